Context: an optimization exercise on an open-source flow, tuned for small area, a short achievable clock period and few clock cycles. The choices shown serve that exercise and are no tape-out recipe. Where RTL was checked, it was by simulation tests only, not by an equivalence proof against the original. Runs are listed by start time; runs that overlapped did not see each other's results, and the first one shown may already differ from the original design. Some runs may be left out. An edit can pass the tests and still lose a function that they never use. Only the layout flow was run in runs 1 to 5, 9, 11 and 12; the RTL was not checked for function there.

**design/flow/run.sh**
```bash
#!/bin/bash
# synth_recipe.tcl (not shown) runs the flow's synth.tcl, then flattens the netlist and writes it again
# the make line also repeats each setting of config.mk as NAME=value (left out here)
make -C /OpenROAD-flow-scripts/flow DESIGN_CONFIG=/design/flow/config.mk WORK_HOME=/design/flow/orfs CLKGATE_MAP_FILE= SYNTH_SCRIPT=/design/flow/synth_recipe.tcl finish
```
**design/flow/config.mk**
```make
export PLATFORM = sky130hd
export DESIGN_NAME = seq_gcd
export DESIGN_NICKNAME = seq_gcd
export VERILOG_FILES = /design/flow/design.v
export SDC_FILE = /design/flow/constraint.sdc
export NUM_CORES = 4
export LEC_CHECK = 0
export CAP_MARGIN = 20
export CORE_MARGIN = 2
export CORE_UTILIZATION = 40
export SLEW_MARGIN = 20
```
**design/flow/constraint.sdc**
```tcl
create_clock -name core_clock -period 80.0 [get_ports {clk}]
set_input_delay 16.0000 -clock core_clock [delete_from_list [all_inputs] [get_ports {clk}]]
set_output_delay 16.0000 -clock core_clock [all_outputs]
set_load 0.01 [all_outputs]
```
**design/flow/design.v**
```verilog
module seq_gcd (
        clk,
        rst_n,
        load_i,
        a_i,
        b_i,
        gcd_o,
        done_o
);
        input wire clk;
        input wire rst_n;
        input wire load_i;
        input wire [31:0] a_i;
        input wire [31:0] b_i;
        output wire [31:0] gcd_o;
        output reg done_o;
        reg [31:0] a_q;
        reg [31:0] b_q;
        wire [31:0] a_muxed;
        wire [31:0] b_muxed;
        reg CS;
        reg NS;
        reg load_int;
        always @(posedge clk or negedge rst_n) begin : proc_seq
                if (~rst_n) begin
                        a_q <= 0;
                        b_q <= 0;
                end
                else begin
                        a_q <= a_muxed;
                        b_q <= b_muxed;
                end
        end
        assign gcd_o = a_q;
        assign a_muxed = (load_int ? a_i : b_q);
        assign b_muxed = (load_int ? b_i : a_q % b_q);
        always @(posedge clk or negedge rst_n) begin : proc_update_state
                if (~rst_n)
                        CS <= 1'd0;
                else
                        CS <= NS;
        end
        always @(*) begin : proc_compute_NS
                load_int = 1'b0;
                done_o = 1'b0;
                case (CS)
                        1'd0: begin
                                done_o = 1'b0;
                                load_int = load_i;
                                if (load_i)
                                        NS = 1'd1;
                                else
                                        NS = 1'd0;
                        end
                        1'd1: begin
                                load_int = 1'b0;
                                done_o = b_q == 0;
                                if (b_q == 0)
                                        NS = 1'd0;
                                else
                                        NS = 1'd1;
                        end
                endcase
        end
endmodule
```
==> results of run 1 <==
## logic make-up (layout without fill, tap and decap cells)
family	after synthesis	after routing	share of synthesized area (%)
buffers and inverters	354	454	4.09
xor gates and xnor gates	369	369	9.88
other	0	1	0
and+or+nand+nor	1666	1666	23.9
adders and majority gates	530	530	20.3
muxes	97	97	3.18
DFF	65	65	4.97
AOI/OAI and AO/OA	1643	1644	33.7
## state kept, by name, summed over array words and instances (netlist names)
| register | flops |
|---|---|
| a_q | 32 |
| b_q | 32 |
| CS | 1 |
## what timing repair did
action                                  4_1_cts  5_1_grt
buffers inserted                              0       10
endpoints found under the setup margin       32       32
cloned                                        0        1
resized for setup                             6       87
pin swaps                                     0        7
## layout by cell type (no fill, tap or decap), types with 18 or more instances in the layout
cell             count
a211o_1             24
a211oi_1            49
a21boi_0            24
a21o_1             208
a21oi_1            394
a31o_2              20
a31oi_1             66
and2_1              38
and3_1              39
buf_4              138
clkdlybuf4s50_1     98
dfrtp_1             65
ha_1               529
inv_1              191
mux2_2              55
mux2i_1             42
nand2_1            480
nand2b_1            43
nand3_1            116
nand4_1             66
nor2_1             490
nor2b_1             29
nor3_1             145
nor4_1              38
o211ai_1            62
o21a_1             120
o21ai_0            283
o21ai_1             18
o21bai_1            54
o31ai_1             39
or2_2               46
or3_1               49
xnor2_1            227
xor2_1             142
## worst register-to-register path, delay by kind of cell (launching register included)
kind | cells | cell delay [ns]
compound gates | 159 | 43.29
xor+xnor | 1 | 0.15
fa+ha+maj | 31 | 10.80
buf+inv | 14 | 3.11
flops | 1 | 0.55
mux | 7 | 2.32
simple gates | 67 | 15.91
## metal layers
metal,up-vias,wire (µm),global-route usage [%]
li1,17897,-,-
met1,17993,64900,46.4
met2,1980,62300,51.6
met3,375,14400,5.45
met4,0,6760,13.8
met5,-,0,0
## through the flow
| step | utilization [%] | cell area, µm² | setup slack (ns) | TNS (ns) | hold slack, ns |
|---|---|---|---|---|---|
| floorplan | - | 32700 | 9.07 | 0 | 0.485 |
| finish | 45.0 | 36300 | 3.85 | 0 | 0.593 |
| global route | 45.0 | 36300 | -0.195 | -2.17 | 0.642 |
| global placement | 44.0 | 35500 | -0.528 | -7.02 | 0.568 |
| detailed placement | 44.0 | 35600 | -0.998 | -22.40 | 0.574 |
| CTS | 44.4 | 35900 | 0.140 | 0 | 0.591 |
## final timing paths
path / to / slack, ns
max in group asynchronous: b_q[23] / 63.36
worst max register to register: b_q[31] / 3.85
min in group asynchronous: a_q[24] / 15.51
worst min-delay path: CS / 0.59
worst max-delay path: b_q[31] / 3.85
worst min register to register: CS / 0.59
## area by class of cell
cell class / count / area share, %
inverter: 198 / 2.05
clock buffer: 9 / 0.620
multi-input combinational: 4306 / 83.2
antenna: 1 / 0.00689
sequential: 65 / 4.48
timing repair buffer: 240 / 5.73
clock inverter: 7 / 0.234
tap: 1060 / 3.65
==> impl_metrics.yaml, run 1 <==
logic_synthesis:
  synthFlopType: "dfrtp_1"
  synthArstFlopShare_pct: 100
  synth.most_common_cell: "ha_1"
  synth_area_mm2: 0.0327
  yosys.area.top_type_share_pct: 20.2
  synth_top_area_cell: "ha_1"
  yosys-top-cells-count: "529 x ha_1, 499 x nor2_1, 480 x nand2_1"
  ys_ff_latch: 65
  ys_warn_count: 1
  synth_area_leaders: "ha_1 20%, a21oi_1 6.2%, xnor2_1 6.1%"
  seq_area_frac_synth_pct: 4.97
  synth_area_per_cell_um2: 6.93
  synthCells: 4724
  synth_enable_flop_cells: 0
  ys_types: 92
cells_and_area:
  multiInputGateArea_mm2: 0.0302
  fin_nets: 5417
  final_layout_size_suffix_gt1_share_pct: 8.56
  fin_cells: 5886
  nFillCells: 8390
  regArea_mm2: 0.00163
  area_growth_pct: 11.0
worst_setup_path:
  cpPeakStageDelay_ns: 0.71
  crit_path_top_delay_cell: "or4_1"
  r2r_start: "b_q[18]"
  crit_top_cell: "ha_1"
  endpoint_kind: "flop"
  critPathLaunch: "b_q[18]"
  reg2reg_depth: 279
  path_depth: 279
  critPathMaxFanout: 30
  worstSetupPathType: "reg -> reg"
  cp.arrival_ns: 76.49
  worst_setup_path_start_kind: "flop"
  path_delay_family: "compound AO/OA/AOI/OAI gates"
  cp.required_ns: 80.35
  path_buf_inv: 14
global_routing:
  grt_pass1_wl_um: 219000
  overflow: 0
  antenna_found_initial: 2
  grt_max_degree: 84
  grt_pass1_vias: 34788
  grt_usage_pct: 33.6
cts:
  cts_tree: "yes"
  clkTransAtPathRegs_ns: 0.08
  root_buffer: "clkbuf_16"
  cts.sinks: 65
  clk_latency_ns: 0.41
  cts_hold_buf: 0
  clockBufferDepth: 2
  htree_levels: 3
  cts_buffers: 9
place:
  place.detailed.hpwl_um: 117000
  place_congestion: 1.08
  io_buffers: 99
  dp.cells: 5858
sta:
  fmax_mhz: 13.1
  maxSlewViolCount: 0
  hold_viol: 0
  tightest_slew_ns: 1.12
  finClkSkew_ns: 0.0255
  fin_crit_ns: 76.15
  relSlewSlack_pct: 25.3
  finalSetupViolations: 0
  min_period_over_period_pct: 95.2
run:
  max_cap_viol_count: 0
drt:
  route.detailed.drc: 0
  avgViaCountPerCell: 6.50
  vias: 38245
  wl_per_cell_um: 25.2
  dr.pass1.iters: 7
  routed_wl_um: 148000
  drt-initial-drc-count: 4166
  final_antenna_net_count: 0
die:
  pin_count: 100
  start_util_pct: 40.5
  fp-row-count: 104
  die_w_um: 290
  dieArea_mm2: 0.0841
  core_mm2: 0.0808
  die_h_um: 290
worst_hold_path:
  whs_path_depth: 2
  hold_path_class: "reg -> reg"
  hp-start: "CS"
status:
  status: "complete, no violations"
Power of run 1 is left out: the tool's default activity adds up to more than one toggle a clock period on the data nets, which glitch-free logic cannot reach.
==> run 2: changes to the inputs <==
==> design/flow/design.v (replaced) <==
module seq_gcd (
        clk,
        rst_n,
        load_i,
        a_i,
        b_i,
        gcd_o,
        done_o
);
        input wire clk;
        input wire rst_n;
        input wire load_i;
        input wire [31:0] a_i;
        input wire [31:0] b_i;
        output wire [31:0] gcd_o;
        output reg done_o;
        reg [31:0] x, y;
        reg [4:0] k;
        reg busy, rs;
        wire xnz = |x;
        wire ynz = |y;
        wire strip = ~x[0] & ~y[0] & xnz & ynz;
        wire caseA = ~x[0] & ynz;
        wire caseC = x[0] & y[0];
        wire add = caseC & (x[1] ^ y[1]);
        wire sub = ~add;
        wire [31:0] P;
        wire [31:0] Q;
        wire [32:0] cp, cq;
        assign cp[0] = sub;
        assign cq[0] = 1'b1;
        genvar g;
        generate
                for (g = 0; g < 32; g = g + 1) begin : rip
                        wire yb = (y[g] & caseC) ^ sub;
                        wire xb = ~(x[g] & caseC);
                        assign P[g] = x[g] ^ yb ^ cp[g];
                        assign cp[g+1] = (x[g] & yb) | (x[g] & cp[g]) | (yb & cp[g]);
                        assign Q[g] = y[g] ^ xb ^ cq[g];
                        assign cq[g+1] = (y[g] & xb) | (y[g] & cq[g]) | (xb & cq[g]);
                end
        endgenerate
        wire xgty = ~cq[32];
        wire keepy = caseA | (caseC & xgty);
        wire usep = caseA | (caseC & (add | xgty));
        wire [32:0] sel = usep ? {add & cp[32], P} : {1'b0, Q};
        wire [31:0] v1 = sel[32:1];
        wire tA = ~strip & ~sel[1] & ~sel[2];
        wire [31:0] v2 = tA ? {2'b0, v1[31:2]} : v1;
        wire tB = ~strip & (tA ? ~sel[3] : ~sel[1]);
        wire [31:0] xn = tB ? {1'b0, v2[31:1]} : v2;
        wire [31:0] yr = keepy ? y : x;
        wire fin = ~strip & ((xn == yr) | (xn == 32'd0));
        wire kz = (k == 5'd0);
        always @(posedge clk) begin
                if (~busy) begin
                        x <= a_i;
                        y <= b_i;
                        k <= 5'd0;
                        rs <= 1'b0;
                end else if (rs) begin
                        y <= {y[30:0], 1'b0};
                        k <= k - 5'd1;
                end else begin
                        x <= xn;
                        y <= strip ? {1'b0, y[31:1]} : yr;
                        if (strip)
                                k <= k + 5'd1;
                        if (fin & ~kz)
                                rs <= 1'b1;
                end
        end
        always @(posedge clk or negedge rst_n) begin
                if (~rst_n) begin
                        busy <= 1'b0;
                        done_o <= 1'b0;
                end else begin
                        busy <= load_i | (busy & ~done_o);
                        done_o <= busy & ~done_o & (rs ? (k == 5'd1) : (fin & kz));
                end
        end
        assign gcd_o = y;
endmodule
==> impl_metrics.yaml, run 2 <==
global_routing:
  overflow: 0
  grt_pass1_wl_um: 60200
  grt_pass1_vias: 9063
  antenna_found_initial: 0
  grt_max_degree: 72
  grt_usage_pct: 34.5
cells_and_area:
  top_regs: "x x32, y x32, k x5"
  nFillCells: 2207
  final_layout_size_suffix_gt1_share_pct: 9.36
  antenna_cells: 0
  multiInputGateArea_mm2: 0.00665
  design_area_mm2: 0.0103
  fin_nets: 1282
  layout_common_cells: "149 x nor2_1, 132 x a21oi_1, 117 x nand2_1"
  final_common_cell: "nor2_1"
  regArea_mm2: 0.00178
  area_growth_pct: 17.9
drt:
  drt-initial-drc-count: 1314
  dr.pass1.iters: 6
  final_antenna_net_count: 0
  route.detailed.drc: 0
  routed_wl_um: 40300
  vias: 9384
  avgViaCountPerCell: 6.54
  wl_per_cell_um: 28.1
worst_setup_path:
  r2r_slack_ns: 61.43
  cp.arrival_ns: 18.84
  worst_setup_path_start_kind: "flop"
  r2r_start: "x[0]"
  crit_top_cell: "fa_1"
  endpoint_kind: "flop"
  worstSetupPathType: "reg -> reg"
  crit_path_top_delay_cell: "edfxtp_1"
  reg2reg_depth: 44
  r2r_end: "done_o"
  critPathMaxFanout: 63
  cpPeakStageDelay_ns: 0.94
  cp.required_ns: 80.27
die:
  die_w_um: 152
  start_util_pct: 40.4
  fp-row-count: 54
  pin_count: 100
  dieArea_mm2: 0.0231
  core_mm2: 0.0217
  die_h_um: 152
logic_synthesis:
  synthCells: 1097
  synth_area_mm2: 0.00876
  synth_area_per_cell_um2: 7.98
  synthFlopType: "dfxtp_1"
  seq_area_frac_synth_pct: 20.2
  yosys.area.top_type_share_pct: 14.2
  synth_top_area_cell: "fa_1"
  synth_area_leaders: "fa_1 14%, edfxtp_1 11%, dfxtp_1 8.7%"
  yosys-top-cells-count: "149 x nor2_1, 133 x a21oi_1, 117 x nand2_1"
  ys_ff_latch: 72
  synth.most_common_cell: "nor2_1"
  synthArstFlopShare_pct: 2.78
  ys_warn_count: 1
  synth_enable_flop_cells: 32
  ys_types: 79
place:
  io_buffers: 99
  place.detailed.hpwl_um: 30700
  place_congestion: 1.03
  placed_cell_area_mm2: 0.0100
sta:
  relSlewSlack_pct: 11.6
  maxSlewViolCount: 0
  min_period_over_period_pct: 23.2
  rsz0062_at_grt: "no"
  hold_viol: 0
  tightest_slew_ns: 1.32
  finalSetupViolations: 0
  finClkSkew_ns: 0.00671
  fin_crit_ns: 18.57
  fin_setup_tns_ns: 0
  fmax_mhz: 53.9
cts:
  htree_levels: 3
  cts_tree: "yes"
  postCtsSetupRepairBufs: 0
  cts.sinks: 72
  clk_latency_ns: 0.35
  cts_hold_buf: 0
  ctsResizeCount: 0
  clkTransAtPathRegs_ns: 0.07
  root_buffer: "clkbuf_16"
  clockBufferDepth: 2
  cts_buffers: 9
worst_hold_path:
  hold-path-endpoint: "k[4]"
  whs_path_depth: 2
  hp-start: "k[4]"
  hold_path_class: "reg -> reg"
run:
  max_cap_viol_count: 0
status:
  status: "complete, no violations"
-- run 2: changes by cell type in the layout (fill, tap and decap cells not counted), sizes merged, moves of 117 or more --
cell	change
a21o	-207
a21oi	-269
buf	-117
ha	-525
inv	-185
nand2	-360
nor2	-349
nor3	-125
o21a	-120
o21ai	-283
xnor2	-186
xor2	-134
-- run 2: cell families (layout without fill, tap and decap cells) --
| family | count (synthesis) | in the layout | share of synthesized area [%] |
|---|---|---|---|
| simple gates | 411 | 411 | 22.9 |
| compound gates | 358 | 358 | 27.4 |
| buf+inv | 97 | 153 | 4.54 |
| flops | 72 | 72 | 20.2 |
| fa+ha+maj | 66 | 66 | 14.7 |
| xor+xnor | 49 | 49 | 4.90 |
| mux | 43 | 43 | 5.19 |
| other cells | 1 | 2 | 0.0428 |
-- run 2: layer usage --
layer	up-vias	track usage, %	routed length, µm
li1	4168	-	-
met1	4555	46.6	16400
met2	547	53.1	17800
met3	114	7.07	3940
met4	0	16.4	2160
met5	-	0	0
-- run 2: per-stage QoR --
stage,hold WS (ns),util [%],cells,setup slack [ns]
after floorplan,0.481,-,1098,63.21
after global routing,0.569,47.6,1434,60.58
after CTS,0.530,47.6,1434,61.58
after global placement,0.497,46.0,1417,61.81
after detailed placement,0.515,46.1,1418,61.64
final,0.526,47.6,1434,61.43
-- run 2: worst max-delay path, delay by kind of cell, from the launching register on --
kind	cells	cell delay (ns)
fa+ha+maj	29	12.43
compound gates	8	2.89
simple gates	4	1.16
flops	1	0.94
buf+inv	2	0.66
mux	1	0.33
-- run 2: worst max-delay path by stage --
stage	start	end	slack [ns]	cells after the start
floorplan	x[0]	done_o	63.21	49
CTS	x[0]	done_o	61.58	44
global placement	x[0]	done_o	61.81	45
detailed placement	x[0]	done_o	61.64	44
global route	x[0]	done_o	60.58	44
finish	x[0]	done_o	61.43	44
-- run 2: cell type report --
type,count,area share [%]
flip-flops and latches,72,17.2
repair buffers,124,11.4
clock inverters,5,0.654
multi-input cells,929,64.3
inverters,13,0.472
well taps,280,3.39
clock buffers,11,2.56
Power of run 2 is left out for the same reason.
==> run 3: changes to the inputs <==
--- a/design/flow/design.v
+++ b/design/flow/design.v
@@ -16,7 +16,7 @@
         output reg done_o;
         reg [31:0] x, y;
         reg [4:0] k;
-        reg busy, rs;
+        reg busy, rs, h;
         wire xnz = |x;
         wire ynz = |y;
         wire strip = ~x[0] & ~y[0] & xnz & ynz;
@@ -41,8 +41,8 @@
                 end
         endgenerate
         wire xgty = ~cq[32];
-        wire keepy = caseA | (caseC & xgty);
-        wire usep = caseA | (caseC & (add | xgty));
+        wire keepy = (caseA & ~strip) | (caseC & xgty);
+        wire usep = (caseA & ~strip) | (caseC & (add | xgty));
         wire [32:0] sel = usep ? {add & cp[32], P} : {1'b0, Q};
         wire [31:0] v1 = sel[32:1];
         wire tA = ~strip & ~sel[1] & ~sel[2];
@@ -50,7 +50,7 @@
         wire tB = ~strip & (tA ? ~sel[3] : ~sel[1]);
         wire [31:0] xn = tB ? {1'b0, v2[31:1]} : v2;
         wire [31:0] yr = keepy ? y : x;
-        wire fin = ~strip & ((xn == yr) | (xn == 32'd0));
+        wire fin = ~strip & ((x == y) | ~xnz);
         wire kz = (k == 5'd0);
         always @(posedge clk) begin
                 if (~busy) begin
@@ -58,13 +58,16 @@
                         y <= b_i;
                         k <= 5'd0;
                         rs <= 1'b0;
+                        h <= 1'b0;
                 end else if (rs) begin
+                        x <= xn;
                         y <= {y[30:0], 1'b0};
                         k <= k - 5'd1;
                 end else begin
                         x <= xn;
-                        y <= strip ? {1'b0, y[31:1]} : yr;
-                        if (strip)
+                        y <= yr;
+                        h <= strip & ~h;
+                        if (strip & ~h)
                                 k <= k + 5'd1;
                         if (fin & ~kz)
                                 rs <= 1'b1;
==> impl_metrics.yaml, run 3 <==
cts:
  htree_levels: 3
  cts_tree: "yes"
  cts_buffers: 9
  root_buffer: "clkbuf_16"
  clockBufferDepth: 2
  clkTransAtPathRegs_ns: 0.06
  ctsResizeCount: 0
  cts_hold_buf: 0
  cts.sinks: 73
  clk_latency_ns: 0.36
  postCtsSetupRepairBufs: 0
logic_synthesis:
  ys_ff_latch: 73
  synthCells: 881
  ys_types: 60
  synthArstFlopShare_pct: 2.74
  synthFlopType: "dfxtp_1"
  synth.most_common_cell: "nand2_1"
  ys_warn_count: 1
  synth_area_per_cell_um2: 8.53
  synth_area_leaders: "fa_1 17%, edfxtp_1 13%, dfxtp_1 10%"
  synth_top_area_cell: "fa_1"
  synth_enable_flop_cells: 32
  yosys.area.top_type_share_pct: 16.5
  seq_area_frac_synth_pct: 23.9
  synth_area_mm2: 0.00751
  yosys-top-cells-count: "94 x nand2_1, 76 x nor3_1, 72 x inv_1"
die:
  core_mm2: 0.0186
  dieArea_mm2: 0.0199
  fp-row-count: 50
  die_w_um: 141
  start_util_pct: 40.4
  die_h_um: 141
  pin_count: 100
worst_setup_path:
  cp.required_ns: 64.00
  r2r_start: "y[0]"
  cpPeakStageDelay_ns: 0.61
  cp_cell_sequence: "clkdlybuf4s50_1"
  r2r_slack_ns: 63.24
  cp.arrival_ns: 1.53
  r2r_end: "x[23]"
  worst_setup_path_start_kind: "flop"
  path_depth: 1
  critPathLaunch: "y[7]"
  critPathMaxFanout: 6
  endpoint_kind: "primary output"
  path_delay_family: "buffers and inverters"
  endpoint: "gcd_o[7]"
  worstSetupPathType: "reg -> out"
  path_buf_inv: 1
  crit_path_top_delay_cell: "clkdlybuf4s50_1"
  reg2reg_depth: 43
global_routing:
  grt_max_degree: 80
  grt_pass1_wl_um: 39000
  overflow: 0
  antenna_found_initial: 0
  grt_usage_pct: 24.9
  grt_pass1_vias: 6970
sta:
  fmax_mhz: 57.1
  finClkSkew_ns: 0.0109
  maxSlewViolCount: 0
  fin_crit_ns: 17.53
  fin_setup_tns_ns: 0
  holdWs_ns: 0.465
  rsz0062_at_grt: "no"
  hold_viol: 0
  tightest_slew_ns: 1.09
  relSlewSlack_pct: 27.0
  min_period_over_period_pct: 21.9
  finalWorstSetupSlack_ns: 62.47
  finalSetupViolations: 0
cells_and_area:
  final_layout_size_suffix_gt1_share_pct: 7.52
  layout_common_cells: "99 x clkdlybuf4s50_1, 94 x nand2_1, 76 x nor3_1"
  area_growth_pct: 19.6
  antenna_cells: 0
  nFillCells: 1818
  design_area_mm2: 0.00899
  top_regs: "x x32, y x32, k x5"
  fin_nets: 1075
  final_common_cell: "clkdlybuf4s50_1"
place:
  place_congestion: 0.906
  place.detailed.hpwl_um: 17100
  placed_cell_area_mm2: 0.00862
  io_buffers: 99
  dpl_worst_slack_ns: 62.86
drt:
  final_antenna_net_count: 0
  drt-initial-drc-count: 594
  wl_per_cell_um: 20.5
  routed_wl_um: 24100
  avgViaCountPerCell: 5.92
  dr.pass1.iters: 5
  route.detailed.drc: 0
  vias: 6979
run:
  max_cap_viol_count: 0
status:
  status: "complete, no violations"
worst_hold_path:
  hold_path_class: "reg -> reg"
run 3: layout make-up:
type / instances / area (µm²) / area share (%)
multi-input cells: 669 / 5160 / 57.5
flip-flops and latches: 73 / 1790 / 20.0
repair buffers: 113 / 1100 / 12.2
well taps: 234 / 293 / 3.26
inverters: 73 / 274 / 3.05
clock buffers: 12 / 267 / 2.97
clock inverters: 4 / 97.6 / 1.09
run 3: logic make-up (layout without fill, tap and decap cells):
kind of cell / Yosys count / in the layout / share of synthesized area [%]
compound gates: 180 / 180 / 19.1
xor+xnor: 37 / 37 / 4.41
fa+ha+maj: 69 / 69 / 17.7
buf+inv: 139 / 202 / 7.56
flops: 73 / 73 / 23.9
mux: 36 / 36 / 5.13
simple gates: 347 / 347 / 22.3
run 3: worst min path at each step:
stage / cells past startpoint / endpoint / start
6_report: 1 / done_o / done_o
5_1_grt: 1 / busy / done_o
4_1_cts: 1 / busy / done_o
3_5_place_dp: 1 / busy / done_o
3_3_place_gp: 1 / done_o / done_o
2_1_floorplan: 2 / k[4] / k[4]
run 3: per-layer routing:
layer  vias up  track usage, %  wire length (µm)
met3        44            4.59              1290
met5         -               0                 0
met4         0            7.89               566
met1      3453            34.9             11100
met2       226            39.2             11100
li1       3256               -                 -
run 3: through the flow:
step           std cells  util [%]
6_report            1178      48.4
5_1_grt             1178      48.4
4_1_cts             1178      48.3
3_5_place_dp        1162      46.4
3_3_place_gp        1162      46.4
2_1_floorplan        881         -
Power of run 3 is left out for the same reason.
==> run 4: changes to the inputs <==
--- a/design/flow/design.v
+++ b/design/flow/design.v
@@ -24,22 +24,41 @@
         wire caseC = x[0] & y[0];
         wire add = caseC & (x[1] ^ y[1]);
         wire sub = ~add;
-        wire [31:0] P;
-        wire [31:0] Q;
+        localparam L = 24;
+        wire [31:0] yb = {32{sub}} ^ (y & {32{caseC}});
+        wire [31:0] xb = ~(x & {32{caseC}});
         wire [32:0] cp, cq;
+        wire [32:L] cp0, cp1, cq0, cq1;
+        wire [31:0] P, Q, P0, P1, Q0, Q1;
         assign cp[0] = sub;
         assign cq[0] = 1'b1;
+        assign cp0[L] = 1'b0;
+        assign cp1[L] = 1'b1;
+        assign cq0[L] = 1'b0;
+        assign cq1[L] = 1'b1;
         genvar g;
         generate
-                for (g = 0; g < 32; g = g + 1) begin : rip
-                        wire yb = (y[g] & caseC) ^ sub;
-                        wire xb = ~(x[g] & caseC);
-                        assign P[g] = x[g] ^ yb ^ cp[g];
-                        assign cp[g+1] = (x[g] & yb) | (x[g] & cp[g]) | (yb & cp[g]);
-                        assign Q[g] = y[g] ^ xb ^ cq[g];
-                        assign cq[g+1] = (y[g] & xb) | (y[g] & cq[g]) | (xb & cq[g]);
+                for (g = 0; g < L; g = g + 1) begin : lo
+                        assign P[g] = x[g] ^ yb[g] ^ cp[g];
+                        assign cp[g+1] = (x[g] & yb[g]) | (x[g] & cp[g]) | (yb[g] & cp[g]);
+                        assign Q[g] = y[g] ^ xb[g] ^ cq[g];
+                        assign cq[g+1] = (y[g] & xb[g]) | (y[g] & cq[g]) | (xb[g] & cq[g]);
+                end
+                for (g = L; g < 32; g = g + 1) begin : hi
+                        assign P0[g] = x[g] ^ yb[g] ^ cp0[g];
+                        assign cp0[g+1] = (x[g] & yb[g]) | (x[g] & cp0[g]) | (yb[g] & cp0[g]);
+                        assign P1[g] = x[g] ^ yb[g] ^ cp1[g];
+                        assign cp1[g+1] = (x[g] & yb[g]) | (x[g] & cp1[g]) | (yb[g] & cp1[g]);
+                        assign Q0[g] = y[g] ^ xb[g] ^ cq0[g];
+                        assign cq0[g+1] = (y[g] & xb[g]) | (y[g] & cq0[g]) | (xb[g] & cq0[g]);
+                        assign Q1[g] = y[g] ^ xb[g] ^ cq1[g];
+                        assign cq1[g+1] = (y[g] & xb[g]) | (y[g] & cq1[g]) | (xb[g] & cq1[g]);
                 end
         endgenerate
+        assign P[31:L] = cp[L] ? P1[31:L] : P0[31:L];
+        assign cp[32] = cp[L] ? cp1[32] : cp0[32];
+        assign Q[31:L] = cq[L] ? Q1[31:L] : Q0[31:L];
+        assign cq[32] = cq[L] ? cq1[32] : cq0[32];
         wire xgty = ~cq[32];
         wire keepy = (caseA & ~strip) | (caseC & xgty);
         wire usep = (caseA & ~strip) | (caseC & (add | xgty));
==> impl_metrics.yaml, run 4 <==
status:
  status: "complete, no violations"
cts:
  clk_latency_ns: 0.34
  postCtsSetupRepairBufs: 0
  htree_levels: 3
  clkTransAtPathRegs_ns: 0.06
  clockBufferDepth: 2
  ctsResizeCount: 0
  root_buffer: "clkbuf_16"
  cts_hold_buf: 0
  cts_buffers: 9
  cts.sinks: 73
  cts_tree: "yes"
die:
  pin_count: 100
  start_util_pct: 40.5
  die_w_um: 141
  fp-row-count: 50
  dieArea_mm2: 0.0200
  die_h_um: 141
  core_mm2: 0.0186
cells_and_area:
  layout_common_cells: "139 x nor2_1, 99 x clkdlybuf4s50_1, 72 x nand2_1"
  top_regs: "x x32, y x32, k x5"
  antenna_cells: 0
  fin_nets: 1081
  final_layout_size_suffix_gt1_share_pct: 8.76
  area_growth_pct: 18.2
  final_common_cell: "nor2_1"
worst_setup_path:
  critPathMaxFanout: 8
  cp.arrival_ns: 1.64
  path_delay_family: "flip-flops"
  worstSetupPathType: "reg -> out"
  crit_path_top_delay_cell: "edfxtp_1"
  cp_cell_sequence: "clkdlybuf4s50_1"
  path_buf_inv: 1
  worst_setup_path_start_kind: "flop"
  cpPeakStageDelay_ns: 0.66
  endpoint_kind: "primary output"
  cp.required_ns: 64.00
logic_synthesis:
  yosys-top-cells-count: "139 x nor2_1, 72 x nand2_1, 69 x mux2i_1"
  synth_top_area_cell: "edfxtp_1"
  ys_warn_count: 1
  synthFlopType: "dfxtp_1"
  synthCells: 876
  synth_area_leaders: "edfxtp_1 13%, fa_1 12%, dfxtp_1 10%"
  seq_area_frac_synth_pct: 23.7
  synthArstFlopShare_pct: 2.74
  synth_area_mm2: 0.00755
  synth.most_common_cell: "nor2_1"
  synth_area_per_cell_um2: 8.62
  yosys.area.top_type_share_pct: 12.7
  ys_ff_latch: 73
  synth_enable_flop_cells: 32
  ys_types: 69
sta:
  fmax_mhz: 56.7
  finClkSkew_ns: 0.00538
  finalSetupViolations: 0
  relSlewSlack_pct: 33.2
  hold_viol: 0
  tightest_slew_ns: 1.00
  fin_setup_tns_ns: 0
  rsz0062_at_grt: "no"
  fin_crit_ns: 17.64
  maxSlewViolCount: 0
  min_period_over_period_pct: 22.1
drt:
  drt-initial-drc-count: 434
  dr.pass1.iters: 5
  vias: 6424
  route.detailed.drc: 0
  avgViaCountPerCell: 5.43
  routed_wl_um: 21600
  wl_per_cell_um: 18.2
  final_antenna_net_count: 0
global_routing:
  grt_max_degree: 66
  grt_usage_pct: 22.3
  antenna_found_initial: 0
  grt_pass1_wl_um: 34900
  grt_pass1_vias: 6493
  overflow: 0
place:
  io_buffers: 99
  place_congestion: 0.921
  place.detailed.hpwl_um: 16100
worst_hold_path:
  hold_path_class: "reg -> reg"
run:
  max_cap_viol_count: 0
-- run 4: logic make-up after synthesis --
logic type                 share of synthesized area, %
and+or+nand+nor                                    20.0
AOI/OAI and AO/OA                                  10.4
buffers and inverters                              6.56
muxes                                              16.1
DFF                                                23.7
adders and majority gates                          16.3
xor gates and xnor gates                           6.99
-- run 4: layout make-up --
type,instances,area [µm²]
Sequential cell,73,1800
Inverter,63,236
Timing Repair Buffer,108,1060
Multi-Input combinational cell,688,5270
Tap cell,234,293
Clock buffer,13,260
Fill cell,1817,9710
Clock inverter,3,15.0
-- run 4: metrics by stage --
stage	setup slack, ns	utilization [%]	std cells	hold WS (ns)	area, µm²
after floorplan	63.51	-	876	0.495	7550
after global placement	62.69	46.4	1166	0.448	8650
after detailed placement	62.71	46.4	1166	0.457	8650
after CTS	62.33	47.9	1182	0.464	8930
after global routing	62.29	47.9	1182	0.487	8930
final	62.36	47.9	1182	0.462	8930
-- run 4: path summary, 6_finish.rpt --
kind	start	to	slack, ns	cells past startpoint
worst max-delay path	y[1]	gcd_o[1]	62.36	1
worst min-delay path	done_o	done_o	0.46	1
worst min register to register	done_o	done_o	0.46	1
max in group asynchronous	rst_n	busy	64.04	1
worst max register to register	y[0]	x[19]	66.17	36
min in group asynchronous	rst_n	busy	15.82	1
-- run 4: metal layers --
| metal | vias up | track usage (%) | wire length [µm] |
|---|---|---|---|
| met3 | 21 | 3.41 | 1150 |
| met2 | 193 | 35.8 | 9970 |
| met4 | 0 | 5.63 | 283 |
| li1 | 3152 | - | - |
| met1 | 3058 | 31.5 | 10200 |
| met5 | - | 0 | 0 |
Power of run 4 is left out for the same reason.
==> run 5: changes to the inputs <==
==> design/flow/design.v: back to that of run 3 <==
==> design/flow/flow/run.sh (new file) <==
#!/bin/bash
# Standard layout, with every port buffered by a sky130_fd_sc_hd__buf_1 instead of the
# cell buffer_ports picks by default.
set -euo pipefail
export BUFFER_PORTS_ARGS="-buffer_cell sky130_fd_sc_hd__buf_1"
bash standard.sh "BUFFER_PORTS_ARGS=$BUFFER_PORTS_ARGS" finish > standard.log 2>&1
==> design/flow/standard.sh (new file) <==
#!/bin/bash
# synth_recipe.tcl (not shown) runs the flow's synth.tcl, then flattens the netlist and writes it again
# the make line also repeats each setting of config.mk as NAME=value (left out here)
make -C /OpenROAD-flow-scripts/flow DESIGN_CONFIG=/design/flow/config.mk WORK_HOME=/design/flow/orfs CLKGATE_MAP_FILE= SYNTH_SCRIPT=/design/flow/synth_recipe.tcl "${@:-finish}"
removed: design/flow/run.sh
==> impl_metrics.yaml, run 5 <==
status:
  status: "complete, no violations"
cts:
  cts_hold_buf: 0
  root_buffer: "clkbuf_16"
  clkTransAtPathRegs_ns: 0.06
  clk_latency_ns: 0.36
  ctsResizeCount: 0
  cts_tree: "yes"
  clockBufferDepth: 2
  htree_levels: 3
  cts_buffers: 9
  postCtsSetupRepairBufs: 0
  cts.sinks: 73
cells_and_area:
  fin_nets: 1076
  final_common_cell: "buf_1"
  antenna_cells: 0
  area_growth_pct: 10.5
  layout_common_cells: "99 x buf_1, 94 x nand2_1, 76 x nor3_1"
  top_regs: "x x32, y x32, k x5"
  postLayoutCoreUtil_pct: 44.7
  final_layout_size_suffix_gt1_share_pct: 7.30
place:
  dpl_worst_slack_ns: 63.13
  place_congestion: 0.844
  io_buffers: 99
  place.detailed.hpwl_um: 16500
logic_synthesis:
  synthArstFlopShare_pct: 2.74
  ys_ff_latch: 73
  ys_warn_count: 1
  yosys-top-cells-count: "94 x nand2_1, 76 x nor3_1, 72 x inv_1"
  yosys.area.top_type_share_pct: 16.5
  synth_area_per_cell_um2: 8.53
  synthCells: 881
  seq_area_frac_synth_pct: 23.9
  synthFlopType: "dfxtp_1"
  synth_area_mm2: 0.00751
  synth_area_leaders: "fa_1 17%, edfxtp_1 13%, dfxtp_1 10%"
  synth_top_area_cell: "fa_1"
  ys_types: 60
  synth_enable_flop_cells: 32
  synth.most_common_cell: "nand2_1"
worst_setup_path:
  critPathLaunch: "y[25]"
  critPathMaxFanout: 6
  cp.required_ns: 64.00
  cp.arrival_ns: 1.12
  path_delay_family: "flip-flops"
  cp_cell_sequence: "buf_1"
  path_buf_inv: 1
  cpPeakStageDelay_ns: 0.56
  crit_path_top_delay_cell: "edfxtp_1"
  worst_setup_path_start_kind: "flop"
  r2r_start: "y[0]"
  worstSetupPathType: "reg -> out"
  endpoint_kind: "primary output"
drt:
  wl_per_cell_um: 20.0
  avgViaCountPerCell: 5.93
  drt-initial-drc-count: 642
  dr.pass1.iters: 6
  vias: 6991
  route.detailed.drc: 0
  routed_wl_um: 23600
  final_antenna_net_count: 0
global_routing:
  overflow: 0
  grtUsageMet3_pct: 4.18
  grt_usage_pct: 24.6
  top_usage_layer: "met2"
  grt_pass1_wl_um: 38300
  use_met2_pct: 37.2
  antenna_found_initial: 0
  met1_usage_pct: 35.0
  grt_pass1_vias: 6832
  grt_max_degree: 80
sta:
  fmax_mhz: 58.4
  finalWorstSetupSlack_ns: 62.88
  rsz0062_at_grt: "no"
  maxSlewViolCount: 0
  finalSetupViolations: 0
  hold_viol: 0
  fin_setup_tns_ns: 0
  min_period_over_period_pct: 21.4
  fin_crit_ns: 17.12
  tightest_slew_ns: 1.12
  holdWs_ns: 0.471
  relSlewSlack_pct: 25.3
  finClkSkew_ns: 0.00780
run:
  max_cap_viol_count: 0
die:
  core_mm2: 0.0186
  fp-row-count: 50
  pin_count: 100
  start_util_pct: 40.4
  dieArea_mm2: 0.0199
  die_h_um: 141
  die_w_um: 141
worst_hold_path:
  hold_path_class: "reg -> reg"
  hp-start: "done_o"
run 5: cell count changes after synthesis, moves of 22 or more:
cell and delta:
a32oi_1 +26, and2_1 +22, and3_1 +29, mux2_2 -41, mux2i_1 -35, nand2_1 +22, nor2_1 -68, nor3_1 +47
run 5: layer usage:
| layer | vias to the layer above | wire length, µm | part of all wire, % |
|---|---|---|---|
| met3 | 57 | 1700 | 7.2 |
| met1 | 3362 | 10600 | 45 |
| met4 | 0 | 690 | 2.9 |
| li1 | 3267 | - | - |
| met2 | 305 | 10600 | 45 |
| met5 | - | 0 | 0 |
run 5: worst paths after layout:
kind	slack (ns)	cells past startpoint	endpoint
worst max-delay path	62.88	1	gcd_o[25]
worst min register to register	0.47	1	done_o
max in group asynchronous	64.43	1	busy
min in group asynchronous	15.42	1	done_o
worst max register to register	63.17	43	x[2]
worst min-delay path	0.47	1	done_o
run 5: cell families after synthesis:
| group | after synthesis | share of synthesized area, % |
|---|---|---|
| xor gates and xnor gates | 37 | 4.41 |
| muxes | 36 | 5.13 |
| DFF | 73 | 23.9 |
| AOI/OAI and AO/OA | 180 | 19.1 |
| buffers and inverters | 139 | 7.56 |
| and+or+nand+nor | 347 | 22.3 |
| adders and majority gates | 69 | 17.7 |
run 5: per-stage QoR:
stage | cells | cell area, µm²
after floorplan | 881 | 7510
after global placement | 1163 | 8000
after detailed placement | 1163 | 8000
after CTS | 1179 | 8290
after global routing | 1179 | 8300
final | 1179 | 8300
run 5: cell type report:
cell class | instances | area [µm²]
inverter | 73 | 274
multi-input combinational | 669 | 5160
timing repair buffer | 114 | 484
tap | 234 | 293
clock inverter | 6 | 58.8
fill | 1902 | 10300
sequential | 73 | 1790
clock buffer | 10 | 229
Power of run 5 is left out for the same reason.
==> run 6: changes to the inputs <==
--- a/design/flow/design.v
+++ b/design/flow/design.v
@@ -24,20 +24,17 @@
         wire caseC = x[0] & y[0];
         wire add = caseC & (x[1] ^ y[1]);
         wire sub = ~add;
-        wire [31:0] P;
-        wire [31:0] Q;
+        wire [31:0] yb = {32{sub}} ^ (y & {32{caseC}});
+        wire [31:0] xb = ~(x & {32{caseC}});
         wire [32:0] cp, cq;
+        wire [31:0] P, Q;
         assign cp[0] = sub;
         assign cq[0] = 1'b1;
         genvar g;
         generate
                 for (g = 0; g < 32; g = g + 1) begin : rip
-                        wire yb = (y[g] & caseC) ^ sub;
-                        wire xb = ~(x[g] & caseC);
-                        assign P[g] = x[g] ^ yb ^ cp[g];
-                        assign cp[g+1] = (x[g] & yb) | (x[g] & cp[g]) | (yb & cp[g]);
-                        assign Q[g] = y[g] ^ xb ^ cq[g];
-                        assign cq[g+1] = (y[g] & xb) | (y[g] & cq[g]) | (xb & cq[g]);
+                        assign {cp[g+1], P[g]} = x[g] + yb[g] + cp[g];
+                        assign {cq[g+1], Q[g]} = y[g] + xb[g] + cq[g];
                 end
         endgenerate
         wire xgty = ~cq[32];
@@ -50,7 +47,7 @@
         wire tB = ~strip & (tA ? ~sel[3] : ~sel[1]);
         wire [31:0] xn = tB ? {1'b0, v2[31:1]} : v2;
         wire [31:0] yr = keepy ? y : x;
-        wire fin = ~strip & ((x == y) | ~xnz);
+        wire fin = ~strip & ((caseC & sub & ~|P) | ~xnz);
         wire kz = (k == 5'd0);
         always @(posedge clk) begin
                 if (~busy) begin
==> impl_metrics.yaml, run 6 <==
die:
  dieArea_mm2: 0.0178
  fp-row-count: 47
  die_w_um: 133
  core_mm2: 0.0165
  start_util_pct: 40.6
  pin_count: 100
  die_h_um: 133
sta:
  maxSlewViolCount: 0
  relSlewSlack_pct: 22.9
  rsz0062_at_grt: "no"
  finalSetupViolations: 0
  finClkSkew_ns: 0.00414
  fin_setup_tns_ns: 0
  tightest_slew_ns: 1.15
  fmax_mhz: 58.0
  fin_crit_ns: 17.23
  min_period_over_period_pct: 21.5
  hold_viol: 0
logic_synthesis:
  synth_top_area_cell: "fa_1"
  ys_types: 64
  synth_compound_area_share_pct: 13.1
  synth_area_leaders: "fa_1 19%, edfxtp_1 14%, dfxtp_1 12%"
  synth_fa_ha_area_share_pct: 19.3
  seq_area_frac_synth_pct: 26.8
  synth_top_family_by_area: "simple AND/OR/NAND/NOR gates"
  synth_area_mm2: 0.00669
  yosys.area.top_type_share_pct: 18.6
  synth_area_per_cell_um2: 8.52
  yosys-top-cells-count: "109 x nand2_1, 69 x inv_1, 67 x and3_1"
  synth_enable_flop_cells: 32
  synth.most_common_cell: "nand2_1"
  ys_warn_count: 1
  synth_xor_area_share_pct: 0.767
  synthArstFlopShare_pct: 2.74
  synth.area.mux_share_pct: 7.02
  synthFlopType: "dfxtp_1"
  synthCells: 785
  ys_ff_latch: 73
  yosys.area_share.simple_pct: 25.4
cells_and_area:
  final_common_cell: "nand2_1"
  final_layout_size_suffix_gt1_share_pct: 5.01
  area_growth_pct: 11.9
  fin_nets: 987
  design_area_mm2: 0.00748
  layout_common_cells: "109 x nand2_1, 99 x buf_1, 69 x inv_1"
  top_regs: "x x32, y x32, k x5"
  antenna_cells: 0
cts:
  clockBufferDepth: 2
  ctsResizeCount: 0
  clkTransAtPathRegs_ns: 0.06
  clk_latency_ns: 0.35
  postCtsSetupRepairBufs: 0
  root_buffer: "clkbuf_16"
  cts_hold_buf: 0
  cts_buffers: 9
  htree_levels: 3
  cts_tree: "yes"
  cts.sinks: 73
status:
  status: "complete, no violations"
place:
  placed_cell_area_mm2: 0.00720
  place.detailed.hpwl_um: 16900
  place_congestion: 0.909
  io_buffers: 99
drt:
  final_antenna_net_count: 0
  vias: 6376
  wl_per_cell_um: 21.5
  drt-initial-drc-count: 811
  avgViaCountPerCell: 5.91
  route.detailed.drc: 0
  routed_wl_um: 23200
  dr.pass1.iters: 5
global_routing:
  grt_usage_pct: 26.7
  antenna_found_initial: 1
  grt_pass1_wl_um: 36100
  grt_pass1_vias: 6162
  grt_max_degree: 86
  overflow: 0
worst_hold_path:
  hold_path_class: "reg -> reg"
worst_setup_path:
  endpoint_kind: "primary output"
  cp.required_ns: 64.00
  critPathMaxFanout: 38
  cp.arrival_ns: 1.23
  worst_setup_path_start_kind: "flop"
  worstSetupPathType: "reg -> out"
run:
  max_cap_viol_count: 0
## run 6: cell count changes after synthesis, sizes merged, moves of 24 or more
cell   previous run  this run
a32oi            26         0
and2             32         3
and3             30        67
nand3             3        46
nor3             76        15
o31ai            25         1
xor2             33         4
## run 6: final timing paths
path	startpoint	to	slack (ns)	depth (start not counted)
max in group asynchronous	rst_n	busy	64.44	1
min in group asynchronous	rst_n	done_o	15.42	1
worst max register to register	x[0]	x[2]	63.15	40
worst min-delay path	done_o	busy	0.48	1
worst max-delay path	y[0]	gcd_o[0]	62.77	2
worst min register to register	done_o	busy	0.48	1
## run 6: final cells by class
class,count,area [µm²]
Fill cell,1699,8980
Timing Repair Buffer,111,462
Clock buffer,12,236
Clock inverter,4,45.0
Tap cell,220,275
Inverter,70,263
Multi-Input combinational cell,589,4410
Sequential cell,73,1790
## run 6: kinds of logic (layout without fill, tap and decap cells)
kind of cell               after synthesis  count (layout)
adders and majority gates               66              66
DFF                                     73              73
other                                    1               2
AOI/OAI and AO/OA                      127             127
xor gates and xnor gates                 5               5
buffers and inverters                  124             197
and+or+nand+nor                        345             345
muxes                                   44              44
## run 6: stage by stage
stage	setup slack [ns]	util [%]	hold WS [ns]	std cells
2_1_floorplan	63.51	-	0.457	786
3_3_place_gp	63.16	43.7	0.453	1063
3_5_place_dp	63.14	43.7	0.474	1063
4_1_cts	62.75	45.4	0.483	1079
5_1_grt	62.55	45.4	0.493	1079
6_report	62.77	45.4	0.483	1079
## run 6: critical path, cell delays in order, from the launching register on
cell and delay [ns]:
edfxtp_1 0.35, buf_4 0.34, buf_1 0.19
## run 6: layer usage
layer | up-vias | part of all wire [%] | track usage [%]
met1 | 3081 | 44 | 38.3
met3 | 50 | 9.0 | 5.18
met2 | 348 | 44 | 39.7
li1 | 2897 | - | -
met5 | - | 0 | 0
met4 | 0 | 3.2 | 10.5
Testbench counts for the RTL of run 6, summed over its fixed seeds: cycles 52,701.
Power of run 6 is left out for the same reason.
==> run 7: changes to the inputs <==
--- a/design/flow/config.mk
+++ b/design/flow/config.mk
@@ -8,4 +8,5 @@
 export CAP_MARGIN = 20
 export CORE_MARGIN = 2
 export CORE_UTILIZATION = 40
+export CTS_BUF_LIST = sky130_fd_sc_hd__clkbuf_8
 export SLEW_MARGIN = 20
==> impl_metrics.yaml, run 7 <==
cts:
  root_buffer: "clkbuf_8"
  ctsResizeCount: 0
  cts_buffers: 9
  htree_levels: 3
  cts.sinks: 73
  clkTransAtPathRegs_ns: 0.08
  clockBufferDepth: 2
  clk_latency_ns: 0.38
  cts_tree: "yes"
  cts_hold_buf: 0
  postCtsSetupRepairBufs: 0
cells_and_area:
  layout_common_cells: "109 x nand2_1, 99 x buf_1, 72 x inv_1"
  final_common_cell: "nand2_1"
  nFillCells: 1713
  final_layout_size_suffix_gt1_share_pct: 5.01
  antenna_cells: 0
  area_growth_pct: 10.4
  top_regs: "x x32, y x32, k x5"
  fin_nets: 987
sta:
  relSlewSlack_pct: 21.3
  fin_crit_ns: 17.27
  hold_viol: 0
  min_period_over_period_pct: 21.6
  finClkSkew_ns: 0.00837
  tightest_slew_ns: 1.18
  rsz0062_at_grt: "no"
  maxSlewViolCount: 0
  finalSetupViolations: 0
  fmax_mhz: 57.9
  fin_setup_tns_ns: 0
worst_setup_path:
  endpoint_kind: "primary output"
  cpPeakStageDelay_ns: 0.35
  worst_setup_path_start_kind: "flop"
  path_buf_inv: 2
  worstSetupPathType: "reg -> out"
  cp.arrival_ns: 1.27
  cp_cell_sequence: "buf_4 -> buf_1"
  path_delay_family: "buffers and inverters"
  crit_path_top_delay_cell: "edfxtp_1"
  cp.required_ns: 64.00
  critPathMaxFanout: 38
die:
  die_h_um: 133
  die_w_um: 133
  core_mm2: 0.0165
  dieArea_mm2: 0.0178
  start_util_pct: 40.6
  pin_count: 100
  fp-row-count: 47
drt:
  final_antenna_net_count: 0
  drt-initial-drc-count: 745
  avgViaCountPerCell: 5.92
  wl_per_cell_um: 21.5
  vias: 6385
  dr.pass1.iters: 7
  route.detailed.drc: 0
  routed_wl_um: 23200
place:
  io_buffers: 99
  place.detailed.hpwl_um: 16900
  place_congestion: 0.909
logic_synthesis:
  yosys.area.top_type_share_pct: 18.6
  synth_area_mm2: 0.00669
  yosys-top-cells-count: "109 x nand2_1, 69 x inv_1, 67 x and3_1"
  ys_ff_latch: 73
  synthArstFlopShare_pct: 2.74
  synth_area_per_cell_um2: 8.52
  synth_area_leaders: "fa_1 19%, edfxtp_1 14%, dfxtp_1 12%"
  seq_area_frac_synth_pct: 26.8
  synthCells: 785
  ys_types: 64
  synthFlopType: "dfxtp_1"
  synth_top_area_cell: "fa_1"
  synth.most_common_cell: "nand2_1"
  ys_warn_count: 1
  synth_enable_flop_cells: 32
run:
  max_cap_viol_count: 0
status:
  status: "complete, no violations"
global_routing:
  grt_usage_pct: 26.6
  antenna_found_initial: 1
  grt_pass1_wl_um: 36200
  overflow: 0
  grt_max_degree: 86
  grt_pass1_vias: 6207
worst_hold_path:
  hold_path_class: "reg -> reg"
## run 7: worst paths after layout
path / to / cells after the start / slack [ns] / start
worst min register to register: busy / 1 / 0.49 / done_o
worst max-delay path: gcd_o[0] / 2 / 62.73 / y[0]
worst max register to register: x[2] / 40 / 63.17 / x[0]
max in group asynchronous: busy / 1 / 64.47 / rst_n
worst min-delay path: busy / 1 / 0.49 / done_o
min in group asynchronous: done_o / 1 / 15.39 / rst_n
## run 7: area by class of cell
class / instances / area, µm² / share of cell area, %
clock buffer: 9 / 124 / 1.68
tap: 220 / 275 / 3.73
sequential: 73 / 1790 / 24.3
clock inverter: 7 / 56.3 / 0.763
timing repair buffer: 111 / 462 / 6.25
multi-input combinational: 589 / 4410 / 59.7
inverter: 70 / 263 / 3.56
## run 7: stage by stage
step | std cells | hold WS, ns | utilization, % | worst slack (ns) | instance area [µm²]
after floorplan | 786 | 0.457 | - | 63.51 | 6690
after global placement | 1063 | 0.453 | 43.7 | 63.16 | 7200
after detailed placement | 1063 | 0.474 | 43.7 | 63.14 | 7200
after CTS | 1079 | 0.486 | 44.8 | 62.72 | 7380
after global routing | 1079 | 0.498 | 44.8 | 62.51 | 7380
final | 1079 | 0.486 | 44.8 | 62.73 | 7380
## run 7: kinds of logic after synthesis
group / share of synthesized area (%)
adder cells (fa/ha/maj): 19.3
AO/OA/AOI/OAI: 13.1
XOR/XNOR: 0.767
other: 0.0561
AND/OR/NAND/NOR: 25.4
flip-flops: 26.8
buffers and inverters: 7.58
multiplexers: 7.02
## run 7: routing by layer
layer | vias to the layer above | track usage [%] | wire (µm)
met1 | 3093 | 38.1 | 10100
met2 | 334 | 39.5 | 10200
met3 | 55 | 5.44 | 2080
met5 | - | 0 | 0
met4 | 0 | 10.5 | 831
li1 | 2903 | - | -
Power of run 7 is left out for the same reason.
==> run 8: changes to the inputs <==
==> design/flow/design.v (replaced) <==
module seq_gcd (
        clk,
        rst_n,
        load_i,
        a_i,
        b_i,
        gcd_o,
        done_o
);
        input wire clk;
        input wire rst_n;
        input wire load_i;
        input wire [31:0] a_i;
        input wire [31:0] b_i;
        output wire [31:0] gcd_o;
        output reg done_o;
        reg [32:0] x;
        reg [31:0] y;
        reg [4:0] k;
        reg busy, rs, h;
        wire xs = x[32];
        wire xnz = |x;
        wire ynz = |y;
        wire strip = ~x[0] & ~y[0] & xnz & ynz;
        wire caseA = ~x[0] & ynz;
        wire caseC = x[0] & y[0];
        wire xoff = strip | ~(caseA | caseC);
        wire yoff = caseA & ~strip;
        wire inv = caseC & ~xs;
        wire [32:0] xg = x & {33{~xoff}};
        wire [32:0] yg = {1'b0, y & {32{~yoff}}} ^ {33{inv}};
        wire [17:0] c;
        wire [32:0] s;
        assign c[0] = inv;
        assign {c[1], s[1:0]} = xg[1:0] + yg[1:0] + c[0];
        assign {c[2], s[3:2]} = xg[3:2] + yg[3:2] + c[1];
        assign {c[3], s[5:4]} = xg[5:4] + yg[5:4] + c[2];
        assign {c[4], s[7:6]} = xg[7:6] + yg[7:6] + c[3];
        assign {c[5], s[9:8]} = xg[9:8] + yg[9:8] + c[4];
        assign {c[6], s[11:10]} = xg[11:10] + yg[11:10] + c[5];
        assign {c[7], s[13:12]} = xg[13:12] + yg[13:12] + c[6];
        assign {c[8], s[15:14]} = xg[15:14] + yg[15:14] + c[7];
        assign {c[9], s[17:16]} = xg[17:16] + yg[17:16] + c[8];
        assign {c[10], s[19:18]} = xg[19:18] + yg[19:18] + c[9];
        assign {c[11], s[21:20]} = xg[21:20] + yg[21:20] + c[10];
        assign {c[12], s[23:22]} = xg[23:22] + yg[23:22] + c[11];
        assign {c[13], s[25:24]} = xg[25:24] + yg[25:24] + c[12];
        assign {c[14], s[27:26]} = xg[27:26] + yg[27:26] + c[13];
        assign {c[15], s[29:28]} = xg[29:28] + yg[29:28] + c[14];
        assign {c[16], s[31:30]} = xg[31:30] + yg[31:30] + c[15];
        assign {c[17], s[32:32]} = xg[32:32] + yg[32:32] + c[16];
        wire [32:0] v1 = {s[32], s[32:1]};
        wire tA = ~strip & ~s[1] & ~s[2];
        wire [32:0] v2 = tA ? {{2{s[32]}}, v1[32:2]} : v1;
        wire tB = ~strip & (tA ? ~s[3] : ~s[1]);
        wire [32:0] xn = tB ? {v2[32], v2[32:1]} : v2;
        wire [31:0] xa = {x[31:1] ^ {31{xs}}, x[0]};
        wire keepy = yoff | (caseC & (s[32] == xs));
        wire [31:0] yr = keepy ? y : xa;
        wire fin = ~strip & ((caseC & ~|s) | ~xnz);
        wire kz = (k == 5'd0);
        always @(posedge clk) begin
                if (~busy) begin
                        x <= {1'b0, a_i};
                        y <= b_i;
                        k <= 5'd0;
                        rs <= 1'b0;
                        h <= 1'b0;
                end else if (rs) begin
                        x <= xn;
                        y <= {y[30:0], 1'b0};
                        k <= k - 5'd1;
                end else begin
                        x <= xn;
                        y <= yr;
                        h <= strip & ~h;
                        if (strip & ~h)
                                k <= k + 5'd1;
                        if (fin & ~kz)
                                rs <= 1'b1;
                end
        end
        always @(posedge clk or negedge rst_n) begin
                if (~rst_n) begin
                        busy <= 1'b0;
                        done_o <= 1'b0;
                end else begin
                        busy <= load_i | (busy & ~done_o);
                        done_o <= busy & ~done_o & (rs ? (k == 5'd1) : (fin & kz));
                end
        end
        assign gcd_o = y;
endmodule
--- a/design/flow/config.mk
+++ b/design/flow/config.mk
@@ -8,5 +8,4 @@
 export CAP_MARGIN = 20
 export CORE_MARGIN = 2
 export CORE_UTILIZATION = 40
-export CTS_BUF_LIST = sky130_fd_sc_hd__clkbuf_8
 export SLEW_MARGIN = 20
==> impl_metrics.yaml, run 8 <==
worst_setup_path:
  cp_cell_sequence: "buf_1"
  path_delay_family: "flip-flops"
  cp.required_ns: 64.00
  path_buf_inv: 1
  cp.arrival_ns: 1.10
  worstSetupPathType: "reg -> out"
  endpoint_kind: "primary output"
  cpPeakStageDelay_ns: 0.57
  crit_path_top_delay_cell: "edfxtp_1"
  critPathMaxFanout: 9
  worst_setup_path_start_kind: "flop"
global_routing:
  grt_max_degree: 78
  grt_pass1_vias: 4831
  overflow: 0
  antenna_found_initial: 0
  grt_pass1_wl_um: 26500
  grt_usage_pct: 21.1
worst_hold_path:
  hold_path_class: "reg -> reg"
die:
  die_h_um: 126
  core_mm2: 0.0145
  dieArea_mm2: 0.0158
  pin_count: 100
  fp-row-count: 44
  start_util_pct: 40.8
  die_w_um: 126
cts:
  ctsResizeCount: 0
  postCtsSetupRepairBufs: 0
  cts_buffers: 9
  clockBufferDepth: 2
  cts_tree: "yes"
  clkTransAtPathRegs_ns: 0.06
  root_buffer: "clkbuf_16"
  htree_levels: 3
  cts_hold_buf: 0
  clk_latency_ns: 0.34
  cts.sinks: 74
sta:
  fin_setup_tns_ns: 0
  finClkSkew_ns: 0.00964
  min_period_over_period_pct: 21.4
  maxSlewViolCount: 0
  fin_crit_ns: 17.10
  fmax_mhz: 58.5
  relSlewSlack_pct: 32.9
  tightest_slew_ns: 1.01
  hold_viol: 0
  finalSetupViolations: 0
  rsz0062_at_grt: "no"
cells_and_area:
  postLayoutCoreUtil_pct: 46.1
  area_growth_pct: 12.9
  final_common_cell: "buf_1"
  largest_reg_flops: 33
  antenna_cells: 0
  top_regs: "x x33, y x32, k x5"
  layout_common_cells: "99 x buf_1, 93 x nor2_1, 81 x a21oi_1"
  nFillCells: 1460
  top_register: "x"
  fin_nets: 855
  design_area_mm2: 0.00670
  final_layout_size_suffix_gt1_share_pct: 9.10
logic_synthesis:
  synth_area_per_cell_um2: 8.64
  synth_area_mm2: 0.00593
  yosys.area.top_type_share_pct: 16.2
  synthCells: 687
  synth_area_leaders: "edfxtp_1 16%, dfxtp_1 13%, fa_1 10%"
  synth_fa_ha_area_share_pct: 11.3
  synth_top_family_by_area: "simple AND/OR/NAND/NOR gates"
  yosys.area_share.simple_pct: 19.9
  ys_warn_count: 1
  seq_area_frac_synth_pct: 30.5
  synth_xor_area_share_pct: 9.74
  synth.most_common_cell: "nor2_1"
  synthFlopType: "dfxtp_1"
  ys_types: 54
  synth.area.mux_share_pct: 10.9
  ys_ff_latch: 74
  synthArstFlopShare_pct: 2.70
  yosys-top-cells-count: "93 x nor2_1, 81 x a21oi_1, 72 x nand2_1"
  synth_compound_area_share_pct: 13.2
  synth_enable_flop_cells: 32
  synth_top_area_cell: "edfxtp_1"
drt:
  final_antenna_net_count: 0
  routed_wl_um: 16300
  vias: 5057
  drt-initial-drc-count: 452
  dr.pass1.iters: 5
  avgViaCountPerCell: 5.37
  wl_per_cell_um: 17.3
  route.detailed.drc: 0
place:
  place_congestion: 0.887
  placed_cell_area_mm2: 0.00640
  io_buffers: 99
  place.detailed.hpwl_um: 12200
run:
  max_cap_viol_count: 0
status:
  status: "complete, no violations"
==> run 8: cell types whose count changed in the layout (fill, tap and decap cells not counted), moves of 32 or more <==
cell / before / now
fa_1: 62 / 30
nor2_1: 54 / 93
and3_1: 67 / 1
inv_1: 72 / 11
nand3_1: 46 / 1
and2_1: 2 / 36
xnor2_1: 0 / 33
nand2_1: 109 / 72
==> run 8: cells by family (layout without fill, tap and decap cells) <==
logic type / count (synthesis) / in the layout
compound gates: 140 / 140
xor+xnor: 66 / 66
fa+ha+maj: 35 / 35
buf+inv: 63 / 134
flops: 74 / 74
mux: 60 / 60
simple gates: 249 / 249
==> run 8: per-stage QoR <==
step | setup slack, ns | hold slack, ns | cells
after CTS | 62.87 | 0.537 | 942
after global placement | 63.25 | 0.489 | 926
final | 62.90 | 0.533 | 942
after floorplan | 63.50 | 0.465 | 687
after global routing | 62.81 | 0.596 | 942
after detailed placement | 63.24 | 0.530 | 926
==> run 8: layout make-up <==
| type | instances | area (µm²) | share of cell area (%) |
|---|---|---|---|
| tap | 184 | 230 | 3.44 |
| clock buffer | 13 | 282 | 4.20 |
| clock inverter | 3 | 17.5 | 0.261 |
| inverter | 11 | 41.3 | 0.616 |
| timing repair buffer | 107 | 432 | 6.44 |
| sequential | 74 | 1820 | 27.1 |
| multi-input combinational | 550 | 3880 | 57.9 |
==> run 8: path summary, 6_finish.rpt <==
path	slack, ns	to	cells after the start	from
min	0.53	h	2	h
min in group asynchronous	15.43	busy	1	rst_n
max	62.90	gcd_o[0]	1	y[0]
max reg2reg	63.32	done_o	45	y[4]
max in group asynchronous	64.43	busy	1	rst_n
min reg2reg	0.53	h	2	h
==> run 8: routing by layer <==
| layer | vias to the layer above | share of wire [%] | global-route usage, % |
|---|---|---|---|
| met3 | 26 | 5.6 | 2.85 |
| met4 | 0 | 2.6 | 8.73 |
| met5 | - | 0 | 0 |
| li1 | 2485 | - | - |
| met1 | 2376 | 50 | 32.5 |
| met2 | 170 | 42 | 29.7 |
==> run 8: worst reg2reg max path: cells and delay by family (launching register included) <==
kind	cells	cell delay (ns)
adders and majority gates	31	12.58
and+or+nand+nor	9	2.68
AOI/OAI and AO/OA	3	0.43
DFF	1	0.43
buffers and inverters	1	0.32
xor gates and xnor gates	1	0.16
Testbench counts for the RTL of run 8, summed over its fixed seeds: cycles 55,907.
Power of run 8 is left out for the same reason.
==> run 9: changes to the inputs <==
--- a/design/flow/design.v
+++ b/design/flow/design.v
@@ -29,26 +29,20 @@
         wire inv = caseC & ~xs;
         wire [32:0] xg = x & {33{~xoff}};
         wire [32:0] yg = {1'b0, y & {32{~yoff}}} ^ {33{inv}};
-        wire [17:0] c;
+        wire [11:0] c;
         wire [32:0] s;
         assign c[0] = inv;
-        assign {c[1], s[1:0]} = xg[1:0] + yg[1:0] + c[0];
-        assign {c[2], s[3:2]} = xg[3:2] + yg[3:2] + c[1];
-        assign {c[3], s[5:4]} = xg[5:4] + yg[5:4] + c[2];
-        assign {c[4], s[7:6]} = xg[7:6] + yg[7:6] + c[3];
-        assign {c[5], s[9:8]} = xg[9:8] + yg[9:8] + c[4];
-        assign {c[6], s[11:10]} = xg[11:10] + yg[11:10] + c[5];
-        assign {c[7], s[13:12]} = xg[13:12] + yg[13:12] + c[6];
-        assign {c[8], s[15:14]} = xg[15:14] + yg[15:14] + c[7];
-        assign {c[9], s[17:16]} = xg[17:16] + yg[17:16] + c[8];
-        assign {c[10], s[19:18]} = xg[19:18] + yg[19:18] + c[9];
-        assign {c[11], s[21:20]} = xg[21:20] + yg[21:20] + c[10];
-        assign {c[12], s[23:22]} = xg[23:22] + yg[23:22] + c[11];
-        assign {c[13], s[25:24]} = xg[25:24] + yg[25:24] + c[12];
-        assign {c[14], s[27:26]} = xg[27:26] + yg[27:26] + c[13];
-        assign {c[15], s[29:28]} = xg[29:28] + yg[29:28] + c[14];
-        assign {c[16], s[31:30]} = xg[31:30] + yg[31:30] + c[15];
-        assign {c[17], s[32:32]} = xg[32:32] + yg[32:32] + c[16];
+        assign {c[1], s[2:0]} = xg[2:0] + yg[2:0] + c[0];
+        assign {c[2], s[5:3]} = xg[5:3] + yg[5:3] + c[1];
+        assign {c[3], s[8:6]} = xg[8:6] + yg[8:6] + c[2];
+        assign {c[4], s[11:9]} = xg[11:9] + yg[11:9] + c[3];
+        assign {c[5], s[14:12]} = xg[14:12] + yg[14:12] + c[4];
+        assign {c[6], s[17:15]} = xg[17:15] + yg[17:15] + c[5];
+        assign {c[7], s[20:18]} = xg[20:18] + yg[20:18] + c[6];
+        assign {c[8], s[23:21]} = xg[23:21] + yg[23:21] + c[7];
+        assign {c[9], s[26:24]} = xg[26:24] + yg[26:24] + c[8];
+        assign {c[10], s[29:27]} = xg[29:27] + yg[29:27] + c[9];
+        assign {c[11], s[32:30]} = xg[32:30] + yg[32:30] + c[10];
         wire [32:0] v1 = {s[32], s[32:1]};
         wire tA = ~strip & ~s[1] & ~s[2];
         wire [32:0] v2 = tA ? {{2{s[32]}}, v1[32:2]} : v1;
==> impl_metrics.yaml, run 9 <==
sta:
  min_period_over_period_pct: 21.3
  fin_crit_ns: 17.05
  rsz0062_at_grt: "no"
  fin_setup_tns_ns: 0
  fmax_mhz: 58.6
  finalSetupViolations: 0
  finClkSkew_ns: 0.00785
  tightest_slew_ns: 1.08
  maxSlewViolCount: 0
  relSlewSlack_pct: 28.1
  hold_viol: 0
logic_synthesis:
  synth_area_per_cell_um2: 9.23
  synthArstFlopShare_pct: 2.70
  synthFlopType: "dfxtp_1"
  synth_top_area_cell: "edfxtp_1"
  synth_enable_flop_cells: 32
  synth_area_mm2: 0.00620
  ys_warn_count: 1
  seq_area_frac_synth_pct: 29.2
  synth_compound_area_share_pct: 15.2
  synth_fa_ha_area_share_pct: 11.6
  synth_area_leaders: "edfxtp_1 15%, dfxtp_1 13%, fa_1 6.8%"
  ys_types: 62
  synth_xor_area_share_pct: 10.7
  yosys.area.top_type_share_pct: 15.5
  synthCells: 672
  yosys.area_share.simple_pct: 17.8
  ys_ff_latch: 74
  synth.most_common_cell: "nand2_1"
  yosys-top-cells-count: "96 x nand2_1, 40 x dfxtp_1, 40 x xor2_1"
  synth.area.mux_share_pct: 11.6
  synth_top_family_by_area: "simple AND/OR/NAND/NOR gates"
worst_setup_path:
  worstSetupPathType: "reg -> out"
  reg2reg_depth: 43
  r2r_slack_ns: 67.26
  cp.arrival_ns: 1.05
  cpPeakStageDelay_ns: 0.51
  crit_path_top_delay_cell: "edfxtp_1"
  path_delay_family: "flip-flops"
  path_buf_inv: 1
  critPathMaxFanout: 7
  endpoint_kind: "primary output"
  cp.required_ns: 64.00
  r2r_end: "done_o"
  worst_setup_path_start_kind: "flop"
  cp_cell_sequence: "buf_1"
  r2r_start: "x[32]"
worst_hold_path:
  hold_path_class: "reg -> reg"
  whs_path_depth: 2
  hp-start: "h"
  hold-path-endpoint: "h"
cts:
  root_buffer: "clkbuf_16"
  clkTransAtPathRegs_ns: 0.06
  cts_tree: "yes"
  clk_latency_ns: 0.35
  cts_buffers: 9
  clockBufferDepth: 2
  ctsResizeCount: 0
  postCtsSetupRepairBufs: 0
  cts.sinks: 74
  htree_levels: 3
  cts_hold_buf: 0
die:
  start_util_pct: 40.8
  fp-row-count: 45
  dieArea_mm2: 0.0165
  die_h_um: 129
  die_w_um: 129
  core_mm2: 0.0152
  pin_count: 100
cells_and_area:
  fin_nets: 858
  largest_reg_flops: 33
  antenna_cells: 0
  final_layout_size_suffix_gt1_share_pct: 9.32
  top_register: "x"
  area_growth_pct: 13.2
  top_regs: "x x33, y x32, k x5"
  layout_common_cells: "99 x buf_1, 96 x nand2_1, 39 x xor2_1"
  design_area_mm2: 0.00702
  final_common_cell: "buf_1"
drt:
  route.detailed.drc: 0
  avgViaCountPerCell: 5.78
  final_antenna_net_count: 0
  drt-initial-drc-count: 395
  dr.pass1.iters: 5
  vias: 5432
  wl_per_cell_um: 19.6
  routed_wl_um: 18400
global_routing:
  grt_pass1_wl_um: 29200
  grt_usage_pct: 22.8
  grt_pass1_vias: 5383
  overflow: 0
  grt_max_degree: 63
  antenna_found_initial: 0
place:
  io_buffers: 99
  placed_cell_area_mm2: 0.00669
  place_congestion: 0.891
  place.detailed.hpwl_um: 13700
run:
  max_cap_viol_count: 0
status:
  status: "complete, no violations"
-- run 9: changes by cell type after synthesis, moves of 20 or more --
cell | previous run | this run
o221ai_1 | 1 | 23
a21o_1 | 1 | 22
nand2_1 | 72 | 96
ha_1 | 4 | 24
nor2_1 | 93 | 18
a21oi_1 | 81 | 19
-- run 9: final cells by class --
cell class / instances / area, µm²
clock buffer: 10 / 239
clock inverter: 6 / 88.8
fill: 1525 / 8180
inverter: 11 / 41.3
multi-input combinational: 543 / 4170
sequential: 74 / 1820
tap: 188 / 235
timing repair buffer: 107 / 432
-- run 9: per-stage QoR --
step                hold WS (ns)  utilization, %  worst slack, ns  instances
global route               0.531            46.2            62.91        939
floorplan                  0.466               -            63.51        672
finish                     0.508            46.2            62.95        939
CTS                        0.504            46.2            62.95        939
global placement           0.489            44.0            63.33        923
detailed placement         0.491            44.0            63.33        923
-- run 9: kinds of logic after synthesis --
group,after synthesis
simple gates,219
compound gates,135
xor+xnor,76
flops,74
mux,68
buf+inv,55
fa+ha+maj,45
-- run 9: routing by layer --
layer / share of wire, % / routed length [µm] / track usage, %
met3: 4.8 / 881 / 3.53
met4: 3.3 / 600 / 9.78
met2: 48 / 8750 / 37.9
met5: 0 / 0 / 0
met1: 44 / 8130 / 29.6
-- run 9: how the worst max path moves through the flow --
stage                 start        end  slack [ns]  depth (start not counted)
floorplan           b_i[10]      y[10]       63.51                          1
global placement      y[15]  gcd_o[15]       63.33                          1
detailed placement    y[15]  gcd_o[15]       63.33                          1
CTS                   y[15]  gcd_o[15]       62.95                          1
global route           y[0]   gcd_o[0]       62.91                          1
finish                 y[0]   gcd_o[0]       62.95                          1
Power of run 9 is left out for the same reason.
==> run 10: changes to the inputs <==
--- a/design/flow/design.v
+++ b/design/flow/design.v
@@ -29,20 +29,26 @@
         wire inv = caseC & ~xs;
         wire [32:0] xg = x & {33{~xoff}};
         wire [32:0] yg = {1'b0, y & {32{~yoff}}} ^ {33{inv}};
-        wire [11:0] c;
+        wire [17:0] c;
         wire [32:0] s;
         assign c[0] = inv;
-        assign {c[1], s[2:0]} = xg[2:0] + yg[2:0] + c[0];
-        assign {c[2], s[5:3]} = xg[5:3] + yg[5:3] + c[1];
-        assign {c[3], s[8:6]} = xg[8:6] + yg[8:6] + c[2];
-        assign {c[4], s[11:9]} = xg[11:9] + yg[11:9] + c[3];
-        assign {c[5], s[14:12]} = xg[14:12] + yg[14:12] + c[4];
-        assign {c[6], s[17:15]} = xg[17:15] + yg[17:15] + c[5];
-        assign {c[7], s[20:18]} = xg[20:18] + yg[20:18] + c[6];
-        assign {c[8], s[23:21]} = xg[23:21] + yg[23:21] + c[7];
-        assign {c[9], s[26:24]} = xg[26:24] + yg[26:24] + c[8];
-        assign {c[10], s[29:27]} = xg[29:27] + yg[29:27] + c[9];
-        assign {c[11], s[32:30]} = xg[32:30] + yg[32:30] + c[10];
+        assign {c[1], s[1:0]} = xg[1:0] + yg[1:0] + c[0];
+        assign {c[2], s[3:2]} = xg[3:2] + yg[3:2] + c[1];
+        assign {c[3], s[5:4]} = xg[5:4] + yg[5:4] + c[2];
+        assign {c[4], s[7:6]} = xg[7:6] + yg[7:6] + c[3];
+        assign {c[5], s[9:8]} = xg[9:8] + yg[9:8] + c[4];
+        assign {c[6], s[11:10]} = xg[11:10] + yg[11:10] + c[5];
+        assign {c[7], s[13:12]} = xg[13:12] + yg[13:12] + c[6];
+        assign {c[8], s[15:14]} = xg[15:14] + yg[15:14] + c[7];
+        assign {c[9], s[17:16]} = xg[17:16] + yg[17:16] + c[8];
+        assign {c[10], s[19:18]} = xg[19:18] + yg[19:18] + c[9];
+        assign {c[11], s[21:20]} = xg[21:20] + yg[21:20] + c[10];
+        assign {c[12], s[23:22]} = xg[23:22] + yg[23:22] + c[11];
+        assign {c[13], s[25:24]} = xg[25:24] + yg[25:24] + c[12];
+        assign {c[14], s[27:26]} = xg[27:26] + yg[27:26] + c[13];
+        assign {c[15], s[29:28]} = xg[29:28] + yg[29:28] + c[14];
+        assign {c[16], s[31:30]} = xg[31:30] + yg[31:30] + c[15];
+        assign {c[17], s[32:32]} = xg[32:32] + yg[32:32] + c[16];
         wire [32:0] v1 = {s[32], s[32:1]};
         wire tA = ~strip & ~s[1] & ~s[2];
         wire [32:0] v2 = tA ? {{2{s[32]}}, v1[32:2]} : v1;
--- a/design/flow/config.mk
+++ b/design/flow/config.mk
@@ -8,4 +8,5 @@
 export CAP_MARGIN = 20
 export CORE_MARGIN = 2
 export CORE_UTILIZATION = 40
+export CTS_BUF_LIST = sky130_fd_sc_hd__clkbuf_8
 export SLEW_MARGIN = 20
==> impl_metrics.yaml, run 10 <==
logic_synthesis:
  synth_area_leaders: "edfxtp_1 16%, dfxtp_1 13%, fa_1 10%"
  synth_area_mm2: 0.00593
  synth_area_per_cell_um2: 8.64
  synth.area.mux_share_pct: 10.9
  synth_xor_area_share_pct: 9.74
  synth_fa_ha_area_share_pct: 11.3
  synth_top_family_by_area: "simple AND/OR/NAND/NOR gates"
  ys_warn_count: 1
  ys_ff_latch: 74
  synthArstFlopShare_pct: 2.70
  ys_types: 54
  yosys-top-cells-count: "93 x nor2_1, 81 x a21oi_1, 72 x nand2_1"
  synth_top_area_cell: "edfxtp_1"
  yosys.area_share.simple_pct: 19.9
  synth.most_common_cell: "nor2_1"
  seq_area_frac_synth_pct: 30.5
  synth_enable_flop_cells: 32
  synthCells: 687
  synth_compound_area_share_pct: 13.2
  synthFlopType: "dfxtp_1"
  yosys.area.top_type_share_pct: 16.2
drt:
  avgViaCountPerCell: 5.37
  routed_wl_um: 16300
  route.detailed.drc: 0
  drt-initial-drc-count: 445
  wl_per_cell_um: 17.3
  dr.pass1.iters: 5
  vias: 5063
  final_antenna_net_count: 0
worst_setup_path:
  r2r_start: "y[4]"
  critPathLaunch: "y[0]"
  endpoint: "gcd_o[0]"
  worstSetupPathType: "reg -> out"
  r2r_slack_ns: 63.31
  cpPeakStageDelay_ns: 0.59
  cp.required_ns: 64.00
  crit_path_top_delay_cell: "edfxtp_1"
  endpoint_kind: "primary output"
  path_delay_family: "flip-flops"
  path_depth: 1
  r2r_end: "done_o"
  worst_setup_path_start_kind: "flop"
  reg2reg_depth: 45
  cp.arrival_ns: 1.15
  path_buf_inv: 1
  critPathMaxFanout: 9
  cp_cell_sequence: "buf_1"
cts:
  cts_hold_buf: 0
  clkTransAtPathRegs_ns: 0.09
  clk_latency_ns: 0.37
  cts_tree: "yes"
  root_buffer: "clkbuf_8"
  clockBufferDepth: 2
  cts_buffers: 9
  ctsResizeCount: 0
  cts.sinks: 74
  htree_levels: 3
  postCtsSetupRepairBufs: 0
cells_and_area:
  fin_nets: 855
  final_common_cell: "buf_1"
  antenna_cells: 0
  area_growth_pct: 11.3
  top_regs: "x x33, y x32, k x5"
  layout_common_cells: "99 x buf_1, 93 x nor2_1, 81 x a21oi_1"
  final_layout_size_suffix_gt1_share_pct: 9.10
  largest_reg_flops: 33
  top_register: "x"
sta:
  relSlewSlack_pct: 33.7
  hold_viol: 0
  finClkSkew_ns: 0.0144
  tightest_slew_ns: 0.994
  rsz0062_at_grt: "no"
  fin_crit_ns: 17.15
  min_period_over_period_pct: 21.4
  finalWorstSetupSlack_ns: 62.85
  fmax_mhz: 58.3
  maxSlewViolCount: 0
  fin_setup_tns_ns: 0
  finalSetupViolations: 0
global_routing:
  grt_usage_pct: 21.1
  antenna_found_initial: 0
  grt_pass1_wl_um: 26600
  grt_pass1_vias: 4827
  overflow: 0
  grt_max_degree: 78
die:
  fp-row-count: 44
  start_util_pct: 40.8
  die_w_um: 126
  dieArea_mm2: 0.0158
  pin_count: 100
  die_h_um: 126
  core_mm2: 0.0145
place:
  place.detailed.hpwl_um: 12200
  io_buffers: 99
  dpl_worst_slack_ns: 63.24
  place_congestion: 0.887
run:
  max_cap_viol_count: 0
worst_hold_path:
  hold_path_class: "reg -> reg"
status:
  status: "complete, no violations"
==> run 10: cell count changes in the layout (fill, tap and decap cells not counted), moves of 9 or more <==
cell / previous run / this run
a21o_1: 22 / 1
a21oi_1: 19 / 81
clkbuf_16: 9 / 0
clkbuf_8: 1 / 11
fa_1: 21 / 30
ha_1: 24 / 4
mux2i_1: 36 / 26
nand2_1: 96 / 72
nor2_1: 18 / 93
nor3b_1: 9 / 0
o221ai_1: 23 / 1
==> run 10: kinds of logic (layout without fill, tap and decap cells) <==
kind of cell | Yosys count | count (layout)
AND/OR/NAND/NOR | 249 | 249
AO/OA/AOI/OAI | 140 | 140
flip-flops | 74 | 74
XOR/XNOR | 66 | 66
buffers and inverters | 63 | 134
multiplexers | 60 | 60
adder cells (fa/ha/maj) | 35 | 35
==> run 10: routing by layer <==
metal	GRT usage [%]	wire length, µm	vias up
li1	-	-	2481
met1	32.6	8180	2397
met2	29.4	6720	158
met3	2.97	928	27
met4	8.73	440	0
met5	0	0	-
==> run 10: worst min path at each step <==
stage	from	endpoint	slack, ns	depth (start not counted)
final	h	h	0.54	2
after global routing	h	h	0.60	2
after CTS	h	h	0.54	2
after detailed placement	h	h	0.53	2
after global placement	h	h	0.49	2
after floorplan	h	h	0.47	2
==> run 10: layout make-up <==
| cell class | instances | area, µm² |
|---|---|---|
| inverter | 11 | 41.3 |
| timing repair buffer | 107 | 432 |
| clock buffer | 11 | 151 |
| sequential | 74 | 1820 |
| tap | 184 | 230 |
| fill | 1475 | 7930 |
| multi-input combinational | 550 | 3880 |
| clock inverter | 5 | 51.3 |
==> run 10: stage by stage <==
step	hold WS (ns)	util (%)	cell area, µm²	cells
after floorplan	0.465	-	5930	687
after global placement	0.489	44.0	6400	926
after detailed placement	0.530	44.0	6400	926
after CTS	0.541	45.4	6600	942
after global routing	0.600	45.4	6600	942
final	0.535	45.4	6600	942
Testbench counts for the RTL of run 10, summed over its fixed seeds: cycles 55,907.
Power of run 10 is left out for the same reason.
==> run 11: changes to the inputs <==
==> design/flow/design.v (replaced) <==
module seq_gcd_step #(parameter W = 0) (
        input  wire [32:0] x,
        input  wire [31:0] y,
        input  wire        h,
        input  wire        xnz,
        input  wire        ynz,
        output wire [32:0] xn,
        output wire [31:0] yn,
        output wire        hn,
        output wire        kinc,
        output wire        fin,
        output wire        xnz_n,
        output wire        ynz_n
);
        wire xs = x[32];
        wire strip = ~x[0] & ~y[0] & xnz & ynz;
        wire caseA = ~x[0] & ynz;
        wire caseC = x[0] & y[0];
        wire caseB = ~caseA & ~caseC;
        wire xoff = strip | caseB;
        wire yoff = caseA & ~strip;
        wire inv = caseC & ~xs;
        wire [32:0] xg = x & {33{~xoff}};
        wire [32:0] yg = {1'b0, y & {32{~yoff}}} ^ {33{inv}};
        wire [32:0] s;
        generate
                if (W == 0) begin : one
                        assign s = xg + yg + {32'd0, inv};
                end else begin : chunks
                        localparam N = (33 + W - 1) / W;
                        wire [N:0] c;
                        assign c[0] = inv;
                        genvar g;
                        for (g = 0; g < N; g = g + 1) begin : ch
                                localparam LO = g * W;
                                localparam HI = (LO + W > 33) ? 32 : LO + W - 1;
                                assign {c[g+1], s[HI:LO]} = xg[HI:LO] + yg[HI:LO] + c[g];
                        end
                end
        endgenerate
        wire sz = ~|s;
        wire [32:0] v1 = {s[32], s[32:1]};
        wire tA = ~strip & ~s[1] & ~s[2];
        wire [32:0] v2 = tA ? {{2{s[32]}}, v1[32:2]} : v1;
        wire tB = ~strip & (tA ? ~s[3] : ~s[1]);
        assign xn = tB ? {v2[32], v2[32:1]} : v2;
        wire [31:0] xa = {x[31:1] ^ {31{xs}}, x[0]};
        wire keepy = yoff | (caseC & (s[32] == xs));
        assign yn = keepy ? y : xa;
        assign hn = strip & ~h;
        assign kinc = strip & ~h;
        assign fin = ~strip & ((caseC & sz) | ~xnz);
        assign xnz_n = ~((caseC & sz) | ~xnz | (caseB & ~ynz));
        assign ynz_n = xnz | ynz;
endmodule
module seq_gcd (
        clk,
        rst_n,
        load_i,
        a_i,
        b_i,
        gcd_o,
        done_o
);
        input wire clk;
        input wire rst_n;
        input wire load_i;
        input wire [31:0] a_i;
        input wire [31:0] b_i;
        output wire [31:0] gcd_o;
        output reg done_o;
        reg [32:0] x;
        reg [31:0] y;
        reg [4:0] k;
        reg busy, rs, h;
        wire [32:0] x1, x2;
        wire [31:0] y1, y2;
        wire h1, h2, ki1, ki2, fin1, fin2, xnz1, ynz1, xnz2, ynz2;
        seq_gcd_step #(.W(0)) st1 (
                .x(x), .y(y), .h(h), .xnz(|x), .ynz(|y),
                .xn(x1), .yn(y1), .hn(h1), .kinc(ki1), .fin(fin1),
                .xnz_n(xnz1), .ynz_n(ynz1));
        seq_gcd_step #(.W(0)) st2 (
                .x(x1), .y(y1), .h(h1), .xnz(xnz1), .ynz(ynz1),
                .xn(x2), .yn(y2), .hn(h2), .kinc(ki2), .fin(fin2),
                .xnz_n(xnz2), .ynz_n(ynz2));
        wire fin = fin1 | fin2;
        wire kz = (k == 5'd0);
        always @(posedge clk) begin
                if (~busy) begin
                        x <= {1'b0, a_i};
                        y <= b_i;
                        k <= 5'd0;
                        rs <= 1'b0;
                        h <= 1'b0;
                end else if (rs) begin
                        x <= x2;
                        y <= {y[30:0], 1'b0};
                        k <= k - 5'd1;
                end else begin
                        x <= x2;
                        y <= y2;
                        h <= h2;
                        k <= k + {4'd0, ki1} + {4'd0, ki2};
                        if (fin & ~kz)
                                rs <= 1'b1;
                end
        end
        always @(posedge clk or negedge rst_n) begin
                if (~rst_n) begin
                        busy <= 1'b0;
                        done_o <= 1'b0;
                end else begin
                        busy <= load_i | (busy & ~done_o);
                        done_o <= busy & ~done_o & (rs ? (k == 5'd1) : (fin & kz));
                end
        end
        assign gcd_o = y;
endmodule
--- a/design/flow/config.mk
+++ b/design/flow/config.mk
@@ -5,6 +5,7 @@
 export SDC_FILE = /design/flow/constraint.sdc
 export NUM_CORES = 4
 export LEC_CHECK = 0
+export ABC_AREA = 1
 export CAP_MARGIN = 20
 export CORE_MARGIN = 2
 export CORE_UTILIZATION = 40
==> impl_metrics.yaml, run 11 <==
status:
  status: "complete, no violations"
logic_synthesis:
  yosys.area.top_type_share_pct: 19.0
  synthFlopType: "dfxtp_1"
  synth_enable_flop_cells: 0
  synthArstFlopShare_pct: 2.70
  synth_area_per_cell_um2: 5.72
  ys_warn_count: 1
  synth.most_common_cell: "nand2_1"
  synthCells: 1892
  synth_area_leaders: "nand2_1 19%, dfxtp_1 13%, xor2_1 8.3%"
  synth_top_area_cell: "nand2_1"
  yosys-top-cells-count: "546 x nand2_1, 208 x nor2_1, 177 x inv_1"
  ys_types: 53
  seq_area_frac_synth_pct: 13.8
  ys_ff_latch: 74
  synth_area_mm2: 0.0108
die:
  core_mm2: 0.0267
  pin_count: 100
  fp-row-count: 60
  start_util_pct: 40.5
  dieArea_mm2: 0.0284
  die_h_um: 168
  die_w_um: 168
cts:
  cts_buffers: 9
  cts_tree: "yes"
  htree_levels: 3
  postCtsSetupRepairBufs: 0
  clockBufferDepth: 2
  cts_hold_buf: 0
  clkTransAtPathRegs_ns: 0.10
  clk_latency_ns: 0.40
  ctsResizeCount: 0
  root_buffer: "clkbuf_8"
  cts.sinks: 74
drt:
  final_antenna_net_count: 0
  avgViaCountPerCell: 5.47
  vias: 12462
  drt-initial-drc-count: 1238
  dr.pass1.iters: 5
  route.detailed.drc: 0
  wl_per_cell_um: 18.1
  routed_wl_um: 41300
place:
  place.detailed.hpwl_um: 33700
  dp.cells: 2264
  place_congestion: 0.955
  io_buffers: 99
cells_and_area:
  final_layout_size_suffix_gt1_share_pct: 3.09
  fin_cells: 2280
  top_register: "x"
  top_regs: "x x33, y x32, k x5"
  fin_nets: 2070
  antenna_cells: 0
  largest_reg_flops: 33
  area_growth_pct: 7.39
  final_common_cell: "nand2_1"
  layout_common_cells: "545 x nand2_1, 208 x nor2_1, 177 x inv_1"
global_routing:
  antenna_found_initial: 0
  grt_pass1_wl_um: 63800
  overflow: 0
  grt_usage_pct: 28.8
  grt_pass1_vias: 11466
  grt_max_degree: 54
worst_setup_path:
  cp_cell_sequence: "buf_1"
  endpoint_kind: "primary output"
  path_buf_inv: 1
  cpPeakStageDelay_ns: 0.44
  cp.arrival_ns: 1.01
  cp.required_ns: 64.00
  critPathMaxFanout: 5
  path_delay_family: "flip-flops"
  worst_setup_path_start_kind: "flop"
  crit_path_top_delay_cell: "dfxtp_1"
  worstSetupPathType: "reg -> out"
sta:
  fmax_mhz: 58.8
  tightest_slew_ns: 1.01
  maxSlewViolCount: 0
  finClkSkew_ns: 0.0127
  hold_viol: 0
  finalSetupViolations: 0
  min_period_over_period_pct: 21.3
  fin_setup_tns_ns: 0
  fin_crit_ns: 17.01
  relSlewSlack_pct: 32.3
  rsz0062_at_grt: "no"
run:
  max_cap_viol_count: 0
worst_hold_path:
  hold_path_class: "reg -> reg"
==> run 11: cell types whose count changed after synthesis, sizes merged, moves of 33 or more <==
cell	delta
nand2	+482
nor2	+118
nand3	+76
xor2	+71
and2	-33
o21ai	+185
a21oi	+52
inv	+170
ha	+62
mux2	-34
==> run 11: worst paths after layout <==
path                       cells past startpoint  startpoint   endpoint  slack, ns
max in group asynchronous                      1       rst_n       busy      64.50
setup reg to reg                              49       x[32]      y[22]      70.37
hold reg to reg                                2        k[3]       k[3]       0.50
hold / removal                                 2        k[3]       k[3]       0.50
setup / recovery                               1       y[28]  gcd_o[28]      62.99
min in group asynchronous                      1       rst_n     done_o      15.36
==> run 11: metal layers <==
layer	routed length [µm]	global-route usage, %	vias to the layer above	part of all wire (%)
met5	0	0	-	0
met4	994	8.02	0	2.4
met3	2320	2.66	61	5.6
met2	18000	44.9	413	43
met1	20000	42.2	5747	48
li1	-	-	6241	-
==> run 11: cells by family (layout without fill, tap and decap cells) <==
group | after synthesis | after routing | synth area share (%)
muxes | 6 | 6 | 0.555
AOI/OAI and AO/OA | 425 | 425 | 21.4
xor gates and xnor gates | 150 | 150 | 12.4
buffers and inverters | 264 | 311 | 9.60
DFF | 74 | 74 | 13.8
adders and majority gates | 69 | 69 | 8.19
and+or+nand+nor | 904 | 904 | 34.1
==> run 11: tightest hold or removal path, stage by stage, from the launching register on <==
cell and delay, ns:
dfxtp_1 0.32, inv_1 0.08, a21oi_1 0.06
==> run 11: through the flow <==
step	worst slack [ns]	hold WS (ns)	utilization (%)	instance area, µm²
after global placement	63.44	0.482	42.5	11400
after floorplan	63.61	0.460	-	10800
after CTS	62.98	0.503	43.5	11600
after detailed placement	63.42	0.488	42.5	11400
after global routing	62.93	0.532	43.5	11600
final	62.99	0.501	43.5	11600
==> run 11: area by class of cell <==
cell class | count | area [µm²]
fill | 3077 | 15100
multi-input combinational | 1554 | 8290
sequential | 74 | 1490
inverter | 183 | 687
timing repair buffer | 112 | 469
tap | 341 | 427
clock buffer | 9 | 124
clock inverter | 7 | 119
Power of run 11 is left out for the same reason.
==> run 12: changes to the inputs <==
--- a/design/flow/design.v
+++ b/design/flow/design.v
@@ -76,11 +76,11 @@
         wire [32:0] x1, x2;
         wire [31:0] y1, y2;
         wire h1, h2, ki1, ki2, fin1, fin2, xnz1, ynz1, xnz2, ynz2;
-        seq_gcd_step #(.W(0)) st1 (
+        seq_gcd_step #(.W(11)) st1 (
                 .x(x), .y(y), .h(h), .xnz(|x), .ynz(|y),
                 .xn(x1), .yn(y1), .hn(h1), .kinc(ki1), .fin(fin1),
                 .xnz_n(xnz1), .ynz_n(ynz1));
-        seq_gcd_step #(.W(0)) st2 (
+        seq_gcd_step #(.W(3)) st2 (
                 .x(x1), .y(y1), .h(h1), .xnz(xnz1), .ynz(ynz1),
                 .xn(x2), .yn(y2), .hn(h2), .kinc(ki2), .fin(fin2),
                 .xnz_n(xnz2), .ynz_n(ynz2));
==> impl_metrics.yaml, run 12 <==
sta:
  maxSlewViolCount: 0
  finClkSkew_ns: 0.0141
  fin_setup_tns_ns: 0
  holdWs_ns: 0.505
  fin_crit_ns: 17.09
  rsz0062_at_grt: "no"
  finalSetupViolations: 0
  hold_viol: 0
  min_period_over_period_pct: 21.4
  tightest_slew_ns: 1.09
  relSlewSlack_pct: 27.3
  fmax_mhz: 58.5
global_routing:
  grt_max_degree: 86
  grt_pass1_wl_um: 53500
  grt_pass1_vias: 9522
  grt_usage_pct: 26.6
  overflow: 0
  antenna_found_initial: 1
worst_setup_path:
  critPathMaxFanout: 5
  path_buf_inv: 1
  crit_path_top_delay_cell: "dfxtp_1"
  endpoint_kind: "primary output"
  cpPeakStageDelay_ns: 0.43
  reg2reg_depth: 82
  path_depth: 1
  cp.arrival_ns: 1.09
  cp.required_ns: 64.00
  r2r_slack_ns: 63.77
  r2r_end: "y[16]"
  path_delay_family: "flip-flops"
  worstSetupPathType: "reg -> out"
  critPathLaunch: "y[22]"
  worst_setup_path_start_kind: "flop"
  endpoint: "gcd_o[22]"
  cp_cell_sequence: "buf_1"
  r2r_start: "x[7]"
cts:
  cts_buffers: 9
  cts_hold_buf: 0
  clkTransAtPathRegs_ns: 0.10
  ctsResizeCount: 0
  cts_tree: "yes"
  postCtsSetupRepairBufs: 0
  clk_latency_ns: 0.39
  htree_levels: 3
  root_buffer: "clkbuf_8"
  cts.sinks: 74
  clockBufferDepth: 2
die:
  dieArea_mm2: 0.0258
  start_util_pct: 40.5
  die_h_um: 161
  pin_count: 100
  fp-row-count: 57
  die_w_um: 161
  core_mm2: 0.0242
drt:
  drt-initial-drc-count: 926
  routed_wl_um: 34500
  final_antenna_net_count: 0
  dr.pass1.iters: 5
  avgViaCountPerCell: 5.34
  route.detailed.drc: 0
  vias: 10403
  wl_per_cell_um: 17.7
cells_and_area:
  top_regs: "x x33, y x32, k x5"
  fin_nets: 1767
  antenna_cells: 0
  layout_common_cells: "486 x nand2_1, 141 x nor2_1, 126 x inv_1"
  area_growth_pct: 6.65
  final_common_cell: "nand2_1"
  largest_reg_flops: 33
  postLayoutCoreUtil_pct: 43.2
  top_register: "x"
  final_layout_size_suffix_gt1_share_pct: 4.98
status:
  status: "complete, no violations"
logic_synthesis:
  synth_area_per_cell_um2: 6.18
  synth.area.mux_share_pct: 0.306
  synth_xor_area_share_pct: 12.7
  synthArstFlopShare_pct: 2.70
  synthFlopType: "dfxtp_1"
  synth_top_area_cell: "nand2_1"
  ys_warn_count: 1
  synth_area_leaders: "nand2_1 19%, dfxtp_1 15%, ha_1 6.8%"
  synth_fa_ha_area_share_pct: 12.3
  yosys-top-cells-count: "486 x nand2_1, 141 x nor2_1, 127 x inv_1"
  seq_area_frac_synth_pct: 15.2
  synthCells: 1586
  synth_area_mm2: 0.00980
  ys_ff_latch: 74
  synth_compound_area_share_pct: 15.4
  ys_types: 55
  yosys.area_share.simple_pct: 34.4
  yosys.area.top_type_share_pct: 18.6
  synth_enable_flop_cells: 0
  synth.most_common_cell: "nand2_1"
  synth_top_family_by_area: "simple AND/OR/NAND/NOR gates"
worst_hold_path:
  whs_path_depth: 2
  hold_path_class: "reg -> reg"
place:
  io_buffers: 99
  place.detailed.hpwl_um: 26800
  place_congestion: 0.969
run:
  max_cap_viol_count: 0
## run 12: cell types whose count changed after synthesis, sizes merged, moves of 19 or more
cell / delta
fa: +24
o21ai: -100
nor2: -67
a22o: +20
inv: -39
nand3: +33
xor2: -29
nand2: -55
a21oi: -52
xnor2: +19
## run 12: metrics by stage
stage,setup WS (ns),instances,area [µm²]
2_1_floorplan,63.58,1586,9800
3_3_place_gp,63.38,1933,10200
3_5_place_dp,63.36,1933,10200
4_1_cts,62.92,1949,10500
5_1_grt,62.49,1949,10500
6_report,62.92,1949,10500
## run 12: per-layer routing
layer	GRT usage, %	vias up	part of all wire (%)
met5	0	-	0.038
met4	8.93	2	2.9
met3	4.05	54	8.1
met2	39.4	404	42
met1	39.2	4763	47
li1	-	5180	-
## run 12: cells by family (layout without fill, tap and decap cells)
logic type | after synthesis | count (layout)
AND/OR/NAND/NOR | 798 | 798
buffers and inverters | 229 | 268
AO/OA/AOI/OAI | 262 | 262
adder cells (fa/ha/maj) | 80 | 80
flip-flops | 74 | 74
XOR/XNOR | 140 | 140
multiplexers | 3 | 3
## run 12: area by class of cell
class / count / area (µm²)
Multi-Input combinational cell: 1283 / 7350
Timing Repair Buffer: 109 / 447
Inverter: 143 / 542
Clock inverter: 6 / 72.6
Tap cell: 324 / 405
Fill cell: 2665 / 13700
Sequential cell: 74 / 1490
Clock buffer: 10 / 138
## run 12: worst min path at each step
stage / startpoint / endpoint / slack (ns)
after CTS: k[4] / k[4] / 0.51
after floorplan: k[3] / k[3] / 0.46
final: k[4] / k[4] / 0.51
after detailed placement: k[4] / k[4] / 0.50
after global placement: k[3] / k[3] / 0.48
after global routing: k[3] / k[3] / 0.54
Power of run 12 is left out for the same reason.
==> run 13: changes to the inputs <==
--- a/design/flow/design.v
+++ b/design/flow/design.v
@@ -76,7 +76,7 @@
         wire [32:0] x1, x2;
         wire [31:0] y1, y2;
         wire h1, h2, ki1, ki2, fin1, fin2, xnz1, ynz1, xnz2, ynz2;
-        seq_gcd_step #(.W(11)) st1 (
+        seq_gcd_step #(.W(0)) st1 (
                 .x(x), .y(y), .h(h), .xnz(|x), .ynz(|y),
                 .xn(x1), .yn(y1), .hn(h1), .kinc(ki1), .fin(fin1),
                 .xnz_n(xnz1), .ynz_n(ynz1));
--- a/design/flow/config.mk
+++ b/design/flow/config.mk
@@ -5,7 +5,6 @@
 export SDC_FILE = /design/flow/constraint.sdc
 export NUM_CORES = 4
 export LEC_CHECK = 0
-export ABC_AREA = 1
 export CAP_MARGIN = 20
 export CORE_MARGIN = 2
 export CORE_UTILIZATION = 40
==> impl_metrics.yaml, run 13 <==
status:
  status: "complete, no violations"
worst_setup_path:
  crit_path_top_delay_cell: "dfxtp_1"
  endpoint_kind: "primary output"
  cpPeakStageDelay_ns: 0.53
  cp.arrival_ns: 1.15
  reg2reg_depth: 63
  cp_cell_sequence: "buf_1"
  path_buf_inv: 1
  path_depth: 1
  critPathMaxFanout: 5
  worstSetupPathType: "reg -> out"
  path_delay_family: "flip-flops"
  worst_setup_path_start_kind: "flop"
  cp.required_ns: 64.00
global_routing:
  antenna_found_initial: 1
  overflow: 0
  grt_pass1_wl_um: 62400
  grt_pass1_vias: 10212
  grt_max_degree: 78
  grt_usage_pct: 30.4
cts:
  cts_buffers: 9
  cts_hold_buf: 0
  cts.sinks: 74
  htree_levels: 3
  clockBufferDepth: 2
  postCtsSetupRepairBufs: 0
  root_buffer: "clkbuf_8"
  clkTransAtPathRegs_ns: 0.09
  ctsResizeCount: 0
  cts_tree: "yes"
  clk_latency_ns: 0.39
drt:
  route.detailed.drc: 0
  final_antenna_net_count: 0
  routed_wl_um: 41600
  avgViaCountPerCell: 6.12
  wl_per_cell_um: 23.0
  drt-initial-drc-count: 1186
  dr.pass1.iters: 6
  vias: 11080
sta:
  holdWs_ns: 0.468
  fin_setup_tns_ns: 0
  finalSetupViolations: 0
  finClkSkew_ns: 0.0190
  min_period_over_period_pct: 21.4
  hold_viol: 0
  fin_crit_ns: 17.15
  fmax_mhz: 58.3
  rsz0062_at_grt: "no"
  maxSlewViolCount: 0
  relSlewSlack_pct: 19.4
  tightest_slew_ns: 1.21
logic_synthesis:
  seq_area_frac_synth_pct: 14.3
  synth_area_mm2: 0.0104
  synth_area_leaders: "dfxtp_1 14%, mux2i_1 7.4%, ha_1 6.6%"
  synth_area_per_cell_um2: 7.35
  synth_top_area_cell: "dfxtp_1"
  synthFlopType: "dfxtp_1"
  synth.most_common_cell: "nand2_1"
  yosys.area.top_type_share_pct: 13.8
  synthArstFlopShare_pct: 2.70
  ys_warn_count: 1
  ys_ff_latch: 74
  synth_enable_flop_cells: 0
  yosys-top-cells-count: "169 x nand2_1, 116 x nor2_1, 99 x o21ai_0"
  synthCells: 1419
  ys_types: 90
cells_and_area:
  largest_reg_flops: 33
  layout_common_cells: "168 x nand2_1, 116 x nor2_1, 99 x o21ai_0, 99 x buf_1, 95 x a21oi_1"
  top_register: "x"
  fin_nets: 1614
  antenna_cells: 0
  area_growth_pct: 8.58
  top_regs: "x x33, y x32, k x5"
  final_common_cell: "nand2_1"
  final_layout_size_suffix_gt1_share_pct: 6.99
  design_area_mm2: 0.0113
  postLayoutCoreUtil_pct: 43.8
die:
  pin_count: 100
  die_h_um: 165
  start_util_pct: 40.4
  dieArea_mm2: 0.0274
  core_mm2: 0.0258
  die_w_um: 165
  fp-row-count: 59
place:
  place_congestion: 1.02
  placed_cell_area_mm2: 0.0111
  io_buffers: 99
  place.detailed.hpwl_um: 32500
worst_hold_path:
  hold_path_class: "reg -> reg"
  whs_path_depth: 1
run:
  max_cap_viol_count: 0
==> run 13: routing by layer <==
| metal | part of all wire [%] | global-route usage (%) |
|---|---|---|
| met5 | 0 | 0 |
| met4 | 3.1 | 9.21 |
| met3 | 9.6 | 6.59 |
| met2 | 43 | 46.9 |
| met1 | 44 | 42.3 |
==> run 13: worst paths after layout <==
check	from	endpoint	slack [ns]
worst max-delay path	y[23]	gcd_o[23]	62.85
worst min-delay path	h	h	0.47
worst max register to register	y[7]	y[29]	64.51
worst min register to register	h	h	0.47
max in group asynchronous	rst_n	busy	64.48
min in group asynchronous	rst_n	busy	15.37
==> run 13: per-stage QoR <==
stage               worst slack [ns]  std cells
floorplan                      63.51       1419
global placement               63.28       1793
detailed placement             63.26       1793
CTS                            62.83       1809
global route                   62.82       1809
finish                         62.85       1809
==> run 13: cell families after synthesis <==
| family | Yosys count | share of synthesized area, % |
|---|---|---|
| adders and majority gates | 78 | 11.0 |
| buffers and inverters | 144 | 5.66 |
| xor gates and xnor gates | 133 | 11.3 |
| DFF | 74 | 14.3 |
| AOI/OAI and AO/OA | 388 | 24.6 |
| muxes | 98 | 9.69 |
| and+or+nand+nor | 504 | 23.4 |
==> run 13: layout make-up <==
type	instances	area, µm²
Fill cell	2700	14500
Multi-Input combinational cell	1201	8380
Timing Repair Buffer	124	559
Inverter	59	221
Sequential cell	74	1500
Tap cell	335	419
Clock buffer	10	138
Clock inverter	6	113
Testbench counts for the RTL of run 13, summed over its fixed seeds: cycles 31,604.
Power of run 13 is left out for the same reason.
==> run 14: changes to the inputs <==
--- a/design/flow/design.v
+++ b/design/flow/design.v
@@ -1,4 +1,4 @@
-module seq_gcd_step #(parameter W = 0) (
+module seq_gcd_step #(parameter W = 0, parameter FS = 0) (
         input  wire [32:0] x,
         input  wire [31:0] y,
         input  wire        h,
@@ -27,14 +27,19 @@
                 if (W == 0) begin : one
                         assign s = xg + yg + {32'd0, inv};
                 end else begin : chunks
-                        localparam N = (33 + W - 1) / W;
+                        localparam NB = FS ? 32 : 33;
+                        localparam N = (NB + W - 1) / W;
                         wire [N:0] c;
                         assign c[0] = inv;
                         genvar g;
                         for (g = 0; g < N; g = g + 1) begin : ch
                                 localparam LO = g * W;
-                                localparam HI = (LO + W > 33) ? 32 : LO + W - 1;
+                                localparam HI = (LO + W > NB) ? NB - 1 : LO + W - 1;
                                 assign {c[g+1], s[HI:LO]} = xg[HI:LO] + yg[HI:LO] + c[g];
+                        end
+                        if (FS) begin : fs
+                                wire [32:0] t = xg[31:0] + yg[31:0] + {31'd0, inv};
+                                assign s[32] = xg[32] ^ yg[32] ^ t[32];
                         end
                 end
         endgenerate
@@ -76,7 +81,7 @@
         wire [32:0] x1, x2;
         wire [31:0] y1, y2;
         wire h1, h2, ki1, ki2, fin1, fin2, xnz1, ynz1, xnz2, ynz2;
-        seq_gcd_step #(.W(0)) st1 (
+        seq_gcd_step #(.W(3), .FS(1)) st1 (
                 .x(x), .y(y), .h(h), .xnz(|x), .ynz(|y),
                 .xn(x1), .yn(y1), .hn(h1), .kinc(ki1), .fin(fin1),
                 .xnz_n(xnz1), .ynz_n(ynz1));
--- a/design/flow/config.mk
+++ b/design/flow/config.mk
@@ -5,6 +5,7 @@
 export SDC_FILE = /design/flow/constraint.sdc
 export NUM_CORES = 4
 export LEC_CHECK = 0
+export ABC_AREA = 1
 export CAP_MARGIN = 20
 export CORE_MARGIN = 2
 export CORE_UTILIZATION = 40
==> impl_metrics.yaml, run 14 <==
worst_setup_path:
  cp_cell_sequence: "buf_1"
  critPathLaunch: "y[0]"
  path_buf_inv: 1
  cp.required_ns: 64.00
  r2r_slack_ns: 64.11
  cpPeakStageDelay_ns: 0.50
  cp.arrival_ns: 1.06
  r2r_start: "x[32]"
  r2r_end: "y[10]"
  endpoint_kind: "primary output"
  endpoint: "gcd_o[0]"
  reg2reg_depth: 68
  worst_setup_path_start_kind: "flop"
  path_depth: 1
  critPathMaxFanout: 6
  path_delay_family: "flip-flops"
  crit_path_top_delay_cell: "dfxtp_1"
  worstSetupPathType: "reg -> out"
logic_synthesis:
  synth.most_common_cell: "nand2_1"
  yosys-top-cells-count: "431 x nand2_1, 135 x nor2_1, 133 x inv_1"
  ys_warn_count: 1
  synth_area_mm2: 0.00961
  synth_top_area_cell: "nand2_1"
  synth_area_leaders: "nand2_1 17%, dfxtp_1 15%, fa_1 8.7%"
  yosys.area.top_type_share_pct: 16.8
  ys_ff_latch: 74
  synth_area_per_cell_um2: 6.34
  synthFlopType: "dfxtp_1"
  synthCells: 1517
  ys_types: 44
  synthArstFlopShare_pct: 2.70
  synth_enable_flop_cells: 0
  seq_area_frac_synth_pct: 15.5
sta:
  fin_crit_ns: 17.06
  fin_setup_tns_ns: 0
  tightest_slew_ns: 1.17
  min_period_over_period_pct: 21.3
  finalSetupViolations: 0
  fmax_mhz: 58.6
  maxSlewViolCount: 0
  relSlewSlack_pct: 22.0
  hold_viol: 0
  finClkSkew_ns: 0.0180
  rsz0062_at_grt: "no"
cells_and_area:
  layout_common_cells: "429 x nand2_1, 134 x nor2_1, 133 x inv_1"
  antenna_cells: 0
  fin_nets: 1722
  final_common_cell: "nand2_1"
  largest_reg_flops: 33
  nFillCells: 2615
  final_layout_size_suffix_gt1_share_pct: 4.93
  top_regs: "x x33, y x32, k x5"
  top_register: "x"
  area_growth_pct: 7.81
global_routing:
  grt_usage_pct: 26.2
  overflow: 0
  grt_max_degree: 106
  grt_pass1_vias: 9414
  grt_pass1_wl_um: 52600
  antenna_found_initial: 0
die:
  die_w_um: 159
  fp-row-count: 56
  core_mm2: 0.0235
  dieArea_mm2: 0.0253
  start_util_pct: 40.8
  die_h_um: 159
  pin_count: 100
cts:
  clk_latency_ns: 0.38
  ctsResizeCount: 0
  postCtsSetupRepairBufs: 0
  cts.sinks: 74
  clockBufferDepth: 2
  htree_levels: 3
  clkTransAtPathRegs_ns: 0.09
  cts_hold_buf: 0
  root_buffer: "clkbuf_8"
  cts_buffers: 9
  cts_tree: "yes"
place:
  place_congestion: 0.948
  io_buffers: 99
  place.detailed.hpwl_um: 25900
drt:
  final_antenna_net_count: 0
  vias: 9933
  avgViaCountPerCell: 5.28
  dr.pass1.iters: 5
  route.detailed.drc: 0
  drt-initial-drc-count: 917
  wl_per_cell_um: 17.6
  routed_wl_um: 33100
status:
  status: "complete, no violations"
run:
  max_cap_viol_count: 0
worst_hold_path:
  hold_path_class: "reg -> reg"
[run 14: cell types whose count changed after synthesis, moves of 23 or more]
cell	change
a22o_1	+24
and2_1	-45
inv_1	+74
inv_2	+23
mux2i_1	-76
nand2_1	+262
nand3_1	+74
nor3_1	-33
[run 14: worst min path at each step]
stage / slack, ns / cells after the start / startpoint / to
final: 0.50 / 1 / k[3] / k[3]
after global routing: 0.55 / 2 / k[4] / k[4]
after CTS: 0.50 / 2 / k[4] / k[4]
after detailed placement: 0.49 / 1 / k[3] / k[3]
after global placement: 0.48 / 1 / k[3] / k[3]
after floorplan: 0.46 / 1 / k[3] / k[3]
[run 14: metal layers]
metal	up-vias	wire (µm)	track usage (%)
met5	-	0	0
li1	4951	-	-
met1	4592	16100	39.3
met3	35	2730	5.03
met2	355	13600	38.2
met4	0	665	6.78
[run 14: area by class of cell]
class                      instances  area [µm²]  area share (%)
inverter                         157         591            5.70
tap                              319         399            3.85
clock inverter                     6        88.8           0.857
sequential                        74        1490            14.4
clock buffer                      10         138            1.33
timing repair buffer             111         462            4.45
multi-input combinational       1205        7190            69.4
[run 14: cell families (layout without fill, tap and decap cells)]
logic type               Yosys count  count (layout)  synth area share, %
AND/OR/NAND/NOR                  719             719                 31.0
AO/OA/AOI/OAI                    248             248                 14.8
buffers and inverters            238             284                 9.93
XOR/XNOR                         140             140                 12.8
adder cells (fa/ha/maj)           97              97                 15.9
flip-flops                        74              74                 15.5
multiplexers                       1               1                0.104
[run 14: per-stage QoR]
stage	cell area, µm²	hold WS (ns)	worst slack (ns)	instances	utilization, %
2_1_floorplan	9610	0.455	63.59	1517	-
3_5_place_dp	10100	0.491	63.34	1866	43.0
6_report	10400	0.505	62.94	1882	44.0
4_1_cts	10400	0.505	62.93	1882	44.0
5_1_grt	10400	0.546	62.90	1882	44.0
3_3_place_gp	10100	0.483	63.37	1866	43.0
Testbench counts for the RTL of run 14, summed over its fixed seeds: cycles 31,604.
Power of run 14 is left out for the same reason.
==> run 15: changes to the inputs <==
--- a/design/flow/config.mk
+++ b/design/flow/config.mk
@@ -10,4 +10,5 @@
 export CORE_MARGIN = 2
 export CORE_UTILIZATION = 40
 export CTS_BUF_LIST = sky130_fd_sc_hd__clkbuf_8
+export CTS_CLUSTER_SIZE = 25
 export SLEW_MARGIN = 20
==> impl_metrics.yaml, run 15 <==
worst_setup_path:
  path_buf_inv: 1
  critPathMaxFanout: 6
  worst_setup_path_start_kind: "flop"
  r2r_start: "x[32]"
  crit_path_top_delay_cell: "dfxtp_1"
  path_delay_family: "flip-flops"
  r2r_end: "y[10]"
  r2r_slack_ns: 64.11
  cp.arrival_ns: 1.06
  cpPeakStageDelay_ns: 0.50
  cp_cell_sequence: "buf_1"
  path_depth: 1
  cp.required_ns: 64.00
  reg2reg_depth: 68
  endpoint_kind: "primary output"
  worstSetupPathType: "reg -> out"
logic_synthesis:
  synth_fa_ha_area_share_pct: 15.9
  synth_area_per_cell_um2: 6.34
  synth_compound_area_share_pct: 14.8
  synth_area_leaders: "nand2_1 17%, dfxtp_1 15%, fa_1 8.7%"
  ys_ff_latch: 74
  synth.most_common_cell: "nand2_1"
  yosys.area_share.simple_pct: 31.0
  synthFlopType: "dfxtp_1"
  yosys.area.top_type_share_pct: 16.8
  ys_types: 44
  synth_top_family_by_area: "simple AND/OR/NAND/NOR gates"
  synth_area_mm2: 0.00961
  synth_xor_area_share_pct: 12.8
  synthCells: 1517
  seq_area_frac_synth_pct: 15.5
  synth.area.mux_share_pct: 0.104
  ys_warn_count: 1
  synth_enable_flop_cells: 0
  yosys-top-cells-count: "431 x nand2_1, 135 x nor2_1, 133 x inv_1"
  synth_top_area_cell: "nand2_1"
  synthArstFlopShare_pct: 2.70
sta:
  hold_viol: 0
  finClkSkew_ns: 0.0180
  fmax_mhz: 58.6
  finalSetupViolations: 0
  maxSlewViolCount: 0
  rsz0062_at_grt: "no"
  relSlewSlack_pct: 22.0
  min_period_over_period_pct: 21.3
  fin_setup_tns_ns: 0
  holdWs_ns: 0.505
  fin_crit_ns: 17.06
  tightest_slew_ns: 1.17
global_routing:
  top_usage_layer: "met1"
  grt_max_degree: 106
  antenna_found_initial: 0
  grt_usage_pct: 26.2
  met1_usage_pct: 39.3
  overflow: 0
  grt_pass1_vias: 9414
  grtUsageMet3_pct: 5.03
  grt_pass1_wl_um: 52600
  use_met2_pct: 38.2
place:
  place_congestion: 0.948
  io_buffers: 99
  place.detailed.hpwl_um: 25900
cells_and_area:
  nFillCells: 2615
  layout_common_cells: "429 x nand2_1, 134 x nor2_1, 133 x inv_1"
  top_regs: "x x33, y x32, k x5"
  top_register: "x"
  fin_nets: 1722
  area_growth_pct: 7.81
  final_common_cell: "nand2_1"
  largest_reg_flops: 33
  antenna_cells: 0
  final_layout_size_suffix_gt1_share_pct: 4.93
die:
  dieArea_mm2: 0.0253
  die_h_um: 159
  fp-row-count: 56
  die_w_um: 159
  pin_count: 100
  core_mm2: 0.0235
  start_util_pct: 40.8
cts:
  cts_buffers: 9
  cts_hold_buf: 0
  htree_levels: 3
  root_buffer: "clkbuf_8"
  cts.sinks: 74
  postCtsSetupRepairBufs: 0
  cts_tree: "yes"
  clkTransAtPathRegs_ns: 0.09
  ctsResizeCount: 0
  clk_latency_ns: 0.38
  clockBufferDepth: 2
drt:
  final_antenna_net_count: 0
  route.detailed.drc: 0
  wl_per_cell_um: 17.6
  dr.pass1.iters: 5
  drt-initial-drc-count: 917
  avgViaCountPerCell: 5.28
  vias: 9933
  routed_wl_um: 33100
run:
  max_cap_viol_count: 0
worst_hold_path:
  whs_path_depth: 1
  hp-start: "k[3]"
  hold_path_class: "reg -> reg"
  hold-path-endpoint: "k[3]"
status:
  status: "complete, no violations"
## run 15: cell counts after synthesis
Identical to the previous run, type by type.
## run 15: worst max-delay path by stage
stage / to / start / slack [ns]
after floorplan: gcd_o[0] / y[0] / 63.59
after global placement: gcd_o[0] / y[0] / 63.37
after detailed placement: gcd_o[0] / y[0] / 63.34
after CTS: gcd_o[0] / y[0] / 62.93
after global routing: gcd_o[0] / y[0] / 62.90
final: gcd_o[0] / y[0] / 62.94
## run 15: area by class of cell
type | count | area (µm²) | share of cell area, %
multi-input combinational | 1205 | 7190 | 69.4
sequential | 74 | 1490 | 14.4
inverter | 157 | 591 | 5.70
timing repair buffer | 111 | 462 | 4.45
tap | 319 | 399 | 3.85
clock buffer | 10 | 138 | 1.33
clock inverter | 6 | 88.8 | 0.857
## run 15: kinds of logic (layout without fill, tap and decap cells)
family	count (synthesis)	in the layout
adders and majority gates	97	97
DFF	74	74
muxes	1	1
buffers and inverters	238	284
xor gates and xnor gates	140	140
AOI/OAI and AO/OA	248	248
and+or+nand+nor	719	719
## run 15: per-stage QoR
step	utilization (%)	setup slack [ns]	instance area, µm²	std cells
floorplan	-	63.59	9610	1517
CTS	44.0	62.93	10400	1882
global placement	43.0	63.37	10100	1866
detailed placement	43.0	63.34	10100	1866
finish	44.0	62.94	10400	1882
global route	44.0	62.90	10400	1882
## run 15: per-layer routing
metal | part of all wire [%] | vias up | routed length (µm)
li1 | - | 4951 | -
met1 | 49 | 4592 | 16100
met2 | 41 | 355 | 13600
met3 | 8.3 | 35 | 2730
met4 | 2.0 | 0 | 665
met5 | 0 | - | 0
Power of run 15 is left out for the same reason.
==> run 16: changes to the inputs <==
--- a/design/flow/config.mk
+++ b/design/flow/config.mk
@@ -8,7 +8,6 @@
 export ABC_AREA = 1
 export CAP_MARGIN = 20
 export CORE_MARGIN = 2
-export CORE_UTILIZATION = 40
+export CORE_UTILIZATION = 60
 export CTS_BUF_LIST = sky130_fd_sc_hd__clkbuf_8
-export CTS_CLUSTER_SIZE = 25
 export SLEW_MARGIN = 20
==> impl_metrics.yaml, run 16 <==
logic_synthesis:
  ys_warn_count: 1
  synth_area_per_cell_um2: 6.34
  synth_top_area_cell: "nand2_1"
  seq_area_frac_synth_pct: 15.5
  synth.most_common_cell: "nand2_1"
  yosys-top-cells-count: "431 x nand2_1, 135 x nor2_1, 133 x inv_1"
  synthFlopType: "dfxtp_1"
  synth_area_mm2: 0.00961
  ys_types: 44
  synth_enable_flop_cells: 0
  yosys.area.top_type_share_pct: 16.8
  synthCells: 1517
  synthArstFlopShare_pct: 2.70
  synth_area_leaders: "nand2_1 17%, dfxtp_1 15%, fa_1 8.7%"
  ys_ff_latch: 74
worst_hold_path:
  whs_path_depth: 1
  hold_path_class: "reg -> reg"
  hp-start: "k[3]"
worst_setup_path:
  cp_cell_sequence: "buf_1"
  reg2reg_depth: 64
  path_delay_family: "flip-flops"
  worst_setup_path_start_kind: "flop"
  critPathMaxFanout: 6
  endpoint_kind: "primary output"
  cpPeakStageDelay_ns: 0.48
  path_depth: 1
  path_buf_inv: 1
  r2r_start: "x[32]"
  cp.arrival_ns: 1.06
  cp.required_ns: 64.00
  critPathLaunch: "y[0]"
  crit_path_top_delay_cell: "dfxtp_1"
  worstSetupPathType: "reg -> out"
sta:
  maxSlewViolCount: 0
  finClkSkew_ns: 0.0283
  rsz0062_at_grt: "no"
  finalSetupViolations: 0
  fmax_mhz: 58.6
  relSlewSlack_pct: 35.7
  hold_viol: 0
  fin_setup_tns_ns: 0
  holdWs_ns: 0.497
  fin_crit_ns: 17.06
  tightest_slew_ns: 0.963
  min_period_over_period_pct: 21.3
die:
  core_mm2: 0.0158
  pin_count: 100
  die_w_um: 131
  fp-row-count: 46
  start_util_pct: 61.0
  die_h_um: 131
  dieArea_mm2: 0.0170
global_routing:
  grt_pass1_vias: 8975
  antenna_found_initial: 0
  grt_pass1_wl_um: 48200
  overflow: 0
  grt_usage_pct: 37.3
  grt_max_degree: 68
place:
  place.detailed.hpwl_um: 24100
  io_buffers: 99
  dp.cells: 1763
  place_congestion: 0.971
cells_and_area:
  fin_cells: 1780
  fin_nets: 1723
  layout_common_cells: "431 x nand2_1, 134 x nor2_1, 133 x inv_1"
  largest_reg_flops: 33
  area_growth_pct: 6.40
  top_register: "x"
  top_regs: "x x33, y x32, k x5"
  postLayoutCoreUtil_pct: 64.9
  final_layout_size_suffix_gt1_share_pct: 4.86
  antenna_cells: 0
  final_common_cell: "nand2_1"
cts:
  cts_buffers: 9
  clockBufferDepth: 2
  clkTransAtPathRegs_ns: 0.10
  root_buffer: "clkbuf_8"
  postCtsSetupRepairBufs: 0
  clk_latency_ns: 0.40
  cts.sinks: 74
  cts_tree: "yes"
  htree_levels: 3
  cts_hold_buf: 0
  ctsResizeCount: 0
run:
  max_cap_viol_count: 0
drt:
  wl_met1_um: 14000
  final_antenna_net_count: 0
  drt-initial-drc-count: 967
  dr.pass1.iters: 6
  wl_per_cell_um: 17.7
  routed_wl_um: 31400
  vias: 10051
  top_layer: "met4"
  dr_wl_met3_um: 3430
  route.detailed.drc: 0
  dr_wl_met2_um: 13400
  avgViaCountPerCell: 5.65
status:
  status: "complete, no violations"
[run 16: cell counts after synthesis]
No cell type changed its count.
[run 16: layout make-up]
class	instances	area [µm²]
clock buffer	10	138
clock inverter	6	72.6
fill	1611	5540
inverter	157	591
multi-input combinational	1205	7190
sequential	74	1490
tap	216	270
timing repair buffer	112	477
[run 16: stage by stage]
step / cell area [µm²] / setup slack, ns
2_1_floorplan: 9610 / 63.59
4_1_cts: 10200 / 62.95
6_report: 10200 / 62.94
3_3_place_gp: 10000 / 63.39
5_1_grt: 10200 / 62.92
3_5_place_dp: 10000 / 63.38
[run 16: worst paths after layout]
kind                            end  slack, ns
setup / recovery           gcd_o[0]      62.94
hold / removal                 k[3]       0.50
setup reg to reg              y[13]      64.86
hold reg to reg                k[3]       0.50
max in group asynchronous      busy      64.50
min in group asynchronous    done_o      15.38
[run 16: logic make-up (layout without fill, tap and decap cells)]
group                    after synthesis  count (layout)  share of synthesized area, %
flip-flops                            74              74                          15.5
buffers and inverters                238             285                          9.93
AO/OA/AOI/OAI                        248             248                          14.8
adder cells (fa/ha/maj)               97              97                          15.9
multiplexers                           1               1                         0.104
XOR/XNOR                             140             140                          12.8
AND/OR/NAND/NOR                      719             719                          31.0
[run 16: routing by layer]
layer / GRT usage (%) / up-vias
li1: - / 4961
met1: 54.0 / 4627
met2: 56.0 / 416
met3: 8.22 / 47
met4: 10.5 / 0
met5: 0 / -
[run 16: worst register-to-register path, delay by kind of cell, from the launching register on]
family | cells | cell delay (ns)
compound gates | 10 | 0.75
flops | 1 | 0.32
xor+xnor | 2 | 0.46
fa+ha+maj | 13 | 5.04
buf+inv | 7 | 2.22
simple gates | 32 | 6.27
Power of run 16 is left out for the same reason.
==> run 17: changes to the inputs <==
--- a/design/flow/config.mk
+++ b/design/flow/config.mk
@@ -5,9 +5,8 @@
 export SDC_FILE = /design/flow/constraint.sdc
 export NUM_CORES = 4
 export LEC_CHECK = 0
-export ABC_AREA = 1
 export CAP_MARGIN = 20
 export CORE_MARGIN = 2
-export CORE_UTILIZATION = 60
+export CORE_UTILIZATION = 40
 export CTS_BUF_LIST = sky130_fd_sc_hd__clkbuf_8
 export SLEW_MARGIN = 20
==> impl_metrics.yaml, run 17 <==
status:
  status: "complete, no violations"
global_routing:
  grt_pass1_wl_um: 51100
  overflow: 0
  grt_max_degree: 57
  grt_pass1_vias: 8725
  grt_usage_pct: 25.6
  antenna_found_initial: 0
sta:
  finClkSkew_ns: 0.00906
  hold_viol: 0
  min_period_over_period_pct: 21.5
  fin_crit_ns: 17.17
  fmax_mhz: 58.2
  relSlewSlack_pct: 22.8
  tightest_slew_ns: 1.16
  holdWs_ns: 0.462
  maxSlewViolCount: 0
  rsz0062_at_grt: "no"
  fin_setup_tns_ns: 0
  finalSetupViolations: 0
die:
  die_h_um: 160
  dieArea_mm2: 0.0256
  fp-row-count: 57
  core_mm2: 0.0241
  pin_count: 100
  die_w_um: 160
  start_util_pct: 40.3
worst_hold_path:
  hp-start: "h"
  hold_path_class: "reg -> reg"
  hold-path-endpoint: "h"
  whs_path_depth: 1
drt:
  dr.pass1.iters: 6
  top_layer: "met4"
  avgViaCountPerCell: 5.70
  drt-initial-drc-count: 744
  route.detailed.drc: 0
  routed_wl_um: 33200
  vias: 9240
  final_antenna_net_count: 0
  wl_per_cell_um: 20.5
  wl_met1_um: 15300
  dr_wl_met2_um: 14400
  dr_wl_met3_um: 2430
worst_setup_path:
  path_delay_family: "flip-flops"
  worstSetupPathType: "reg -> out"
  cpPeakStageDelay_ns: 0.59
  cp.arrival_ns: 1.17
  worst_setup_path_start_kind: "flop"
  critPathMaxFanout: 5
  endpoint_kind: "primary output"
  r2r_start: "y[15]"
  cp_cell_sequence: "buf_1"
  critPathLaunch: "y[15]"
  crit_path_top_delay_cell: "dfxtp_1"
  r2r_end: "y[24]"
  reg2reg_depth: 62
  path_depth: 1
  r2r_slack_ns: 64.15
  path_buf_inv: 1
  cp.required_ns: 64.00
logic_synthesis:
  synth.most_common_cell: "nand2_1"
  ys_warn_count: 1
  synth_enable_flop_cells: 0
  yosys-top-cells-count: "152 x nand2_1, 107 x xor2_1, 92 x a21oi_1"
  synthCells: 1247
  synthArstFlopShare_pct: 2.70
  synthFlopType: "dfxtp_1"
  synth_top_area_cell: "dfxtp_1"
  synth_area_mm2: 0.00973
  yosys.area.top_type_share_pct: 14.8
  synth_area_per_cell_um2: 7.80
  synth_area_leaders: "dfxtp_1 15%, xor2_1 9.6%, fa_1 8.6%"
  ys_ff_latch: 74
  seq_area_frac_synth_pct: 15.3
  ys_types: 62
cts:
  htree_levels: 3
  cts_buffers: 9
  cts_hold_buf: 0
  clockBufferDepth: 2
  clk_latency_ns: 0.38
  root_buffer: "clkbuf_8"
  cts_tree: "yes"
  postCtsSetupRepairBufs: 0
  ctsResizeCount: 0
  cts.sinks: 74
  clkTransAtPathRegs_ns: 0.09
place:
  place_congestion: 0.959
  place.detailed.hpwl_um: 25300
  io_buffers: 99
cells_and_area:
  layout_common_cells: "152 x nand2_1, 107 x xor2_1, 99 x buf_1"
  nFillCells: 2561
  antenna_cells: 0
  final_common_cell: "nand2_1"
  area_growth_pct: 8.10
  fin_nets: 1455
  top_register: "x"
  top_regs: "x x33, y x32, k x5"
  final_layout_size_suffix_gt1_share_pct: 7.10
  largest_reg_flops: 33
run:
  max_cap_viol_count: 0
run 17: worst max path at each step:
| stage | to | slack, ns |
|---|---|---|
| global route | gcd_o[15] | 62.83 |
| finish | gcd_o[15] | 62.83 |
| floorplan | gcd_o[0] | 63.54 |
| detailed placement | gcd_o[15] | 63.27 |
| CTS | gcd_o[15] | 62.85 |
| global placement | gcd_o[15] | 63.26 |
run 17: kinds of logic after synthesis:
family | Yosys count | share of synthesized area [%]
AO/OA/AOI/OAI | 283 | 18.1
XOR/XNOR | 165 | 15.0
adder cells (fa/ha/maj) | 97 | 15.7
buffers and inverters | 144 | 6.29
flip-flops | 74 | 15.3
multiplexers | 104 | 11.2
AND/OR/NAND/NOR | 380 | 18.4
run 17: through the flow:
stage	setup slack (ns)	std cells	util (%)	instance area, µm²
floorplan	63.54	1247	-	9730
global placement	63.26	1604	42.7	10300
detailed placement	63.27	1604	42.7	10300
CTS	62.85	1620	43.6	10500
global route	62.83	1620	43.6	10500
finish	62.83	1620	43.6	10500
run 17: routing by layer:
layer	vias up	GRT usage, %
li1	4410	-
met1	4443	36.1
met2	334	39.3
met3	53	4.73
met4	0	8.64
met5	-	0
run 17: final cells by class:
cell class                 instances  area, µm²  share of cell area (%)
inverter                          60        225                    2.14
multi-input combinational       1029       7670                    73.0
clock inverter                     7       86.3                   0.821
tap                              324        405                    3.86
clock buffer                       9        124                    1.18
timing repair buffer             117        507                    4.82
sequential                        74       1490                    14.2
Power of run 17 is left out for the same reason.
==> run 18: changes to the inputs <==
--- a/design/flow/config.mk
+++ b/design/flow/config.mk
@@ -5,8 +5,9 @@
 export SDC_FILE = /design/flow/constraint.sdc
 export NUM_CORES = 4
 export LEC_CHECK = 0
+export ABC_AREA = 1
 export CAP_MARGIN = 20
 export CORE_MARGIN = 2
-export CORE_UTILIZATION = 40
+export CORE_UTILIZATION = 75
 export CTS_BUF_LIST = sky130_fd_sc_hd__clkbuf_8
 export SLEW_MARGIN = 20
==> impl_metrics.yaml, run 18 <==
worst_setup_path:
  reg2reg_depth: 64
  path_depth: 1
  r2r_start: "x[32]"
  r2r_end: "y[14]"
  cp_cell_sequence: "buf_1"
  path_delay_family: "flip-flops"
  path_buf_inv: 1
  cp.required_ns: 64.00
  worstSetupPathType: "reg -> out"
  critPathLaunch: "y[0]"
  worst_setup_path_start_kind: "flop"
  endpoint: "gcd_o[0]"
  cp.arrival_ns: 1.04
  cpPeakStageDelay_ns: 0.47
  r2r_slack_ns: 64.48
  endpoint_kind: "primary output"
  crit_path_top_delay_cell: "dfxtp_1"
  critPathMaxFanout: 6
drt:
  wl_per_cell_um: 18.1
  routed_wl_um: 31300
  dr.pass1.iters: 8
  vias: 10571
  route.detailed.drc: 0
  avgViaCountPerCell: 6.10
  final_antenna_net_count: 0
  drt-initial-drc-count: 1436
logic_synthesis:
  synth_xor_area_share_pct: 12.8
  synth_area_leaders: "nand2_1 17%, dfxtp_1 15%, fa_1 8.7%"
  ys_types: 44
  synth_area_per_cell_um2: 6.34
  synth_compound_area_share_pct: 14.8
  synth_enable_flop_cells: 0
  synth.most_common_cell: "nand2_1"
  synth_area_mm2: 0.00961
  ys_ff_latch: 74
  synth_top_family_by_area: "simple AND/OR/NAND/NOR gates"
  synthArstFlopShare_pct: 2.70
  synth_fa_ha_area_share_pct: 15.9
  seq_area_frac_synth_pct: 15.5
  yosys.area_share.simple_pct: 31.0
  synth_top_area_cell: "nand2_1"
  synthFlopType: "dfxtp_1"
  yosys-top-cells-count: "431 x nand2_1, 135 x nor2_1, 133 x inv_1"
  synthCells: 1517
  yosys.area.top_type_share_pct: 16.8
  synth.area.mux_share_pct: 0.104
  ys_warn_count: 1
sta:
  fin_setup_tns_ns: 0
  maxSlewViolCount: 0
  hold_viol: 0
  tightest_slew_ns: 1.05
  fin_crit_ns: 17.04
  relSlewSlack_pct: 29.8
  finClkSkew_ns: 0.0195
  fmax_mhz: 58.7
  min_period_over_period_pct: 21.3
  rsz0062_at_grt: "no"
  finalSetupViolations: 0
cts:
  clockBufferDepth: 2
  cts_buffers: 9
  cts.sinks: 74
  cts_hold_buf: 0
  cts_tree: "yes"
  htree_levels: 3
  clkTransAtPathRegs_ns: 0.09
  postCtsSetupRepairBufs: 0
  ctsResizeCount: 0
  root_buffer: "clkbuf_8"
  clk_latency_ns: 0.40
place:
  io_buffers: 99
  place.detailed.hpwl_um: 23300
  place_congestion: 1.04
global_routing:
  antenna_found_initial: 0
  overflow: 0
  grt_max_degree: 93
  grt_pass1_vias: 9479
  grt_usage_pct: 46.1
  grt_pass1_wl_um: 48100
cells_and_area:
  area_growth_pct: 5.52
  top_register: "x"
  final_common_cell: "nand2_1"
  antenna_cells: 0
  largest_reg_flops: 33
  final_layout_size_suffix_gt1_share_pct: 4.80
  fin_nets: 1721
  layout_common_cells: "430 x nand2_1, 134 x nor2_1, 133 x inv_1"
  top_regs: "x x33, y x32, k x5"
worst_hold_path:
  hp-start: "k[4]"
  whs_path_depth: 2
  hold_path_class: "reg -> reg"
die:
  fp-row-count: 41
  die_w_um: 117
  die_h_um: 117
  core_mm2: 0.0126
  dieArea_mm2: 0.0137
  pin_count: 100
  start_util_pct: 76.5
status:
  status: "complete, no violations"
run:
  max_cap_viol_count: 0
-- run 18: cell count changes after synthesis, moves of 33 or more --
cell     before  now
nand2_1     152  431
mux2_2       33    0
mux2i_1      69    1
inv_1        60  133
nor2_1       81  135
nand3_1      14   98
-- run 18: cell type report --
class                   instances  area [µm²]
fillers                       979        2420
clock buffers                   9         124
well taps                     172         215
repair buffers                110         454
clock inverters                 7        76.3
flip-flops and latches         74        1490
inverters                     157         591
multi-input cells            1205        7190
-- run 18: how the worst min path moves through the flow --
stage / end / slack [ns]
after CTS: k[4] / 0.52
after global placement: k[3] / 0.49
after floorplan: k[3] / 0.46
after global routing: k[4] / 0.55
final: k[4] / 0.52
after detailed placement: k[3] / 0.50
-- run 18: metal layers --
layer / vias up / routed length (µm) / global-route usage (%)
li1: 4953 / - / -
met1: 4729 / 11900 / 60.2
met2: 755 / 13300 / 69.0
met3: 134 / 4840 / 17.3
met4: 0 / 1300 / 18.4
met5: - / 0 / 0
-- run 18: per-stage QoR --
step	cells	setup WS, ns	utilization [%]	hold slack [ns]	area (µm²)
4_1_cts	1734	62.98	80.7	0.520	10100
2_1_floorplan	1517	63.59	-	0.455	9610
3_3_place_gp	1718	63.40	79.1	0.485	9940
5_1_grt	1734	62.96	80.7	0.550	10100
3_5_place_dp	1718	63.39	79.1	0.499	9940
6_report	1734	62.96	80.7	0.521	10100
-- run 18: logic make-up (layout without fill, tap and decap cells) --
logic type      Yosys count  after routing
simple gates            719            719
mux                       1              1
flops                    74             74
buf+inv                 238            283
fa+ha+maj                97             97
compound gates          248            248
xor+xnor                140            140
-- run 18: worst min-delay path, stage by stage, from the launching register on --
cell     delay [ns]
dfxtp_1        0.31
inv_1          0.10
a21oi_1        0.07
Power of run 18 is left out for the same reason.

-- separate check: timing with driven ports --
In the flow no input, the clock included, has a driving cell. The finished layouts below were timed again as built, in two steps. Step 1, drivers: a clkbuf_16 drives clk and a buf_2 each remaining input, both assumed. Step 2 times the ports against the registers' clock, not the clock port: input delays grow and output delays shrink by t, the midpoint of the rising clock arrivals with the driver on. a / b / c = no drivers / after step 1 / after step 2; a / b = the first two.
run | shift t [ns] | setup slack, ns | worst setup path after step 2 | slew at the worst register clock pin (ns) | pins driven straight from the clock port
run 1 | 0.459 | 3.855 / 3.855 / 3.855 | register to register | 0.09 / 0.09 | 1
run 2 | 0.398 | 61.432 / 61.432 / 61.432 | register to register | 0.07 / 0.07 | 1
run 3 | 0.399 | 62.472 / 62.426 / 62.825 | register to output | 0.07 / 0.07 | 1
run 4 | 0.385 | 62.359 / 62.314 / 62.699 | register to output | 0.06 / 0.06 | 1
run 5 | 0.403 | 62.881 / 62.836 / 63.167 | register to register | 0.06 / 0.06 | 1
run 6 | 0.394 | 62.767 / 62.726 / 63.119 | register to output | 0.06 / 0.06 | 1
run 7 | 0.414 | 62.730 / 62.694 / 63.108 | register to output | 0.08 / 0.08 | 1
run 8 | 0.375 | 62.900 / 62.863 / 63.238 | register to output | 0.06 / 0.06 | 1
run 9 | 0.388 | 62.946 / 62.906 / 63.294 | register to output | 0.06 / 0.06 | 1
run 10 | 0.400 | 62.852 / 62.819 / 63.220 | register to output | 0.09 / 0.09 | 1
run 11 | 0.433 | 62.986 / 62.945 / 63.379 | register to output | 0.10 / 0.10 | 1
run 12 | 0.424 | 62.915 / 62.874 / 63.298 | register to output | 0.11 / 0.11 | 1
run 13 | 0.428 | 62.850 / 62.805 / 63.234 | register to output | 0.10 / 0.10 | 1
run 14 | 0.415 | 62.944 / 62.903 / 63.318 | register to output | 0.10 / 0.10 | 1
run 15 | 0.415 | 62.944 / 62.903 / 63.318 | register to output | 0.10 / 0.10 | 1
run 16 | 0.424 | 62.943 / 62.903 / 63.327 | register to output | 0.11 / 0.11 | 1
run 17 | 0.414 | 62.826 / 62.786 / 63.201 | register to output | 0.10 / 0.10 | 1
run 18 | 0.429 | 62.962 / 62.922 / 63.352 | register to output | 0.10 / 0.10 | 1
After both steps setup and hold are still met in every run listed.
